Source: an optimization exercise on an open RTL-to-GDS flow (aim: small area). Production flows keep margins and buffers that such runs may drop.
Where RTL was checked, it was by simulation tests only, not by an equivalence proof against the original.
The runs stand in the order in which they began. Some may have run side by side, so a run need not build on the results above it, and the first need not be the original design.
The series may have gaps, and a smaller design here may also do less where the tests do not look.
No functional check of the RTL was part of runs 1 to 3.
In runs 5 to 11 the design's own scripts or RTL, not TritonCTS, make the clock network.
The flow treats the clock pin as an ideal source. Dropping or thinning the clock tree relies on that and would not hold on a real chip.
Power and IR drop assume default switching activity.

==> design/flow/run.sh <==
#!/bin/bash
# synth_recipe.tcl (not shown) runs the flow's synth.tcl, then flattens the netlist and writes it again
# the make line also repeats each setting of config.mk as NAME=value (left out here)
make -C /OpenROAD-flow-scripts/flow DESIGN_CONFIG=/design/flow/config.mk WORK_HOME=/design/flow/orfs CLKGATE_MAP_FILE= SYNTH_SCRIPT=/design/flow/synth_recipe.tcl finish
==> design/flow/config.mk <==
export PLATFORM = sky130hd
export DESIGN_NAME = Clock_one
export DESIGN_NICKNAME = Clock_one
export VERILOG_FILES = /design/flow/design.v
export SDC_FILE = /design/flow/constraint.sdc
export NUM_CORES = 4
export LEC_CHECK = 0
export CAP_MARGIN = 20
export CORE_MARGIN = 2
export CORE_UTILIZATION = 40
export SLEW_MARGIN = 20
==> design/flow/constraint.sdc <==
create_clock -name core_clock -period 10.0 [get_ports {clk}]
set_input_delay 2.0000 -clock core_clock [delete_from_list [all_inputs] [get_ports {clk}]]
set_output_delay 2.0000 -clock core_clock [all_outputs]
set_load 0.01 [all_outputs]
==> design/flow/design.v <==
`timescale 1ns / 1ps
module UnBounceBB(
input  iclk,
input  rst ,
input  en  ,
input  iin ,
output iout
);
parameter STAGE = 10;
wire  [STAGE-1:0] chain_nxt;
wire  deb_nxt; 
reg   [STAGE-1:0] chain;
reg   deb;
assign iout = deb;
assign chain_nxt = {chain[STAGE-2:0], iin};
assign deb_nxt   = &chain[STAGE-1:1] ? 1'b1 : ~(|chain[STAGE-1:1]) ? 1'b0 : deb;
always @(posedge iclk)
	begin
        if (rst) begin
            chain <= {STAGE{1'b0}};
            deb   <= 1'b0;
        end
        else if (en) begin
            chain <= chain_nxt;
            deb   <= deb_nxt;
        end
	end
endmodule
`timescale 1ns / 1ps
module onbeep #(parameter [31:0] BEEP_LAST = 32'd24)
(
	input	 clk,
	input  rst,
	input  en,
	output beep	
);
wire[31:0]addcnt; 
reg[31:0]cnt_khz;
reg clk_1k;
assign addcnt[31:0] = cnt_khz[31:0] + 1'b1; 
assign beep = clk_1k;
	always@(posedge clk)
		if(rst) begin
				cnt_khz[31:0] <= {32{1'b0}};
				clk_1k <= 1'b0;
			end
		else if(cnt_khz[31:0] == BEEP_LAST)
			begin 				
				cnt_khz[31:0] <= {32{1'b0}};
				if(en == 1'b1) begin
					clk_1k <= !clk_1k;
				end
			end
		else begin 
			cnt_khz[31:0] <= addcnt[31:0];
			end
endmodule
`timescale 1ns / 1ps
module SixteenToSixteen(
								selD, 
								numPart0, numPart1, numPart2, numPart3,
								numPart4, numPart5, numPart6, numPart7,
								numPart8, numPart9, numPart10, numPart11,
								numPart12, numPart13, numPart14, numPart15,
								outD
							  );
    input wire [1:0]selD;
	 input wire [3:0]numPart0;
    input wire [3:0]numPart1;
	 input wire [3:0]numPart2;
    input wire [3:0]numPart3;
	 input wire [3:0]numPart4;
    input wire [3:0]numPart5;
	 input wire [3:0]numPart6;
    input wire [3:0]numPart7;
	 input wire [3:0]numPart8;
    input wire [3:0]numPart9;
	 input wire [3:0]numPart10;
    input wire [3:0]numPart11;
 	 input wire [3:0]numPart12;
    input wire [3:0]numPart13;
	 input wire [3:0]numPart14;
    input wire [3:0]numPart15;
	 output reg [15:0] outD;
    always @(selD, numPart0, numPart1, numPart2, numPart3, 
				 numPart4, numPart5, numPart6, numPart7,
				 numPart8, numPart9, numPart10, numPart11, 
				 numPart12, numPart13, numPart14, numPart15)
    begin
        case (selD)
            2'b00: outD <= {numPart12, numPart13, numPart14, numPart15};
				2'b01: outD <= {numPart4, numPart5, numPart6, numPart7};
	         2'b10: outD <= {numPart8, numPart9, numPart10, numPart11};
   			2'b11: outD <= {numPart0, numPart1, numPart2, numPart3};
        endcase
    end
endmodule
`timescale 1ns / 1ps
module SixteenToFour(selData, numPart0, numPart1, numPart2, numPart3, outData);
    input wire [1:0] selData;
	 input wire [3:0]numPart0;
    input wire [3:0]numPart1;
	 input wire [3:0]numPart2;
	 input wire [3:0]numPart3;
	 output reg [3:0] outData;
    always @(selData, numPart0, numPart1, numPart2, numPart3)
    begin
        case (selData)
            2'b00: outData <= numPart0;
				2'b01: outData <= numPart1;
            2'b10: outData <= numPart2;
            2'b11: outData <= numPart3;            
        endcase
    end
endmodule
`timescale 1ns / 1ps
module Bublik_two(
		inrg,
		DNM
	);  
	input [1:0]inrg;
	output reg [3:0]DNM;
	always @ (inrg)
	begin
		case(inrg)			
			2'b00: DNM <= 4'b0111;
			2'b01: DNM <= 4'b1011;
			2'b10: DNM <= 4'b1101;
			2'b11: DNM <= 4'b1110;
		endcase
	end   
endmodule
`timescale 1ns / 1ps
module Bublik_segment(
		inrg,
		DNMSEG
	);  
	input [3:0]inrg;
	output reg [6:0]DNMSEG;
	always @ (inrg)
	begin
		case(inrg)			
			4'b0000: DNMSEG <= 7'b1111110;  
			4'b0001: DNMSEG <= 7'b0110000;  
			4'b0010: DNMSEG <= 7'b1101101;  
			4'b0011: DNMSEG <= 7'b1111001;  
			4'b0100: DNMSEG <= 7'b0110011;  
			4'b0101: DNMSEG <= 7'b1011011;  
			4'b0110: DNMSEG <= 7'b1011111;  
			4'b0111: DNMSEG <= 7'b1110000;  
			4'b1000: DNMSEG <= 7'b1111111;  
			4'b1001: DNMSEG <= 7'b1111011;  
			4'b1010: DNMSEG <= 7'b1110111;  
			4'b1011: DNMSEG <= 7'b0011111;  
			4'b1100: DNMSEG <= 7'b1001110;  
			4'b1101: DNMSEG <= 7'b0111101;  
			4'b1110: DNMSEG <= 7'b1001111;  
			4'b1111: DNMSEG <= 7'b1000111;  
		endcase
	end   
endmodule
`timescale 1ns / 1ps
module Clock_one #(parameter MAINCLOCK = 15)
	(
	 input    clk, 
	 input    rst,
	 input    [1:0]swch,
	 input 	 BUT1,
	 input 	 BUT2,
	 output   [15:0]OUTCR
	 );
localparam [MAINCLOCK:0]   SEC_LAST  = 50000;
localparam integer         KHZ_BITS  = 6;
localparam [KHZ_BITS-1:0]  KHZ_MATCH = 6'h27;
localparam [MAINCLOCK-2:0] SET_MATCH = 12500;
reg  [1:0]Reg_dynamics;
reg  [MAINCLOCK:0]RG;
reg  sec1KHZ;
reg  tikTak;
reg  SETtikTak;
reg  [1:0]Atamaton;
reg  prev_BUT1;
reg  prev_BUT2;
reg  ALARM;
reg  [3:0]Reg_milisecth;
reg  [3:0]Reg_milisecsec;
reg  [3:0]Reg_milisecfrst;
reg  [3:0]Reg_secundes;
reg  [2:0]Reg_secten;
reg  [3:0]Reg_minutes;
reg  [3:0]Reg_minTT;
reg  [2:0]Reg_minten;
reg  [2:0]Reg_mTT;
reg  [3:0]Reg_HourJun;
reg  [3:0]Reg_HourTT;
reg  [1:0]Reg_HourSen;
reg  [1:0]Reg_TT;
wire in_BUT1;
wire in_BUT2;
wire in_BUT3;
wire in_BUT4;
wire [MAINCLOCK:0]add;
wire [1:0]add_dynamics;
wire [3:0]Connect_MUX;
wire [15:0]Connect_MUXTWO;
wire GND;
wire [3:0]add_milisecth;
wire [3:0]add_milisecsec;
wire [3:0]add_milisecfrst;
wire [3:0]add_secundes;
wire [2:0]add_secten;
wire [3:0]add_minutes;
wire [3:0]add_minTT;
wire [2:0]add_minten;
wire [2:0]add_mTT;
wire [3:0]add_HourJun;
wire [3:0]add_HourTT;
wire [1:0]add_HourSen;
wire [1:0]add_TT;
assign add_milisecth[3:0] = Reg_milisecth[3:0] + 1'b1; 
assign add_milisecsec[3:0] = Reg_milisecsec[3:0] + 1'b1;
assign add_milisecfrst[3:0] = Reg_milisecfrst[3:0] + 1'b1;
assign add[MAINCLOCK:0] = RG[MAINCLOCK:0] + 1'b1;
assign add_dynamics[1:0] = Reg_dynamics[1:0] + 1'b1;
assign add_secundes[3:0] = Reg_secundes[3:0] + 1'b1;
assign add_secten[2:0] = Reg_secten[2:0] + 1'b1;
assign add_minutes[3:0] = Reg_minutes[3:0] + 1'b1;
assign add_minten[2:0] = Reg_minten[2:0] + 1'b1;
assign add_HourJun[3:0] = Reg_HourJun[3:0] + 1'b1;
assign add_HourSen[1:0] = Reg_HourSen[1:0] + 1'b1;
assign add_HourTT[3:0] = Reg_HourTT[3:0] + 1'b1;
assign add_TT[1:0] = Reg_TT[1:0] + 1'b1;
assign add_minTT[3:0] = Reg_minTT[3:0] + 1'b1;
assign add_mTT[2:0] = Reg_mTT[2:0] + 1'b1;
assign OUTCR[11] = Reg_secundes[0];
assign OUTCR[12] = RG[MAINCLOCK];
assign OUTCR[14] = 1'b1;
assign OUTCR[15] = 1'b1;
assign GND = 0;
UnBounceBB ubnc_c(.iclk(clk), .rst(rst), .en(sec1KHZ), .iin(swch[0]), .iout(in_BUT3));
UnBounceBB ubnc_d(.iclk(clk), .rst(rst), .en(sec1KHZ), .iin(swch[1]), .iout(in_BUT4));
always@(in_BUT3, in_BUT4) begin
		Atamaton[0] <= in_BUT4;
		Atamaton[1] <= in_BUT3;
end
UnBounceBB ubnc_a(.iclk(clk), .rst(rst), .en(sec1KHZ), .iin(BUT1), .iout(in_BUT1));
UnBounceBB ubnc_b(.iclk(clk), .rst(rst), .en(sec1KHZ), .iin(BUT2), .iout(in_BUT2));
always@(posedge clk) begin
		if(rst) begin
		  ALARM <= 1'b1;
		  SETtikTak <= 1'b0;
		  RG <= {(MAINCLOCK+1){1'b0}};
		  tikTak <= 1'b0;
		  sec1KHZ <= 1'b0;
		  Reg_dynamics <= 2'b0;
		  Reg_HourJun <= 4'b0;
		  Reg_HourSen <= 2'b0;
		  Reg_minutes <= 4'b0;
		  Reg_minten <= 3'b0;
		  Reg_secundes <= 4'b0;
		  Reg_secten <= 3'b0;
		end
		else begin
		  if({Reg_HourSen[1:0],Reg_HourJun[3:0],Reg_minten[2:0],Reg_minutes[3:0]}
		   == {Reg_TT[1:0],Reg_HourTT[3:0],Reg_mTT[2:0],Reg_minTT[3:0]}) 
			begin
			 ALARM <= RG[MAINCLOCK];
			end
		  else begin
			 ALARM <= 1'b0;
		  end
		  SETtikTak <= (RG[MAINCLOCK-2:0] == SET_MATCH) ? 1'b1 : 1'b0;
		  if(RG[MAINCLOCK:0] < SEC_LAST) begin
			RG[MAINCLOCK:0] <= add[MAINCLOCK:0];
			tikTak <= 1'b0;
		  end
		  else begin
		   RG[MAINCLOCK:0] <= {(MAINCLOCK+1){1'b0}};
		   tikTak <= 1'b1;			
		  end		  
		  sec1KHZ <= (RG[KHZ_BITS-1:0] == KHZ_MATCH) ? 1'b1 : 1'b0; 
		  if(sec1KHZ)
		  begin
		  	  Reg_dynamics[1:0] <= add_dynamics[1:0];
		  end		  
			if ((Atamaton[1:0] == {1'b1, 1'b1}) && (SETtikTak && !in_BUT1)) begin	
						if({Reg_HourSen[1:0],Reg_HourJun[3:0]} == {2'b10,4'b0011}) begin							 
							Reg_HourJun[3:0] <= 4'b0;
							Reg_HourSen[1:0] <= 2'b0;
						end 
						else begin
							if(Reg_HourJun[3:0] < 4'b1001) begin						
								Reg_HourJun[3:0] <= add_HourJun[3:0];						
							end
							else begin						  
								Reg_HourJun[3:0] <= 4'b0;							 
								if(Reg_HourSen[1:0] < 2'b10) begin
									Reg_HourSen[1:0] <= add_HourSen[1:0];
								end
								else begin
									Reg_HourSen[1:0] <= 2'b0;				 
								end							 
						   end						  
						end
			end
			if ((Atamaton[1:0] == {1'b1, 1'b1}) && (SETtikTak && !in_BUT2)) begin	
							if(Reg_minutes[3:0] < 4'b1001) begin
								Reg_minutes[3:0] <= add_minutes[3:0];
							end
							else begin
							Reg_minutes[3:0] <= 4'b0;
									if(Reg_minten[2:0] < 3'b101) begin
									Reg_minten[2:0] <= add_minten[2:0];
									end
									else begin
									Reg_minten[2:0] <= 3'b0;
									end
							end
			end
			if(tikTak) begin
				if(Reg_secundes[3:0] < 4'b1001) begin				 
					Reg_secundes[3:0] <= add_secundes[3:0];
				end
				else begin
					Reg_secundes[3:0] <= 4'b0;
						if(Reg_secten[2:0] < 3'b101) begin
							Reg_secten[2:0] <= add_secten[2:0];					
						end
						else begin
							Reg_secten[2:0] <= 3'b0;
							if(Reg_minutes[3:0] < 4'b1001) begin
								Reg_minutes[3:0] <= add_minutes[3:0];
							end
							else begin
							Reg_minutes[3:0] <= 4'b0;
									if(Reg_minten[2:0] < 3'b101) begin
									Reg_minten[2:0] <= add_minten[2:0];
									end
									else begin
									Reg_minten[2:0] <= 3'b0;
										if({Reg_HourSen[1:0],Reg_HourJun[3:0]} == {2'b10,4'b0011}) begin							 
											Reg_HourJun[3:0] <= 4'b0;
											Reg_HourSen[1:0] <= 2'b0;
										end 
										else begin
										if(Reg_HourJun[3:0] < 4'b1001) begin						
												Reg_HourJun[3:0] <= add_HourJun[3:0];						
										end
										else begin						  
												Reg_HourJun[3:0] <= 4'b0;							 
												if(Reg_HourSen[1:0] < 2'b10) begin
														Reg_HourSen[1:0] <= add_HourSen[1:0];
											   end
											   else begin
														Reg_HourSen[1:0] <= 2'b0;				 
												 	  end							 
											 end
										end									
									end							
							end							
						end						
			end				
			end
		end
end
always@(posedge clk) begin
		if(rst) begin
			Reg_milisecth <= 4'b0;
			Reg_milisecsec <= 4'b0;
			Reg_milisecfrst <= 4'b0;
		end
   	else if(sec1KHZ) begin
			if(Reg_milisecth[3:0] < 4'b1001) begin
				 Reg_milisecth[3:0] <= add_milisecth[3:0];
				end
			else begin
				 Reg_milisecth[3:0] <= 4'b0;
						if(Reg_milisecsec[3:0] < 4'b1001) begin
							Reg_milisecsec[3:0] <= add_milisecsec[3:0];
						end
						else begin
							Reg_milisecsec[3:0] <= 4'b0;
								if(Reg_milisecfrst[3:0] < 4'b1001) begin
									Reg_milisecfrst[3:0] <= add_milisecfrst[3:0];
								end
								else begin
									Reg_milisecfrst[3:0] <= 4'b0;
								end
						end
				end
		end
end
always@(posedge clk) begin
	if(rst) begin
		prev_BUT1 <= 1'b0;
		prev_BUT2 <= 1'b0;
	end
	else begin
		prev_BUT1 <= in_BUT1;
		prev_BUT2 <= in_BUT2;
	end
end
always@(posedge clk) begin	
	if(rst) begin
		Reg_HourTT <= 4'b0;
		Reg_TT <= 2'b0;
	end
	else if(prev_BUT1 && !in_BUT1 && Atamaton[1:0] == {1'b0, 1'b0}) begin
		if({Reg_TT[1:0],Reg_HourTT[3:0]} == {2'b10,4'b0011}) begin							 
			Reg_HourTT[3:0] <= 4'b0;
  		   Reg_TT[1:0] <= 2'b0;
		end 
		else begin
			if(Reg_HourTT[3:0] < 4'b1001) begin						
				Reg_HourTT[3:0] <= add_HourTT[3:0];						
			end
			else begin						  
				Reg_HourTT[3:0] <= 4'b0;							 
				if(Reg_TT[1:0] < 2'b10) begin
					Reg_TT[1:0] <= add_TT[1:0];
				end
				else begin
					Reg_TT[1:0] <= 2'b0;				 
				end							 
			end
		end												
	end	
end
always@(posedge clk) begin	
			if(rst) begin
				Reg_minTT <= 4'b0101;
				Reg_mTT <= 3'b0;
			end
			else if (prev_BUT2 && !in_BUT2 && Atamaton[1:0] == {1'b0, 1'b0}) begin	
							if(Reg_minTT[3:0] < 4'b1001) begin
								Reg_minTT[3:0] <= add_minTT[3:0];
							end
							else begin
							Reg_minTT[3:0] <= 4'b0;
									if(Reg_mTT[2:0] < 3'b101) begin
									Reg_mTT[2:0] <= add_mTT[2:0];
									end
									else begin
									Reg_mTT[2:0] <= 3'b0;
									end
							end							
			end
end
onbeep beepalarm ( .clk(clk), .rst(rst), .en(ALARM), .beep(OUTCR[13]) );
SixteenToSixteen switchData(
									.selD({in_BUT4,in_BUT3}), 																		
									.numPart15(Reg_minTT[3:0]), 
									.numPart14({GND,Reg_mTT[2:0]}), 
									.numPart13(Reg_HourTT[3:0]), 
									.numPart12({{2{GND}},Reg_TT[1:0]}), 
									.numPart11(Reg_milisecth[3:0]), 
									.numPart10(Reg_milisecsec[3:0]), 
									.numPart9(Reg_milisecfrst[3:0]), 
									.numPart8(Reg_secundes[3:0]), 									
									.numPart7(Reg_secundes[3:0]), 
									.numPart6({GND,Reg_secten[2:0]}), 
									.numPart5(Reg_minutes[3:0]), 
									.numPart4({GND,Reg_minten[2:0]}),
									.numPart3(Reg_minutes[3:0]), 
									.numPart2({GND,Reg_minten[2:0]}), 
									.numPart1(Reg_HourJun[3:0]), 
									.numPart0({{2{GND}},Reg_HourSen[1:0]}), 
   								.outD(Connect_MUXTWO[15:0])
									 );
SixteenToFour stofmult(
							 .selData(Reg_dynamics[1:0]), 
							 .numPart0(Connect_MUXTWO[3:0]), 
							 .numPart1(Connect_MUXTWO[7:4]), 
							 .numPart2(Connect_MUXTWO[11:8]), 
							 .numPart3(Connect_MUXTWO[15:12]), 
							 .outData(Connect_MUX[3:0])
						    );
Bublik_two Dynamic_d(.inrg(Reg_dynamics[1:0]), .DNM(OUTCR[3:0]));
Bublik_segment serout(.inrg(Connect_MUX[3:0]), .DNMSEG(OUTCR[10:4]));
endmodule
==> notes.md, run 1 <==
WL final 14920 um; worst r2r src Reg_secundes[0]; Arrival @ worst endpoint between 3 and 4 ns; largest net degree at the start of global routing 88; core area about 18000 um2; commonest non-fill, non-tap cell in the layout dfxtp_1; fin crit period roughly 5.8 ns; Yosys reg bits about 150; critical path class reg -> out; setup TNS 0 ns; ratio of final minimum period to clock period 0.5781; GRT Total Usage 0.1600; Pleak between 2 and 3 nW; Synth async-reset ratio 0; Setup Buffers After CTS 0; post-cts resize count 0; vias in the first global route 5214; clock skew about 0.0069 ns; VDD IR max between 0.09 and 0.1 mV; Pre-antenna DRT Iters 4; clock latency (worst-skew pair) approximately 0.43 ns; Final Hold Viols 0; Overflow after GRT 0; DR iter-0 viols 332; PD cells 148.6 nW/um2; sequential share of the synthesized area 0.3973; CP most frequent cell inv_1; FF-to-FF End Reg_minten[0]; Worst Hold Class reg -> reg; status no timing/DRC/antenna violations; slowest stage cell, crit path dfxtp_1; IO Count 22; Initial Utilization 0.4081; Register-to-Register Path Depth 8; Mapped Area roughly 7400 um2; CTS Buffer Depth 2; ANT nets after route 0; CTS tree built; DR WL/cell about 14 um; Site Rows 49; most frequent cells in the layout dfxtp_1, nor2_1, mux2i_1, nand2_1, inv_1; Die Y 139.6 um; GR peak layer met2; Syn. warnings 7; critical path endpoint category output port; initial antenna violation count 0; ANT cells 0; fmax 0.1730 GHz; layout cell share with drive strength beyond 1 0.05965; unrepaired setup endpoints after global routing no; RD Place Congestion 0.8346; crit-path max FO 23; HPWL Detailed roughly 10000 um; instance count on the critical path 8; CP Cell Sequence inv_1 > o311ai_0 > o41a_1 > inv_1 > ha_1 > mux2_2 > o22ai_1 > clkdlybuf4s50_1; Layout area overhead 11.43%; Tot Pwr 1.218 mW; Worst Tran Pin Value a little under 0.9 ns; grt met3 use 0.04301; DIE WIDTH between 100 and 150 um; CTS Buf Count 17; relative slew slack 0.4147; first-pass GRT wire length 25610 um; Vias 5665; max incr delay on CP 0.86 ns; clock sinks approximately 150; Post-synth EDFFs 0; reg-to-reg slack, setup around 7.4 ns; drt via density between 5 and 6; CP bufs+invs 3; Die ar. between 15000 and 20000 um2; GR Util met1 0.2174; Slew Limit Fails 0; clock slew at reported path FFs approximately 0.060 ns; hold buffer count at CTS 0; DRC Markers 0; Final #Nets about 900; Critical Path Sink OUTCR[7]; main flop type after synthesis dfxtp_1; worst path required time 8.00 ns; crit-path leading delay family buffers and inverters; Crit. Startpoint ubnc_d.deb; endpoints failing setup 0; htree depth 4; CP startpoint kind register; Max-Cap Viols 0; met2 usage 0.2433; distinct cell type count after synthesis 66; syn_area_per_cell 8.726 um2; CTS root buf clkbuf_16; Buffers on Ports 19; synthesized netlist cell count between 800 and 900
==> synth_stat cells (4+ instances only) <==
master	n	share of area
o21ai_0	24	0.016
dfxtp_1	146	0.40
or3_1	9	0.0077
a21oi_1	38	0.026
xor2_1	37	0.044
buf_1	4	0.0020
buf_4	6	0.0061
nand3_1	28	0.019
o21a_1	4	0.0041
buf_6	4	0.0061
nor2b_1	6	0.0051
buf_2	10	0.0068
xnor2_1	29	0.035
ha_1	35	0.060
clkbuf_1	17	0.0087
nand2b_1	13	0.011
inv_1	43	0.022
a31oi_1	4	0.0034
nor2_1	136	0.069
nor3_1	24	0.016
nand4_1	20	0.017
mux4_2	4	0.012
nor4_1	14	0.012
nand2_1	50	0.026
and3_1	11	0.0094
mux2i_1	50	0.068
a41oi_1	8	0.0095
a22oi_1	5	0.0051
and4_1	7	0.0083
==> state kept, by name, indices dropped and copies added, names as in the netlist, 4 cells and up <==
register / flops
Reg_minTT: 4
RG: 16
beepalarm.cnt_khz: 32
ubnc_c.chain: 10
Reg_HourTT: 4
ubnc_d.chain: 10
Reg_milisecfrst: 4
Reg_milisecth: 4
Reg_HourJun: 4
Reg_secundes: 4
Reg_minutes: 4
ubnc_b.chain: 10
Reg_milisecsec: 4
ubnc_a.chain: 10
==> layer usage <==
layer | wire length [um] | share of wire
met1 | 7534 | 0.51
met2 | 6571 | 0.44
met3 | 497 | 0.033
met4 | 312 | 0.021
met5 | 0 | 0
==> how the worst min path moves through the flow <==
stage	startpoint	to	slack, ns	cells after the start
3_3_place_gp	beepalarm.cnt_khz[0]	beepalarm.cnt_khz[0]	0.45	1
6_report	beepalarm.cnt_khz[0]	beepalarm.cnt_khz[0]	0.46	1
5_1_grt	ubnc_b.chain[9]	ubnc_b.deb	0.51	1
2_1_floorplan	beepalarm.cnt_khz[0]	beepalarm.cnt_khz[0]	0.43	1
3_5_place_dp	beepalarm.cnt_khz[0]	beepalarm.cnt_khz[0]	0.45	1
4_1_cts	beepalarm.cnt_khz[0]	beepalarm.cnt_khz[0]	0.47	1
==> final cells by class <==
cell class              instances  area (um2)
clock inverters                14       132.6
repair buffers                 21       200.2
fillers                      1797        9828
clock buffers                  18       439.2
inverters                      43       161.4
well taps                     229       286.5
multi-input cells             613        4051
flip-flops and latches        146        2925
==> worst reg2reg max path, delay by kind of cell, from the launching register on <==
family	cells	cell delay [ns]
adder cells (fa/ha/maj)	1	0.20
flip-flops	1	0.50
multiplexers	1	0.25
AO/OA/AOI/OAI	2	0.75
AND/OR/NAND/NOR	2	0.60
buffers and inverters	2	0.14
==> logic make-up after synthesis <==
group           after synthesis  synth area share
flops                       146            0.3973
simple gates                337            0.2215
fa+ha+maj                    35           0.05953
xor+xnor                     66           0.07858
buf+inv                      85           0.05239
other cells                   1         0.0005098
mux                          55           0.08182
compound gates              118            0.1084
==> through the flow <==
| step | area, um2 | hold WS [ns] | utilization | worst slack, ns | std cells |
|---|---|---|---|---|---|
| 5_1_grt | 8197 | 0.5137 | 0.4547 | 3.907 | 1084 |
| 2_1_floorplan | 7360 | 0.4296 | - | 5.514 | 844 |
| 3_3_place_gp | 7624 | 0.4460 | 0.4229 | 4.545 | 1052 |
| 6_report | 8197 | 0.4625 | 0.4547 | 4.219 | 1084 |
| 3_5_place_dp | 7624 | 0.4513 | 0.4229 | 4.501 | 1052 |
| 4_1_cts | 8195 | 0.4654 | 0.4547 | 4.031 | 1084 |
==> where the power goes <==
group	internal (mW)	leakage [nW]	switching [mW]
registers	0.584	1.18	0.00276
logic	0.00627	1.45	0.0132
clock network	0.351	0.267	0.261
==> run 2: changes to the inputs <==
==> design/flow/design.v (replaced) <==
module UnBounceBB(
input  iclk,
input  rst ,
input  en  ,
input  iin ,
output iout
);
reg       d;
reg       v;
reg [3:0] c;
reg       deb;
assign iout = deb;
always @(posedge iclk)
	begin
        if (rst) begin
            d   <= 1'b0;
            v   <= 1'b0;
            c   <= 4'd8;
            deb <= 1'b0;
        end
        else if (en) begin
            d <= iin;
            v <= d;
            if (c[3]) deb <= v;
            if (d != v) c <= 4'd0;
            else if (!c[3]) c <= c + 1'b1;
        end
	end
endmodule
module onbeep
(
	input  clk,
	input  rst,
	input  en,
	output beep
);
reg [4:0] cnt;
reg clk_1k;
wire top = cnt[4] & cnt[3];    
assign beep = clk_1k;
always @(posedge clk)
	if (rst | top) cnt <= 5'd0;
	else cnt <= cnt + 1'b1;
always @(posedge clk)
	if (rst) clk_1k <= 1'b0;
	else if (top & en) clk_1k <= !clk_1k;
endmodule
module bcd_digit(
		input  clk,
		input  rst,
		input  en,
		output reg [3:0] q
	);
	always @(posedge clk)
		if (rst) q <= 4'd0;
		else if (en) begin
			q[0] <= !q[0];
			q[1] <= q[1] ^ (q[0] & !q[3]);
			q[2] <= q[2] ^ (q[0] & q[1]);
			q[3] <= q[3] ? !q[0] : (q[0] & q[1] & q[2]);
		end
endmodule
module digit_mux(
		input  [1:0] sel,
		input  [1:0] dyn,
		input  [3:0] minTT, input [2:0] mTT, input [3:0] HourTT, input [1:0] TT,
		input  [3:0] msth, input [3:0] mssec, input [3:0] msfrst,
		input  [3:0] sec, input [2:0] secten,
		input  [3:0] min, input [2:0] minten,
		input  [3:0] hj, input [1:0] hs,
		output reg [3:0] out
	);
	always @* begin
		case ({sel, dyn})
			4'b0000: out = minTT;
			4'b0001: out = {1'b0, mTT};
			4'b0010: out = HourTT;
			4'b0011: out = {2'b0, TT};
			4'b0100: out = sec;
			4'b0101: out = {1'b0, secten};
			4'b0110: out = min;
			4'b0111: out = {1'b0, minten};
			4'b1000: out = msth;
			4'b1001: out = mssec;
			4'b1010: out = msfrst;
			4'b1011: out = sec;
			4'b1100: out = min;
			4'b1101: out = {1'b0, minten};
			4'b1110: out = hj;
			default: out = {2'b0, hs};
		endcase
	end
endmodule
module Bublik_two(
		input  [1:0] inrg,
		output [3:0] DNM
	);
	assign DNM = ~(4'b1000 >> inrg);
endmodule
module Bublik_segment(
		input  [3:0] inrg,
		output [6:0] DNMSEG
	);
	wire A = inrg[3], B = inrg[2], C = inrg[1], D = inrg[0];
	assign DNMSEG[6] = A | C | (B & D) | (!B & !D);
	assign DNMSEG[5] = !B | (C & D) | (!C & !D);
	assign DNMSEG[4] = B | !C | D;
	assign DNMSEG[3] = A | (!B & !D) | (!B & C) | (C & !D) | (B & !C & D);
	assign DNMSEG[2] = (!B & !D) | (C & !D);
	assign DNMSEG[1] = A | (!C & !D) | (B & !C) | (B & !D);
	assign DNMSEG[0] = A | (!B & C) | (B & !C) | (C & !D);
endmodule
module Clock_one #(parameter MAINCLOCK = 15)
	(
	 input    clk,
	 input    rst,
	 input    [1:0]swch,
	 input 	 BUT1,
	 input 	 BUT2,
	 output   [15:0]OUTCR
	 );
reg  [15:0] RG;
reg         tikTak;
wire        rg_last = RG[15] & RG[14] & RG[9] & RG[8] & RG[6] & RG[4];
always @(posedge clk) begin
	if (rst | rg_last) RG <= 16'd0;
	else RG <= RG + 1'b1;
	tikTak <= !rst & rg_last;
end
wire sec1KHZ   = (RG[5:0] == 6'h28);
wire SETtikTak = (RG[13:0] == 14'd12501);
wire in_BUT1, in_BUT2, in_BUT3, in_BUT4;
UnBounceBB ubnc_c(.iclk(clk), .rst(rst), .en(sec1KHZ), .iin(swch[0]), .iout(in_BUT3));
UnBounceBB ubnc_d(.iclk(clk), .rst(rst), .en(sec1KHZ), .iin(swch[1]), .iout(in_BUT4));
UnBounceBB ubnc_a(.iclk(clk), .rst(rst), .en(sec1KHZ), .iin(BUT1), .iout(in_BUT1));
UnBounceBB ubnc_b(.iclk(clk), .rst(rst), .en(sec1KHZ), .iin(BUT2), .iout(in_BUT2));
wire mode_set   = in_BUT3 & in_BUT4;
wire mode_alarm = !in_BUT3 & !in_BUT4;
reg [1:0] Reg_dynamics;
always @(posedge clk)
	if (rst) Reg_dynamics <= 2'b0;
	else if (sec1KHZ) Reg_dynamics <= Reg_dynamics + 1'b1;
wire [3:0] Reg_milisecth, Reg_milisecsec, Reg_milisecfrst;
wire ms_c0 = sec1KHZ & Reg_milisecth[3] & Reg_milisecth[0];
wire ms_c1 = ms_c0 & Reg_milisecsec[3] & Reg_milisecsec[0];
bcd_digit ms_th  (.clk(clk), .rst(rst), .en(sec1KHZ), .q(Reg_milisecth));
bcd_digit ms_sec (.clk(clk), .rst(rst), .en(ms_c0),   .q(Reg_milisecsec));
bcd_digit ms_frst(.clk(clk), .rst(rst), .en(ms_c1),   .q(Reg_milisecfrst));
reg  [2:0] Reg_secten;
reg  [2:0] Reg_minten;
reg  [3:0] Reg_HourJun;
reg  [1:0] Reg_HourSen;
wire [3:0] Reg_secundes, Reg_minutes;
wire sec9   = Reg_secundes[3] & Reg_secundes[0];
wire sec59  = sec9 & Reg_secten[2] & Reg_secten[0];
wire min9   = Reg_minutes[3] & Reg_minutes[0];
wire min59  = min9 & Reg_minten[2] & Reg_minten[0];
wire min_inc  = (mode_set & SETtikTak & !in_BUT2) | (tikTak & sec59);
wire hour_inc = (mode_set & SETtikTak & !in_BUT1) | (tikTak & sec59 & min59);
bcd_digit d_sec(.clk(clk), .rst(rst), .en(tikTak),  .q(Reg_secundes));
bcd_digit d_min(.clk(clk), .rst(rst), .en(min_inc), .q(Reg_minutes));
always @(posedge clk) begin
	if (rst) begin
		Reg_secten <= 3'b0;
		Reg_minten <= 3'b0;
	end
	else begin
		if (tikTak & sec9) Reg_secten <= inc6(Reg_secten);
		if (min_inc & min9) Reg_minten <= inc6(Reg_minten);
	end
end
always @(posedge clk)
	if (rst) {Reg_HourSen, Reg_HourJun} <= 6'b0;
	else if (hour_inc) {Reg_HourSen, Reg_HourJun} <= inc24({Reg_HourSen, Reg_HourJun});
reg prev_BUT1, prev_BUT2;
always @(posedge clk) begin
	prev_BUT1 <= !rst & in_BUT1;
	prev_BUT2 <= !rst & in_BUT2;
end
reg [3:0] Reg_HourTT;
reg [1:0] Reg_TT;
reg [3:0] Reg_minTT;
reg [2:0] Reg_mTT;
wire amin_inc  = prev_BUT2 & !in_BUT2 & mode_alarm;
wire ahour_inc = prev_BUT1 & !in_BUT1 & mode_alarm;
always @(posedge clk)
	if (rst) {Reg_TT, Reg_HourTT} <= 6'b0;
	else if (ahour_inc) {Reg_TT, Reg_HourTT} <= inc24({Reg_TT, Reg_HourTT});
always @(posedge clk)
	if (rst) begin
		Reg_minTT <= 4'd5;
		Reg_mTT   <= 3'd0;
	end
	else if (amin_inc) begin
		Reg_minTT <= inc10(Reg_minTT);
		if (Reg_minTT[3] & Reg_minTT[0]) Reg_mTT <= inc6(Reg_mTT);
	end
reg ALARM;
always @(posedge clk)
	if (rst) ALARM <= 1'b1;
	else ALARM <= RG[15] & ({Reg_HourSen, Reg_HourJun, Reg_minten, Reg_minutes}
	                        == {Reg_TT, Reg_HourTT, Reg_mTT, Reg_minTT});
onbeep beepalarm(.clk(clk), .rst(rst), .en(ALARM), .beep(OUTCR[13]));
wire [3:0] digit;
digit_mux dmux(
	.sel({in_BUT4, in_BUT3}), .dyn(Reg_dynamics),
	.minTT(Reg_minTT), .mTT(Reg_mTT), .HourTT(Reg_HourTT), .TT(Reg_TT),
	.msth(Reg_milisecth), .mssec(Reg_milisecsec), .msfrst(Reg_milisecfrst),
	.sec(Reg_secundes), .secten(Reg_secten),
	.min(Reg_minutes), .minten(Reg_minten),
	.hj(Reg_HourJun), .hs(Reg_HourSen),
	.out(digit));
Bublik_two Dynamic_d(.inrg(Reg_dynamics), .DNM(OUTCR[3:0]));
Bublik_segment serout(.inrg(digit), .DNMSEG(OUTCR[10:4]));
assign OUTCR[11] = Reg_secundes[0];
assign OUTCR[12] = RG[15];
assign OUTCR[15:14] = 2'b11;
function [3:0] inc10(input [3:0] q);
	inc10 = {q[3] ? !q[0] : (q[0] & q[1] & q[2]),
	         q[2] ^ (q[0] & q[1]),
	         q[1] ^ (q[0] & !q[3]),
	         !q[0]};
endfunction
function [2:0] inc6(input [2:0] q);
	inc6 = {q[2] ? !q[0] : (q[0] & q[1]),
	        q[1] ^ (q[0] & !q[2]),
	        !q[0]};
endfunction
function [5:0] inc24(input [5:0] h);
	if (h[5] & h[1] & h[0]) inc24 = 6'd0;
	else inc24 = {h[5] | (h[4] & h[3] & h[0]), h[4] ^ (h[3] & h[0]), inc10(h[3:0])};
endfunction
endmodule
--- a/design/flow/config.mk
+++ b/design/flow/config.mk
@@ -8,4 +8,7 @@
 export CAP_MARGIN = 20
 export CORE_MARGIN = 2
 export CORE_UTILIZATION = 40
+export CTS_BUF_LIST = sky130_fd_sc_hd__clkbuf_8
+export CTS_CLUSTER_DIAMETER = 500
+export CTS_CLUSTER_SIZE = 100
 export SLEW_MARGIN = 20
==> run 2 against run 1 <==
Effect of this change:
- synthesized area decreased by 28%
- first-iteration DRC count is 16% lower
- worst hold slack worse by 0.0048 ns
- still clean
- via count shrank 26%
==> notes.md, run 2 <==
commonest non-fill, non-tap cell in the layout dfxtp_1; DR iter-0 viols 279 (-16%); RD Place Congestion 0.8703 (+4.3%); CTS Buffer Depth 2 (unchanged); dpl cells 793 (-25%); max incr delay on CP 0.95 ns (+0.09 ns); endpoints failing setup 0 (unchanged); CP most frequent cell a2111oi_2; synthesized netlist cell count 636 (-25%); Arrival @ worst endpoint 3.57 ns (-0.21 ns); hold buffer count at CTS 0 (unchanged); Setup Buffers After CTS 0 (unchanged); critical path endpoint category output port; vias in the first global route 3917 (-25%); distinct cell type count after synthesis 65 (-1.5%); clock latency (worst-skew pair) 0.39 ns (-0.04 ns); Synth Area in Adders 0.04744 (-0.01210); Slew Limit Fails 0 (unchanged); slowest stage cell, crit path dfxtp_1; Overflow after GRT 0 (unchanged); status no timing/DRC/antenna violations; CP startpoint kind register; PD cells 117.4 nW/um2 (-21%); drt via density 5.219 (-0.13%); fin crit period 5.568 ns (-0.2131 ns); GRT Total Usage 0.1663 (+0.006313); clock sinks 101 (-31%); Final Hold Viols 0 (unchanged); Post-synth EDFFs 0 (unchanged); relative slew slack 0.3634 (-0.05133); Yosys top cell by area dfxtp_1; Initial Utilization 0.4146 (+0.006540); most frequent cell after synthesis dfxtp_1; Syn. warnings 5 (-2); largest registers RG: 16 flops, beepalarm.cnt: 5 flops; CP Cell Sequence nand2_1 > a2111oi_2 > a2111oi_2 > a21oi_2 > nor4_1 > a211oi_1 > clkdlybuf4s50_1; DRC Markers 0 (unchanged); Final #Nets 658 (-25%); Compound-Gate Fraction of Synth Area 0.1444 (+0.03610); ANT nets after route 0 (unchanged); clock slew at reported path FFs 0.09 ns (+0.03 ns); Yosys reg bits 101 (-31%); Pre-antenna DRT Iters 4 (unchanged); dpl ws 4.867 ns (+0.3652 ns); clock skew 0.01379 ns (+0.006851 ns); Synth async-reset ratio 0 (unchanged); worst path required time 8.00 ns (about the same); main flop type after synthesis dfxtp_1; ratio of final minimum period to clock period 0.5568 (-0.02131); Largest Register RG; Max-Cap Viols 0 (unchanged); Layout area overhead 7.804%; unrepaired setup endpoints after global routing no; IO Count 22 (unchanged); most frequent cells in the layout dfxtp_1, nor2_1, nand2_1; crit-path max FO 27 (+17%); DR WL/cell 14.05 um (+2.1%); initial antenna violation count 0 (unchanged); post-cts resize count 0 (unchanged); setup TNS 0 ns (unchanged); layout cell share with drive strength beyond 1 0.05346 (-0.006190); Synth Area in Simple Gates 0.2645 (+0.04300); ranking of synthesized cells by area dfxtp_1, nor2_1, nand2_1; Worst Hold Class reg -> reg; Die ar. 14120 um2 (-28%); Finished Layout Cells 808 (-25%); fmax 0.1796 GHz (+3.8%); fill cell count 1312 (-27%); post-synthesis mux area share 0.02609 (-0.05573); setup ws final 4.432 ns (+0.2131 ns); CTS root buf clkbuf_8; Post-synth top cells dfxtp_1, nor2_1, nand2_1, a21oi_1, xnor2_1; HPWL Detailed 8010 um (-20%); largest net degree at the start of global routing 82 (-6.8%); WL final 11350 um (-24%); share of the synthesized area in the top cell type 0.3833 (-0.01404); Pleak 2.068 nW (-29%); ANT cells 0 (unchanged); FF/Latch Area 2022 um2 (-31%); first-pass GRT wire length 18820 um (-27%); combinational family with the most area after synthesis simple AND/OR/NAND/NOR gates; critical path class reg -> out; htree depth 3 (-1); CTS tree built; max reg flops 16 (-50%); sequential share of the synthesized area 0.3833 (-0.01404); core area 12720 um2 (-29%); Multi-input gate area 3020 um2 (-25%); Synth Area in XOR/XNOR 0.08800 (+0.009413); Worst Tran Pin Value 0.9536 ns (+0.07569 ns); Vias 4217 (-26%); Mapped Area 5275 um2 (-28%); Site Rows 41 (-16%); DIE WIDTH 118.8 um (-15%); Buffers on Ports 19 (unchanged); VDD IR max 0.08301 mV (-15%); CTS Buf Count 9 (-8); syn_area_per_cell 8.294 um2 (-4.9%); Die Y 118.8 um (-15%)
==> run 2: cell count changes after synthesis, sizes merged, moves of 8 or more <==
cell	delta
o21ai	-8
nand2	+31
mux2i	-40
dfxtp	-45
nand2b	-9
nor4	-12
inv	-29
nor2	-44
o21bai	+9
ha	-15
and2	+14
xor2	-17
nand4	-14
nor3	-14
==> run 2: final timing paths <==
kind | endpoint | start | slack (ns) | depth (start not counted)
max | OUTCR[7] | ubnc_c.deb | 4.43 | 7
max reg2reg | Reg_minten[1] | ubnc_c.deb | 7.45 | 6
min reg2reg | beepalarm.cnt[0] | beepalarm.cnt[0] | 0.46 | 1
min | beepalarm.cnt[0] | beepalarm.cnt[0] | 0.46 | 1
==> run 2: critical path, delay by kind of cell (launching register included) <==
family                 cells  cell delay (ns)
AO/OA/AOI/OAI              4             1.32
AND/OR/NAND/NOR            2             0.33
buffers and inverters      1             0.58
flip-flops                 1             0.95
==> run 2: layout make-up <==
class / instances / share of cell area
flip-flops and latches: 101 / 0.3556
multi-input cells: 485 / 0.5311
clock buffers: 11 / 0.02662
clock inverters: 4 / 0.004400
well taps: 172 / 0.03784
repair buffers: 21 / 0.03520
inverters: 14 / 0.009241
==> run 2: cell families after synthesis <==
family,count (synthesis)
other,1
buffers and inverters,51
and+or+nand+nor,287
adders and majority gates,20
muxes,13
DFF,101
xor gates and xnor gates,53
AOI/OAI and AO/OA,110
==> run 2: power breakdown <==
part | leakage [nW] | switching, mW | internal (mW)
Sequential | 0.815 | 0.00223 | 0.404
Combinational | 1.16 | 0.00978 | 0.00527
Clock | 0.0926 | 0.144 | 0.102
==> run 2: layer usage <==
metal,vias to the layer above,wire [um],GRT usage
met5,-,0,0
met4,0,263,0.06771
met3,21,428,0.04646
met2,63,5261,0.2730
met1,1969,5398,0.2056
li1,2164,-,-
==> run 2: metrics by stage <==
step,instance area (um2),utilization,power (mW),hold WS (ns)
after floorplan,5279,-,0.4265,0.4178
after global placement,5507,0.4328,0.4303,0.4273
after global routing,5687,0.4470,0.6955,0.4699
final,5687,0.4470,0.6676,0.4577
after CTS,5683,0.4467,0.6770,0.4601
after detailed placement,5507,0.4328,0.4310,0.4397
==> run 3: changes to the inputs <==
--- a/design/flow/config.mk
+++ b/design/flow/config.mk
@@ -5,6 +5,7 @@
 export SDC_FILE = /design/flow/constraint.sdc
 export NUM_CORES = 4
 export LEC_CHECK = 0
+export ABC_AREA = 1
 export CAP_MARGIN = 20
 export CORE_MARGIN = 2
 export CORE_UTILIZATION = 40
==> run 3 against run 2 <==
Effect of this change:
- worst hold slack better by 0.0052 ns
- critical path type unchanged
- flip-flop and latch count unchanged
- setup slack better by 0.71 ns
- register-to-register slack better by 0.35 ns
- non-clock buffer count unchanged
- sequential share of layout area down 1.6 points
- via count up 18%
- combinational power up 13%
- die area up 3.1%
- critical path depth up 7
==> notes.md, run 3 <==
status no timing/DRC/antenna violations; combinational family with the most area after synthesis simple AND/OR/NAND/NOR gates; Post-synth top cells nand2_1, dfxtp_1, inv_1, a21oi_1; Slew Limit Fails 0 (unchanged); Worst Hold Class reg -> reg; DR iter-0 viols 318 (+14%); Layout area overhead 9.398%; clock skew 0.01421 ns (+0.0004199 ns); commonest non-fill, non-tap cell in the layout nand2_1; fill cell count 1384 (+5.5%); unrepaired setup endpoints after global routing no; Post-synth EDFFs 0 (unchanged); Die ar. 14560 um2 (+3.1%); hold buffer count at CTS 0 (unchanged); Sequential Power Share 0.555 (-0.054); sequential share of the synthesized area 0.3713 (-0.01198); vias in the first global route 4570 (+17%); ANT nets after route 0 (unchanged); Final Hold Viols 0 (unchanged); GRT Total Usage 0.1836 (+0.01722); Initial Utilization 0.4112 (-0.003447); FF/Latch Area 2022 um2 (unchanged); CP startpoint kind register; VDD IR max 0.07680 mV (-7.5%); PD cells 122.9 nW/um2 (+4.7%); Yosys reg bits 101 (unchanged); htree depth 3 (unchanged); CTS Buffer Depth 2 (unchanged); Overflow after GRT 0 (unchanged); Buffers on Ports 19 (unchanged); clock latency (worst-skew pair) 0.39 ns (about the same); clock slew at reported path FFs 0.10 ns (about the same); CTS root buf clkbuf_8; Synth Area in Simple Gates 0.3178 (+0.05332); Pleak 2.455 nW (+19%); ANT cells 0 (unchanged); layout cell share with drive strength beyond 1 0.07252 (+0.01906); core area 13240 um2 (+4.1%); DRC Markers 0 (unchanged); Die Y 120.7 um (+1.5%); CTS Buf Count 9 (unchanged); reg-to-reg slack, setup 7.80 ns (+0.35 ns); post-cts resize count 0 (unchanged); ratio of final minimum period to clock period 0.4863 (-0.07053); first-pass GRT wire length 21450 um (+14%); IO Count 22 (unchanged); Synth Area in Adders 0.04596 (-0.001482); Vias 4963 (+18%); endpoints failing setup 0 (unchanged); Finished Layout Cells 962 (+19%); largest registers RG: 16 flops, beepalarm.cnt: 5 flops; Multi-input gate area 2873 um2 (-4.9%); Arrival @ worst endpoint 2.86 ns (-0.71 ns); Psw 0.1566 mW (+0.22%); clock sinks 101 (unchanged); drt via density 5.159 (-1.1%); Largest Register RG; crit-path max FO 12 (-56%); worst path required time 8.00 ns (about the same); setup TNS 0 ns (unchanged); Site Rows 42 (+2.4%); Yosys top cell by area dfxtp_1; distinct cell type count after synthesis 42 (-35%); RD Place Congestion 0.9190 (+5.6%); share of the synthesized area in the top cell type 0.3713 (-0.01198); critical path class reg -> out; clock share of power 0.421 (+0.052); Synth Area in XOR/XNOR 0.02574 (-0.06226); Setup Buffers After CTS 0 (unchanged); Max-Cap Viols 0 (unchanged); Final #Nets 808 (+23%); Sw Ratio 0.2139 (-0.02007); most frequent cells in the layout nand2_1, inv_1, dfxtp_1; Synth async-reset ratio 0 (unchanged); fin crit period 4.863 ns (-0.7053 ns); largest net degree at the start of global routing 44 (-46%); DIE WIDTH 120.7 um (+1.5%); Compound-Gate Fraction of Synth Area 0.1367 (-0.007731); Mapped Area 5445 um2 (+3.2%); initial antenna violation count 0 (unchanged); fmax 0.2057 GHz (+15%); WL final 12810 um (+13%); Pre-antenna DRT Iters 5 (+1); main flop type after synthesis dfxtp_1; most frequent cell after synthesis nand2_1; dpl cells 947 (+19%); relative slew slack 0.5855 (+0.2221); combinational share of power 0.023 (about the same); synthesized netlist cell count 775 (+22%); Worst Tran Pin Value 0.6209 ns (-0.3327 ns); Syn. warnings 5 (unchanged); post-synthesis mux area share 0 (-0.02609); HPWL Detailed 9531 um (+19%); syn_area_per_cell 7.026 um2 (-15%); Internal 0.5753 mW (+12%); ranking of synthesized cells by area dfxtp_1, nand2_1, inv_1; DR WL/cell 13.31 um (-5.2%); max reg flops 16 (unchanged); critical path endpoint category output port; CTS tree built
-- run 3: cell types whose count changed after synthesis, sizes merged, moves of 14 or more --
| cell | previous run | this run |
|---|---|---|
| a21oi | 45 | 68 |
| and2 | 16 | 0 |
| inv | 14 | 105 |
| nand2 | 81 | 164 |
| nand3 | 25 | 72 |
| nor3 | 11 | 25 |
| o21ai | 16 | 49 |
| xnor2 | 33 | 9 |
-- run 3: through the flow --
| step | hold slack, ns | setup WS [ns] | utilization | area (um2) | power (mW) |
|---|---|---|---|---|---|
| after floorplan | 0.4179 | 6.407 | - | 5449 | 0.4277 |
| after global placement | 0.4291 | 5.643 | 0.4321 | 5722 | 0.4327 |
| after detailed placement | 0.4514 | 5.587 | 0.4321 | 5722 | 0.4332 |
| after CTS | 0.4650 | 5.142 | 0.4498 | 5957 | 0.7429 |
| after global routing | 0.4902 | 4.907 | 0.4498 | 5957 | 0.7636 |
| final | 0.4629 | 5.137 | 0.4498 | 5957 | 0.7319 |
-- run 3: cell families (layout without fill, tap and decap cells) --
logic type,after synthesis,in the layout
AOI/OAI and AO/OA,138,138
DFF,101,101
other,1,2
buffers and inverters,133,143
and+or+nand+nor,366,366
xor gates and xnor gates,16,16
adders and majority gates,20,20
-- run 3: power by group through the flow --
stage,clock network [mW],logic (mW),registers (mW)
floorplan,0,0.0124,0.415
global placement,0,0.0169,0.416
detailed placement,0,0.0173,0.416
CTS,0.319,0.0173,0.407
global route,0.337,0.0196,0.407
finish,0.308,0.0171,0.406
-- run 3: critical path, cell delays in order (launching register included) --
cell             delay [ns]
dfxtp_1                0.38
inv_1                  0.10
ha_1                   0.36
nand3_1                0.18
inv_1                  0.07
nand2_1                0.06
nand2_1                0.06
nor2_1                 0.17
nand2_1                0.08
nor2_2                 0.19
nand3_2                0.14
nand2_1                0.07
inv_1                  0.04
nand2_1                0.05
clkdlybuf4s50_1        0.52
-- run 3: final timing paths --
kind,start,to,cells after the start
setup / recovery,Reg_dynamics[0],OUTCR[7],14
setup reg to reg,RG[0],ubnc_c.c[2],7
hold reg to reg,beepalarm.cnt[0],beepalarm.cnt[0],1
hold / removal,beepalarm.cnt[0],beepalarm.cnt[0],1
-- run 3: final cells by class --
type / count / share of cell area
clock buffer: 9 / 0.02079
clock inverter: 6 / 0.01869
inverter: 107 / 0.06742
multi-input combinational: 542 / 0.4823
sequential: 101 / 0.3394
tap: 176 / 0.03697
timing repair buffer: 21 / 0.03445
-- run 3: routing by layer --
metal	routed length (um)	part of all wire	track usage	up-vias
met1	5943	0.46	0.2338	2292
li1	-	-	-	2550
met3	576	0.045	0.04953	21
met4	320	0.025	0.06904	0
met2	5969	0.47	0.2966	100
met5	0	0	0	-
==> run 4: changes to the inputs <==
==> design/flow/design.v (replaced) <==
module Clock_one #(parameter MAINCLOCK = 15)
	(
	 input    clk,
	 input    rst,
	 input    [1:0]swch,
	 input 	 BUT1,
	 input 	 BUT2,
	 output   [15:0]OUTCR
	 );
function [3:0] inc10(input [3:0] q);
	inc10 = {q[3] ? !q[0] : (q[0] & q[1] & q[2]),
	         q[2] ^ (q[0] & q[1]),
	         q[1] ^ (q[0] & !q[3]),
	         !q[0]};
endfunction
function [2:0] inc6(input [2:0] q);
	inc6 = {q[2] ? !q[0] : (q[0] & q[1]),
	        q[1] ^ (q[0] & !q[2]),
	        !q[0]};
endfunction
function [5:0] inc24(input [5:0] h);
	if (h[5] & h[1] & h[0]) inc24 = 6'd0;
	else inc24 = {h[5] | (h[4] & h[3] & h[0]), h[4] ^ (h[3] & h[0]), inc10(h[3:0])};
endfunction
reg  [15:0] RG;
reg         tikTak;
wire        rg_last = RG[15] & RG[14] & RG[9] & RG[8] & RG[6] & RG[4];
always @(posedge clk) begin
	if (rst | rg_last) RG <= 16'd0;
	else RG <= RG + 1'b1;
	tikTak <= !rst & rg_last;
end
wire sec1KHZ   = (RG[5:0] == 6'h28);
wire SETtikTak = (RG[13:0] == 14'd12501);
wire [3:0]  db_in = {BUT2, BUT1, swch[1], swch[0]};
reg  [3:0]  db_d, db_v, db_full, db_deb;
reg  [11:0] db_cnt;
integer i;
always @(posedge clk)
	if (rst) begin
		db_d    <= 4'b0;
		db_v    <= 4'b0;
		db_full <= 4'hf;
		db_deb  <= 4'b0;
	end
	else if (sec1KHZ) begin
		db_d <= db_in;
		db_v <= db_d;
		for (i = 0; i < 4; i = i + 1) begin
			if (db_full[i]) db_deb[i] <= db_v[i];
			if (db_d[i] != db_v[i]) db_full[i] <= 1'b0;
			else if (&db_cnt[3*i +: 3]) db_full[i] <= 1'b1;
		end
	end
always @(posedge clk)
	if (sec1KHZ)
		for (i = 0; i < 4; i = i + 1)
			db_cnt[3*i +: 3] <= (db_d[i] != db_v[i]) ? 3'd0 : db_cnt[3*i +: 3] + 1'b1;
wire in_BUT3 = db_deb[0];    
wire in_BUT4 = db_deb[1];    
wire in_BUT1 = db_deb[2];
wire in_BUT2 = db_deb[3];
wire mode_set   = in_BUT3 & in_BUT4;
wire mode_alarm = !in_BUT3 & !in_BUT4;
reg  [1:0] dyn_g;
always @(posedge clk)
	if (rst) dyn_g <= 2'b0;
	else if (sec1KHZ) dyn_g <= {dyn_g[0], !dyn_g[1]};
reg  [3:0] Reg_milisecth, Reg_milisecsec, Reg_milisecfrst;
wire ms_c0 = Reg_milisecth[3] & Reg_milisecth[0];
wire ms_c1 = ms_c0 & Reg_milisecsec[3] & Reg_milisecsec[0];
always @(posedge clk)
	if (rst) begin
		Reg_milisecth   <= 4'd0;
		Reg_milisecsec  <= 4'd0;
		Reg_milisecfrst <= 4'd0;
	end
	else if (sec1KHZ) begin
		Reg_milisecth <= inc10(Reg_milisecth);
		if (ms_c0) Reg_milisecsec <= inc10(Reg_milisecsec);
		if (ms_c1) Reg_milisecfrst <= inc10(Reg_milisecfrst);
	end
reg  [3:0] Reg_secundes;
reg  [2:0] Reg_secten;
reg  [3:0] Reg_minutes;
reg  [2:0] Reg_minten;
reg  [3:0] Reg_HourJun;
reg  [1:0] Reg_HourSen;
wire sec9     = Reg_secundes[3] & Reg_secundes[0];
wire sec59    = sec9 & Reg_secten[2] & Reg_secten[0];
wire min9     = Reg_minutes[3] & Reg_minutes[0];
wire min59    = min9 & Reg_minten[2] & Reg_minten[0];
wire min_inc  = (mode_set & SETtikTak & !in_BUT2) | (tikTak & sec59);
wire hour_inc = (mode_set & SETtikTak & !in_BUT1) | (tikTak & sec59 & min59);
always @(posedge clk)
	if (rst) begin
		Reg_secundes <= 4'd0;
		Reg_secten   <= 3'd0;
		Reg_minutes  <= 4'd0;
		Reg_minten   <= 3'd0;
		{Reg_HourSen, Reg_HourJun} <= 6'd0;
	end
	else begin
		if (tikTak) Reg_secundes <= inc10(Reg_secundes);
		if (tikTak & sec9) Reg_secten <= inc6(Reg_secten);
		if (min_inc) Reg_minutes <= inc10(Reg_minutes);
		if (min_inc & min9) Reg_minten <= inc6(Reg_minten);
		if (hour_inc) {Reg_HourSen, Reg_HourJun} <= inc24({Reg_HourSen, Reg_HourJun});
	end
reg prev_BUT1, prev_BUT2;
always @(posedge clk) begin
	prev_BUT1 <= !rst & in_BUT1;
	prev_BUT2 <= !rst & in_BUT2;
end
reg [3:0] Reg_HourTT;
reg [1:0] Reg_TT;
reg [3:0] Reg_minTT;
reg [2:0] Reg_mTT;
wire amin_inc  = prev_BUT2 & !in_BUT2 & mode_alarm;
wire ahour_inc = prev_BUT1 & !in_BUT1 & mode_alarm;
always @(posedge clk)
	if (rst) begin
		{Reg_TT, Reg_HourTT} <= 6'd0;
		Reg_minTT <= 4'd5;
		Reg_mTT   <= 3'd0;
	end
	else begin
		if (ahour_inc) {Reg_TT, Reg_HourTT} <= inc24({Reg_TT, Reg_HourTT});
		if (amin_inc) Reg_minTT <= inc10(Reg_minTT);
		if (amin_inc & Reg_minTT[3] & Reg_minTT[0]) Reg_mTT <= inc6(Reg_mTT);
	end
reg ALARM;
always @(posedge clk)
	ALARM <= RG[15] & ({Reg_HourSen, Reg_HourJun, Reg_minten, Reg_minutes}
	                   == {Reg_TT, Reg_HourTT, Reg_mTT, Reg_minTT});
reg [4:0] beep_cnt;
reg       clk_1k;
wire      beep_top = beep_cnt[4] & beep_cnt[3];    
always @(posedge clk) begin
	if (rst | beep_top) beep_cnt <= 5'd0;
	else beep_cnt <= beep_cnt + 1'b1;
	if (rst) clk_1k <= 1'b0;
	else if (beep_top & ALARM) clk_1k <= !clk_1k;
end
reg [3:0] digit;
always @* begin
	case ({in_BUT4, in_BUT3, dyn_g})
		4'b0000: digit = Reg_minTT;
		4'b0001: digit = {1'b0, Reg_mTT};
		4'b0011: digit = Reg_HourTT;
		4'b0010: digit = {2'b0, Reg_TT};
		4'b0100: digit = Reg_secundes;
		4'b0101: digit = {1'b0, Reg_secten};
		4'b0111: digit = Reg_minutes;
		4'b0110: digit = {1'b0, Reg_minten};
		4'b1000: digit = Reg_milisecth;
		4'b1001: digit = Reg_milisecsec;
		4'b1011: digit = Reg_milisecfrst;
		4'b1010: digit = Reg_secundes;
		4'b1100: digit = Reg_minutes;
		4'b1101: digit = {1'b0, Reg_minten};
		4'b1111: digit = Reg_HourJun;
		default: digit = {2'b0, Reg_HourSen};
	endcase
end
wire A = digit[3], B = digit[2], C = digit[1], D = digit[0];
assign OUTCR[10] = A | C | (B & D) | (!B & !D);
assign OUTCR[9]  = !B | (C & D) | (!C & !D);
assign OUTCR[8]  = B | !C | D;
assign OUTCR[7]  = A | (!B & !D) | (!B & C) | (C & !D) | (B & !C & D);
assign OUTCR[6]  = (!B & !D) | (C & !D);
assign OUTCR[5]  = A | (!C & !D) | (B & !C) | (B & !D);
assign OUTCR[4]  = A | (!B & C) | (B & !C) | (C & !D);
assign OUTCR[3] = dyn_g[1] | dyn_g[0];
assign OUTCR[2] = dyn_g[1] | !dyn_g[0];
assign OUTCR[1] = !(dyn_g[1] & dyn_g[0]);
assign OUTCR[0] = !dyn_g[1] | dyn_g[0];
assign OUTCR[11] = Reg_secundes[0];
assign OUTCR[12] = RG[15];
assign OUTCR[13] = clk_1k;
assign OUTCR[15:14] = 2'b11;
endmodule
==> design/flow/flow/run.sh (new file) <==
#!/bin/bash
# Own layout flow: the standard flow (standard.sh) with
#  - a one-level clock tree without dummy loads;
#  - the smallest buffer on every port.
# Every tool's output goes to a log file in this folder.
set -euo pipefail
W=$PWD
P=$FLOW_PLATFORM

# synth_recipe.tcl with the abc override after its first line.
{ head -1 synth_recipe.tcl; cat flow/abc_proc.tcl; tail -n +2 synth_recipe.tcl; } > synth_area.tcl

# standard.sh's make command with another WORK_HOME and synthesis script.
variant() { # variant WORK_HOME SYNTH_SCRIPT_AND_EXTRA > script
  sed -e "s#WORK_HOME=[^ ]*#WORK_HOME=$1#" -e "s#SYNTH_SCRIPT=[^ ]*#SYNTH_SCRIPT=$2#" standard.sh
}
regs() { grep -E '^\s*sky130_fd_sc_hd__[a-z0-9_]+ ' "$1" | awk '$1 ~ /__(df|edf|sdf|dl)/ {print $1, $2}' | sort; }
area() { grep 'Chip area' "$1" | awk '{print $NF}'; }

# Standard synthesis, for reference.
variant "$W/std" "$W/synth_recipe.tcl" > std.sh
bash std.sh synth > std_synth.log 2>&1
regs std/results/$P/Clock_one/base/1_2_yosys.v > std_regs.txt
echo "standard synthesis: $(area std/reports/$P/Clock_one/base/synth_stat.txt) um2, $(wc -l < std_regs.txt) registers"

best=""; best_area=""
for s in flow/abc_*.script; do
  n=$(basename $s .script)
  variant "$W/try_$n" "$W/synth_area.tcl ADDER_MAP_FILE=" > try_$n.sh
  MY_ABC_SCRIPT=$W/$s bash try_$n.sh synth > synth_$n.log 2>&1 || { echo "$n: synthesis failed"; continue; }
  regs try_$n/results/$P/Clock_one/base/1_2_yosys.v > regs_$n.txt
  if ! cmp -s regs_$n.txt std_regs.txt; then echo "$n: registers differ from the standard synthesis"; continue; fi
  a=$(area try_$n/reports/$P/Clock_one/base/synth_stat.txt)
  echo "$n: $a um2"
  if [[ -z "$best" ]] || awk "BEGIN{exit !($a < $best_area)}"; then best=$n; best_area=$a; fi
done
[[ -n "$best" ]] || { echo "no area synthesis kept the standard registers"; exit 1; }
echo "using $best"

variant "$W/orfs" "$W/synth_area.tcl ADDER_MAP_FILE=" > area.sh
MY_ABC_SCRIPT=$W/flow/$best.script bash area.sh synth > synth.log 2>&1
regs orfs/results/$P/Clock_one/base/1_2_yosys.v > regs_final.txt
cmp regs_final.txt std_regs.txt

export CTS_ARGS="-sink_clustering_enable -sink_clustering_size 100 -sink_clustering_max_diameter 500 -buf_list sky130_fd_sc_hd__clkbuf_16 -dont_use_dummy_load -repair_clock_nets"
export BUFFER_PORTS_ARGS="-buffer_cell sky130_fd_sc_hd__buf_1"
bash standard.sh > layout.log 2>&1
tail -3 layout.log
==> design/flow/flow/abc_a1.script (new file) <==
strash
dch -f
map -a
topo
==> design/flow/flow/abc_a2.script (new file) <==
&get -n
&st
&dch -f
&nf -a
&put
==> design/flow/flow/abc_a3.script (new file) <==
strash
ifraig
scorr
dc2
strash
&get -n
&dch -f
&nf
&put
==> design/flow/flow/abc_proc.tcl (new file) <==
# Added to synth_recipe.tcl: Yosys's abc call runs the ABC script named by
# MY_ABC_SCRIPT instead of ORFS's speed script. Everything before it (and so
# every register) is as in the standard synthesis.
proc abc {args} {
  set i [lsearch -exact $args -script]
  if { $i >= 0 && [info exists ::env(MY_ABC_SCRIPT)] } {
    set args [lreplace $args [expr {$i + 1}] [expr {$i + 1}] $::env(MY_ABC_SCRIPT)]
  }
  yosys abc {*}$args
}
==> design/flow/standard.sh (new file) <==
#!/bin/bash
# synth_recipe.tcl (not shown) runs the flow's synth.tcl, then flattens the netlist and writes it again
# the make line also repeats each setting of config.mk as NAME=value (left out here)
make -C /OpenROAD-flow-scripts/flow DESIGN_CONFIG=/design/flow/config.mk WORK_HOME=/design/flow/orfs CLKGATE_MAP_FILE= SYNTH_SCRIPT=/design/flow/synth_recipe.tcl "${@:-finish}"
==> design/flow/config.mk (replaced) <==
export PLATFORM = sky130hd
export DESIGN_NAME = Clock_one
export DESIGN_NICKNAME = Clock_one
export VERILOG_FILES = /design/flow/design.v
export SDC_FILE = /design/flow/constraint.sdc
export NUM_CORES = 4
export LEC_CHECK = 0
export CAP_MARGIN = 20
export CORE_MARGIN = 2
export CORE_UTILIZATION = 40
export SLEW_MARGIN = 20
removed: design/flow/run.sh
==> run 4 against run 3 <==
Effect of this change:
- synthesized area is 18% lower
- setup slack lost 0.10 ns
- clock power fell by 6%
- non-clock buffer count increased by 1
- final cell count is 29% lower
- power down 2.3%
- combinational power shrank 32%
- first-iteration DRC count fell by 51%
- register-to-register slack lost 0.66 ns
- maximum frequency fell by 2.1%
- largest power group unchanged
==> notes.md, run 4 <==
status no timing/DRC/antenna violations; endpoints failing setup 0 (unchanged); Mapped Area 4459 um2 (-18%); first-pass GRT wire length 16860 um (-21%); VDD IR max 0.1504 mV (+96%); Final #Nets 549 (-32%); fin crit period 4.967 ns (+0.1048 ns); ANT nets after route 0 (unchanged); ratio of final minimum period to clock period 0.4967 (+0.01048); Max-Cap Viols 0 (unchanged); PD cells 144.8 nW/um2 (+18%); GRT Total Usage 0.1844 (+0.0008187); Final Hold Viols 0 (unchanged); critical path class reg -> out; Synth async-reset ratio 0 (unchanged); Tot Pwr 0.7153 mW (-2.3%); dpl cell area 4716 um2 (-18%); clock skew 0.02669 ns (+0.01248 ns); WHS 0.4714 ns (+0.008531 ns); clock sinks 101 (unchanged); Yosys reg bits 101 (unchanged); fmax 0.2013 GHz (-2.1%); CP Cell Sequence nor4bb_1 > a32oi_1 > nand4_1 > nor3_1 > o22ai_1 > o211ai_1 > buf_1; htree depth 3 (unchanged); Layout area overhead 10.80%; Post-synth top cells dfxtp_1, a21oi_1, nor2_1, nand2_1, nor3_1; CP startpoint kind register; post-cts resize count 0 (unchanged); IO Count 22 (unchanged); Post-synth EDFFs 12 (+12); reg-to-reg slack, setup 7.14 ns (-0.66 ns); initial antenna violation count 0 (unchanged); Pre-antenna DRT Iters 4 (-1); clock slew at reported path FFs 0.07 ns (-0.03 ns); largest net degree at the start of global routing 63 (+43%); relative slew slack 0.5361 (-0.04939); worst hold start db_d[3]; main flop type after synthesis dfxtp_1; CTS root buf clkbuf_16; distinct cell type count after synthesis 43 (+2.4%); largest registers RG: 16 flops, db_cnt: 12 flops, beep_cnt: 5 flops; max incr delay on CP 0.77 ns (+0.25 ns); most frequent cells in the layout dfxtp_1, a21oi_1, nor2_1; WL final 10220 um (-20%); Worst Hold Class reg -> reg; HPWL Detailed 7224 um (-24%); Multi-input gate area 2212 um2 (-23%); crit-path max FO 21 (+9); Largest Register RG; Buffers on Ports 19 (unchanged); ranking of synthesized cells by area dfxtp_1, edfxtp_1, a21oi_1; Die ar. 12010 um2 (-18%); CTS Buf Count 9 (unchanged); Vias 3794 (-24%); worst r2r src db_deb[0]; most frequent cell after synthesis dfxtp_1; Die Y 109.6 um (-9.2%); ANT cells 0 (unchanged); syn_area_per_cell 8.676 um2 (+23%); Post-Route Utilization 0.4558 (+0.005964); max reg flops 16 (unchanged); Syn. warnings 1 (-4); synthesized netlist cell count 514 (-34%); worst path required time 8.00 ns (about the same); core area 10840 um2 (-18%); Crit. Startpoint db_deb[1]; DR iter-0 viols 155 (-51%); clock latency (worst-skew pair) 0.35 ns (-0.04 ns); crit-path leading delay family simple AND/OR/NAND/NOR gates; Slew Limit Fails 0 (unchanged); sequential share of the synthesized area 0.4804 (+0.1090); Yosys top cell by area dfxtp_1; FF/Latch Area 2142 um2 (+5.9%); Worst Tran Pin Value 0.6949 ns (+0.07398 ns); layout cell share with drive strength beyond 1 0.02403 (-0.04849); fill cell count 1067 (-23%); slowest stage cell, crit path dfxtp_1; DRC Markers 0 (unchanged); DR WL/cell 15.00 um (+13%); Overflow after GRT 0 (unchanged); unrepaired setup endpoints after global routing no; RD Place Congestion 0.8862 (-3.6%); setup TNS 0 ns (unchanged); CP bufs+invs 1 (-3); vias in the first global route 3418 (-25%); Setup Buffers After CTS 0 (unchanged); Site Rows 38 (-9.5%); critical path endpoint category output port; DIE WIDTH 109.6 um (-9.2%); Arrival @ worst endpoint 2.97 ns (+0.11 ns); Pleak 1.762 nW (-28%); CTS Buffer Depth 2 (unchanged); Initial Utilization 0.4114 (about the same); share of the synthesized area in the top cell type 0.3996 (+0.02823); commonest non-fill, non-tap cell in the layout dfxtp_1; drt via density 5.571 (+8.0%); Final Cell Area 4941 um2 (-17%); CTS tree built; hold buffer count at CTS 0 (unchanged)
==> run 4: cell count changes in the layout (fill, tap and decap cells not counted), moves of 12 or more <==
cell,before,now
clkdlybuf4s50_1,19,0
clkinv_1,2,19
nor2_1,66,51
o21ai_0,48,24
nor3_1,19,39
a22oi_1,0,13
and3_1,0,21
nand2_1,155,42
nand3_1,66,12
buf_1,0,18
dfxtp_1,101,89
ha_1,20,0
inv_1,102,0
edfxtp_1,0,12
==> run 4: final timing paths <==
check | to | depth (start not counted)
worst max-delay path | OUTCR[7] | 7
worst min-delay path | db_v[3] | 2
worst max register to register | Reg_HourJun[3] | 6
worst min register to register | db_v[3] | 2
==> run 4: through the flow <==
step / worst slack, ns / cells
global route: 4.712 / 681
finish: 5.033 / 681
detailed placement: 5.416 / 672
CTS: 5.043 / 681
global placement: 5.561 / 671
floorplan: 5.976 / 515
==> run 4: logic make-up after synthesis <==
| logic type | count (synthesis) | share of synthesized area |
|---|---|---|
| flip-flops | 101 | 0.4804 |
| buffers and inverters | 24 | 0.02441 |
| other | 1 | 0.0008409 |
| AO/OA/AOI/OAI | 139 | 0.1869 |
| AND/OR/NAND/NOR | 236 | 0.2820 |
| XOR/XNOR | 13 | 0.02553 |
==> run 4: power breakdown <==
group	leakage [nW]	switching [mW]	internal, mW	total (mW)
Combinational	0.825	0.00775	0.00395	0.0117
Sequential	0.826	0.00197	0.411	0.413
Clock	0.111	0.132	0.158	0.291
==> run 4: final cells by class <==
cell class                      instances  share of cell area
Clock buffer                            9             0.04558
Inverter                               19             0.01443
Timing Repair Buffer                   22             0.02330
Tap cell                              140             0.03545
Multi-Input combinational cell        390              0.4477
Sequential cell                       101              0.4335
==> run 4: metal layers <==
layer / vias up / global-route usage / share of wire
met5: - / 0 / 0
met2: 70 / 0.2906 / 0.45
li1: 1955 / - / -
met4: 0 / 0.06510 / 0.019
met3: 15 / 0.05987 / 0.045
met1: 1754 / 0.2370 / 0.48
==> run 4: worst register-to-register path: stages, from the launching register on <==
cell and delay, ns:
dfxtp_1 0.76, nand4_1 0.16, or4_1 0.61, o21ai_0 0.40, and2_0 0.43, a31o_1 0.30, a211oi_1 0.07
==> run 5: changes to the inputs <==
--- a/design/flow/flow/run.sh
+++ b/design/flow/flow/run.sh
@@ -1,6 +1,7 @@
 #!/bin/bash
 # Own layout flow: the standard flow (standard.sh) with
-#  - a one-level clock tree without dummy loads;
+#  - in place of ORFS's clock tree, MY_CTS_K buffers fed by the clock port,
+#    each driving a compact group of registers (cts_clusters.tcl);
 #  - the smallest buffer on every port.
 # Every tool's output goes to a log file in this folder.
 set -euo pipefail
@@ -42,7 +43,8 @@
 regs orfs/results/$P/Clock_one/base/1_2_yosys.v > regs_final.txt
 cmp regs_final.txt std_regs.txt
 
-export CTS_ARGS="-sink_clustering_enable -sink_clustering_size 100 -sink_clustering_max_diameter 500 -buf_list sky130_fd_sc_hd__clkbuf_16 -dont_use_dummy_load -repair_clock_nets"
+export PRE_CTS_TCL=$W/flow/cts_clusters.tcl
+export MY_CTS_K=4 MY_CTS_LEAF=sky130_fd_sc_hd__buf_12 MY_CTS_ROOT=
 export BUFFER_PORTS_ARGS="-buffer_cell sky130_fd_sc_hd__buf_1"
 bash standard.sh > layout.log 2>&1
 tail -3 layout.log
==> design/flow/flow/abc_b3.script (new file) <==
strash
ifraig
scorr
dc2
strash
&get -n
&dch -f
&nf -R 1000
&put
==> design/flow/flow/abc_b5.script (new file) <==
strash
dc2
balance
rewrite
refactor
balance
rewrite
rewrite -z
balance
refactor -z
rewrite -z
balance
dc2
dch -f
&get -n
&nf -R 1000
&put
==> design/flow/flow/abc_c1.script (new file) <==
strash
ifraig
scorr
dc2
strash
dch -f
amap
topo
==> design/flow/flow/abc_c4.script (new file) <==
strash
ifraig
scorr
dc2
strash
&get -n
&dch -f
&nf -R 1000
&put
strash
&get -n
&dch -f
&nf -R 1000
&put
==> design/flow/flow/abc_c5.script (new file) <==
strash
ifraig
scorr
dc2
strash
&get -n
&dch -f
&nf -R 10000 -E 1000
&put
==> design/flow/flow/cts_clusters.tcl (new file) <==
# Sourced before ORFS's CTS step: its clock_tree_synthesis call instead
# builds a two-level clock tree. The clock pins are split by recursive
# bisection into MY_CTS_K groups of nearly equal size, each driven by one
# MY_CTS_LEAF buffer at its centre; a MY_CTS_ROOT buffer at the centre of the
# leaf buffers drives them from the clock port.
proc cts_bisect {items k} {
  if {$k <= 1 || [llength $items] <= 1} { return [list $items] }
  set xs {}; set ys {}
  foreach it $items { lappend xs [lindex $it 0]; lappend ys [lindex $it 1] }
  set xs [lsort -real $xs]; set ys [lsort -real $ys]
  set dx [expr {[lindex $xs end] - [lindex $xs 0]}]
  set dy [expr {[lindex $ys end] - [lindex $ys 0]}]
  set idx [expr {$dx >= $dy ? 0 : 1}]
  set items [lsort -real -index $idx $items]
  set k1 [expr {$k / 2}]
  set n1 [expr {int(round([llength $items] * double($k1) / $k))}]
  return [concat [cts_bisect [lrange $items 0 [expr {$n1 - 1}]] $k1] \
                 [cts_bisect [lrange $items $n1 end] [expr {$k - $k1}]]]
}

proc clock_tree_synthesis {args} {
  set dbu [[ord::get_db_block] getDbUnitsPerMicron]
  set items {}
  foreach p [get_pins -of_objects [get_nets clk]] {
    if {[get_property $p direction] ne "input"} { continue }
    set b [[sta::sta_to_db_inst [get_cells -of_objects $p]] getBBox]
    lappend items [list [expr {([$b xMin] + [$b xMax]) / 2.0 / $dbu}] \
                        [expr {([$b yMin] + [$b yMax]) / 2.0 / $dbu}] $p]
  }
  set groups [cts_bisect $items $::env(MY_CTS_K)]
  set i 0; set lx 0.0; set ly 0.0
  foreach g $groups {
    set sx 0.0; set sy 0.0; set pins {}
    foreach it $g {
      set sx [expr {$sx + [lindex $it 0]}]; set sy [expr {$sy + [lindex $it 1]}]
      lappend pins [lindex $it 2]
    }
    set x [expr {$sx / [llength $g]}]; set y [expr {$sy / [llength $g]}]
    set lx [expr {$lx + $x}]; set ly [expr {$ly + $y}]
    puts "clock leaf $i: $::env(MY_CTS_LEAF) for [llength $g] pins at ($x, $y)"
    insert_buffer -buffer_cell $::env(MY_CTS_LEAF) -net clk -load_pins $pins \
      -location [list $x $y] -buffer_name clkbuf_leaf_$i -net_name clknet_leaf_$i
    incr i
  }
  if {[info exists ::env(MY_CTS_ROOT)] && $::env(MY_CTS_ROOT) ne ""} {
    set x [expr {$lx / $i}]; set y [expr {$ly / $i}]
    puts "clock root: $::env(MY_CTS_ROOT) for $i leaves at ($x, $y)"
    insert_buffer -buffer_cell $::env(MY_CTS_ROOT) -net clk -location [list $x $y] \
      -buffer_name clkbuf_root -net_name clknet_root
  }
  set_propagated_clock [all_clocks]
}
--- a/design/flow/config.mk
+++ b/design/flow/config.mk
@@ -7,5 +7,5 @@
 export LEC_CHECK = 0
 export CAP_MARGIN = 20
 export CORE_MARGIN = 2
-export CORE_UTILIZATION = 40
+export CORE_UTILIZATION = 80
 export SLEW_MARGIN = 20
removed: design/flow/flow/abc_a1.script
removed: design/flow/flow/abc_a2.script
==> run 5 against run 4 <==
Effect of this change:
- utilization up 42 points
- worst hold slack better by 0.0090 ns
- critical path depth up 2
- critical path type unchanged
- critical endpoint unchanged
==> notes.md, run 5 <==
worst hold path depth 1 (-1); Setup Buffers After CTS 0 (unchanged); worst path required time 8.00 ns (about the same); sequential share of the synthesized area 0.5001 (+0.01979); clock share of power 0.278 (-0.128); ranking of synthesized cells by area dfxtp_1, edfxtp_1, a21oi_1; fin crit period 4.757 ns (-0.2107 ns); Pre-antenna DRT Iters 6 (+2); Post-synth top cells dfxtp_1, nor2_1, a21oi_1, nor3_1, nand2_1; most frequent cell after synthesis dfxtp_1; reg-to-reg slack, setup 7.48 ns (+0.34 ns); VDD IR max 0.1474 mV (-2.0%); Post-synth EDFFs 12 (unchanged); Die ar. 5955 um2 (-50%); Max-Cap Viols 0 (unchanged); Final Hold Viols 0 (unchanged); RD Place Congestion 0.9937 (+12%); critical path endpoint category output port; Largest Register RG; GRT Total Usage 0.3384 (+0.1540); crit-path max FO 9 (-57%); core area 5140 um2 (-53%); post-cts resize count 0 (unchanged); endpoints failing setup 0 (unchanged); Buffers on Ports 19 (unchanged); Yosys top cell by area dfxtp_1; DR WL/cell 17.26 um (+15%); main flop type after synthesis dfxtp_1; Worst Hold Class reg -> reg; Arrival @ worst endpoint 2.76 ns (-0.21 ns); Sequential Power Share 0.703 (+0.126); CP startpoint kind register; drt via density 6.701 (+20%); worst r2r src RG[0]; DRC Markers 0 (unchanged); Vias 3940 (+3.8%); clock latency (worst-skew pair) 0.14 ns (-0.21 ns); Slew Limit Fails 0 (unchanged); ratio of final minimum period to clock period 0.4757 (-0.02107); Mapped Area 4283 um2 (-4.0%); status no timing/DRC/antenna violations; Worst Tran Pin Value 0.8610 ns (+0.1661 ns); synthesized netlist cell count 497 (-3.3%); syn_area_per_cell 8.617 um2 (-0.67%); Register-to-Register Path Depth 9 (+3); IO Count 22 (unchanged); critical path class reg -> out; relative slew slack 0.4216 (-0.1145); Overflow after GRT 0 (unchanged); DIE WIDTH 77.17 um (-30%); FF-to-FF End RG[14]; Final #Nets 526 (-4.2%); unrepaired setup endpoints after global routing no; DR iter-0 viols 482 (+210%); Final Cell Area 4504 um2 (-8.8%); layout cell share with drive strength beyond 1 0.01351 (-0.01052); Pleak 1.612 nW (-8.5%); distinct cell type count after synthesis 38 (-12%); dpl cell area 4424 um2 (-6.2%); largest net degree at the start of global routing 62 (-1.6%); Sw Ratio 0.1828 (-0.01573); fill cell count 278 (-74%); fmax 0.2102 GHz (+4.4%); vias in the first global route 3684 (+7.8%); ANT nets after route 0 (unchanged); ANT cells 0 (unchanged); Yosys reg bits 101 (unchanged); worst hold start beep_cnt[0]; Site Rows 26 (-32%); share of the synthesized area in the top cell type 0.4160 (+0.01646); hold-critical path endpoint beep_cnt[0]; Syn. warnings 1 (unchanged); hold buffer count at CTS 0 (unchanged); clock slew at reported path FFs 0.10 ns (+0.03 ns); combinational share of power 0.019 (+0.003); Internal 0.4791 mW (-16%); PD cells 130.1 nW/um2 (-10%); clock skew 0.009323 ns (-0.01737 ns); first-pass GRT wire length 16850 um (about the same); WL final 10150 um (-0.63%); Tot Pwr 0.5862 mW (-18%); Initial Utilization 0.8333 (+0.4219); setup TNS 0 ns (unchanged); most frequent cells in the layout dfxtp_1, nor2_1, a21oi_1; largest registers RG: 16 flops, db_cnt: 12 flops, beep_cnt: 5 flops; Synth async-reset ratio 0 (unchanged); initial antenna violation count 0 (unchanged); Layout area overhead 5.171%; commonest non-fill, non-tap cell in the layout dfxtp_1; Psw 0.1072 mW (-25%); HPWL Detailed 7415 um (+2.6%); Die Y 77.17 um (-30%); max reg flops 16 (unchanged)
==> run 5: worst max-delay path by stage <==
stage	startpoint	endpoint	slack, ns	cells after the start
after floorplan	dyn_g[1]	OUTCR[7]	5.89	8
after global placement	db_deb[1]	OUTCR[7]	5.77	9
after detailed placement	db_deb[1]	OUTCR[7]	5.50	9
after CTS	db_deb[1]	OUTCR[7]	5.33	9
after global routing	db_deb[1]	OUTCR[7]	5.16	9
final	db_deb[1]	OUTCR[7]	5.24	9
==> run 5: cells by family (layout without fill, tap and decap cells) <==
family,count (synthesis),after routing,synth area share
xor+xnor,14,14,0.02863
other cells,1,2,0.0008756
buf+inv,25,45,0.02629
compound gates,117,117,0.1753
flops,101,101,0.5001
simple gates,239,239,0.2688
==> run 5: power by group through the flow <==
stage / logic (mW) / clock network, mW / registers (mW)
2_1_floorplan: 0.00606 / 0 / 0.421
3_3_place_gp: 0.0104 / 0 / 0.421
3_5_place_dp: 0.0109 / 0 / 0.422
4_1_cts: 0.0108 / 0.162 / 0.412
5_1_grt: 0.0126 / 0.173 / 0.412
6_report: 0.0111 / 0.163 / 0.412
==> run 5: through the flow <==
stage	cells	utilization	hold WS, ns	worst slack (ns)
after floorplan	498	-	0.4306	5.893
after global placement	584	0.8608	0.4440	5.771
after detailed placement	584	0.8608	0.4638	5.498
after CTS	588	0.8763	0.4860	5.326
after global routing	588	0.8763	0.5083	5.160
final	588	0.8763	0.4805	5.243
==> run 5: worst max-delay path: stages, from the launching register on <==
cell and delay [ns]:
dfxtp_1 0.48, nand2b_1 0.22, o22ai_1 0.16, a222oi_1 0.40, nand4_1 0.16, a211oi_1 0.47, o21ai_0 0.26, nand2b_1 0.23
nand3b_1 0.09, buf_1 0.15
==> run 5: final cells by class, without the clock buffers <==
type,instances,area [um2],share of cell area
multi-input combinational,372,2032,0.4511
tap,70,87.58,0.01944
inverter,20,75.07,0.01667
timing repair buffer,21,87.58,0.01944
sequential,101,2142,0.4756
==> run 5: layer usage <==
| layer | up-vias | track usage | share of wire |
|---|---|---|---|
| li1 | 1850 | - | - |
| met1 | 1785 | 0.4142 | 0.38 |
| met2 | 252 | 0.6252 | 0.50 |
| met3 | 53 | 0.03176 | 0.079 |
| met4 | 0 | 0.1054 | 0.037 |
| met5 | - | 0 | 0 |
==> run 6: changes to the inputs <==
--- a/design/flow/design.v
+++ b/design/flow/design.v
@@ -62,13 +62,10 @@
 wire in_BUT2 = db_deb[3];
 wire mode_set   = in_BUT3 & in_BUT4;
 wire mode_alarm = !in_BUT3 & !in_BUT4;
-reg  [1:0] dyn_g;
-always @(posedge clk)
-	if (rst) dyn_g <= 2'b0;
-	else if (sec1KHZ) dyn_g <= {dyn_g[0], !dyn_g[1]};
 reg  [3:0] Reg_milisecth, Reg_milisecsec, Reg_milisecfrst;
 wire ms_c0 = Reg_milisecth[3] & Reg_milisecth[0];
 wire ms_c1 = ms_c0 & Reg_milisecsec[3] & Reg_milisecsec[0];
+wire [1:0] dyn = {Reg_milisecth[1] ^ Reg_milisecsec[0], Reg_milisecth[0]};
 always @(posedge clk)
 	if (rst) begin
 		Reg_milisecth   <= 4'd0;
@@ -144,22 +141,22 @@
 end
 reg [3:0] digit;
 always @* begin
-	case ({in_BUT4, in_BUT3, dyn_g})
+	case ({in_BUT4, in_BUT3, dyn})
 		4'b0000: digit = Reg_minTT;
 		4'b0001: digit = {1'b0, Reg_mTT};
-		4'b0011: digit = Reg_HourTT;
-		4'b0010: digit = {2'b0, Reg_TT};
+		4'b0010: digit = Reg_HourTT;
+		4'b0011: digit = {2'b0, Reg_TT};
 		4'b0100: digit = Reg_secundes;
 		4'b0101: digit = {1'b0, Reg_secten};
-		4'b0111: digit = Reg_minutes;
-		4'b0110: digit = {1'b0, Reg_minten};
+		4'b0110: digit = Reg_minutes;
+		4'b0111: digit = {1'b0, Reg_minten};
 		4'b1000: digit = Reg_milisecth;
 		4'b1001: digit = Reg_milisecsec;
-		4'b1011: digit = Reg_milisecfrst;
-		4'b1010: digit = Reg_secundes;
+		4'b1010: digit = Reg_milisecfrst;
+		4'b1011: digit = Reg_secundes;
 		4'b1100: digit = Reg_minutes;
 		4'b1101: digit = {1'b0, Reg_minten};
-		4'b1111: digit = Reg_HourJun;
+		4'b1110: digit = Reg_HourJun;
 		default: digit = {2'b0, Reg_HourSen};
 	endcase
 end
@@ -171,10 +168,10 @@
 assign OUTCR[6]  = (!B & !D) | (C & !D);
 assign OUTCR[5]  = A | (!C & !D) | (B & !C) | (B & !D);
 assign OUTCR[4]  = A | (!B & C) | (B & !C) | (C & !D);
-assign OUTCR[3] = dyn_g[1] | dyn_g[0];
-assign OUTCR[2] = dyn_g[1] | !dyn_g[0];
-assign OUTCR[1] = !(dyn_g[1] & dyn_g[0]);
-assign OUTCR[0] = !dyn_g[1] | dyn_g[0];
+assign OUTCR[3] = dyn != 2'd0;
+assign OUTCR[2] = dyn != 2'd1;
+assign OUTCR[1] = dyn != 2'd2;
+assign OUTCR[0] = dyn != 2'd3;
 assign OUTCR[11] = Reg_secundes[0];
 assign OUTCR[12] = RG[15];
 assign OUTCR[13] = clk_1k;
==> run 6 against run 5 <==
Effect of this change:
- power fell by 1.7%
- worst hold slack gained 0.014 ns
- synthesized area is 1.1% lower
- critical endpoint is now OUTCR[10]
- synthesized cell count decreased by 2.4%
- utilization fell by 0.23 points
- maximum frequency increased by 2.4%
- combinational power increased by 9%
- largest cell class unchanged
- setup slack better by 0.11 ns
- via count is 0.58% lower
- sequential power decreased by 2%
- sequential share of layout area decreased by 0.47 points
==> notes.md, run 6 <==
status no timing/DRC/antenna violations; worst r2r src db_deb[1]; critical path endpoint category output port; Pleak 1.576 nW (-2.2%); WL final 9971 um (-1.8%); DRC Markers 0 (unchanged); VDD IR max 0.1820 mV (+24%); hold buffer count at CTS 0 (unchanged); Register-to-Register Path Depth 9 (unchanged); Initial Utilization 0.8297 (-0.003512); IO Count 22 (unchanged); HPWL Detailed 6925 um (-6.6%); Yosys reg bits 99 (-2.0%); worst hold start RG[14]; Post-synth EDFFs 12 (unchanged); CP Cell Sequence xor2_1 > nand2b_1 > nor3_1 > a22oi_1 > and3_1 > nand3_1 > nor2_1 > or2_0 > a211o_1 > buf_1; Slew Limit Fails 0 (unchanged); Vias 3917 (-0.58%); fill cell count 256 (-7.9%); crit-path leading delay family simple AND/OR/NAND/NOR gates; vias in the first global route 3792 (+2.9%); Post-Route Utilization 0.8741 (-0.002258); Final Hold Viols 0 (unchanged); worst path required time 8.00 ns (about the same); most frequent cells in the layout dfxtp_1, nor2_1, a21oi_1; share of the synthesized area in the top cell type 0.4110 (-0.005026); dpl ws 5.593 ns (+0.09512 ns); main flop type after synthesis dfxtp_1; Arrival @ worst endpoint 2.64 ns (-0.12 ns); Synth async-reset ratio 0 (unchanged); dpl cell area 4384 um2 (-0.91%); CP bufs+invs 1 (unchanged); endpoints failing setup 0 (unchanged); Layout area overhead 5.344%; ratio of final minimum period to clock period 0.4643 (-0.01134); setup TNS 0 ns (unchanged); most frequent cell after synthesis dfxtp_1; max incr delay on CP 0.43 ns (-0.05 ns); distinct cell type count after synthesis 38 (unchanged); ANT cells 0 (unchanged); Pre-antenna DRT Iters 6 (unchanged); dpl cells 572 (-2.1%); DIE WIDTH 76.78 um (-0.51%); clock skew 0.01036 ns (+0.001037 ns); drt via density 6.800 (+1.5%); slowest stage cell, crit path dfxtp_1; Worst Hold Class reg -> reg; relative slew slack 0.5932 (+0.1716); initial antenna violation count 0 (unchanged); Worst Tran Pin Value 0.6102 ns (-0.2508 ns); clock slew at reported path FFs 0.10 ns (about the same); critical path class reg -> out; largest net degree at the start of global routing 61 (-1.6%); Site Rows 26 (unchanged); max reg flops 16 (unchanged); Finished Layout Cells 576 (-2.0%); Buffers on Ports 19 (unchanged); commonest non-fill, non-tap cell in the layout dfxtp_1; ranking of synthesized cells by area dfxtp_1, edfxtp_1, a21oi_1; core area 5107 um2 (-0.63%); fin crit period 4.643 ns (-0.1134 ns); FF-to-FF End Reg_minten[1]; RD Place Congestion 1.083 (+9.0%); crit-path max FO 6 (-3); reg-to-reg slack, setup 7.15 ns (-0.33 ns); setup ws final 5.357 ns (+0.1134 ns); worst hold path depth 1 (unchanged); layout cell share with drive strength beyond 1 0.01581 (+0.002297); PD cells 129.1 nW/um2 (-0.82%); Max-Cap Viols 0 (unchanged); Die Y 76.78 um (-0.51%); Largest Register RG; unrepaired setup endpoints after global routing no; GRT Total Usage 0.3535 (+0.01515); Final Cell Area 4464 um2 (-0.89%); clock latency (worst-skew pair) 0.13 ns (about the same); Multi-input gate area 2032 um2 (unchanged); post-cts resize count 0 (unchanged); Post-synth top cells dfxtp_1, nor2_1, a21oi_1, nor3_1, nand2_1; WHS 0.4944 ns (+0.01396 ns); Tot Pwr 0.5763 mW (-1.7%); synthesized netlist cell count 485 (-2.4%); largest registers RG: 16 flops, db_cnt: 12 flops, beep_cnt: 5 flops; Die ar. 5895 um2 (-1.0%); first-pass GRT wire length 17520 um (+4.0%); Final #Nets 514 (-2.3%); Setup Buffers After CTS 0 (unchanged); DR WL/cell 17.31 um (+0.27%); CP startpoint kind register; Yosys top cell by area dfxtp_1; Mapped Area 4238 um2 (-1.1%); syn_area_per_cell 8.738 um2 (+1.4%); Overflow after GRT 0 (unchanged); Syn. warnings 1 (unchanged); hold-critical path endpoint RG[14]; DR iter-0 viols 557 (+16%); sequential share of the synthesized area 0.4960 (-0.004132); fmax 0.2154 GHz (+2.4%); FF/Latch Area 2102 um2 (-1.9%); ANT nets after route 0 (unchanged)
[run 6: cell types whose count changed after synthesis, moves of 6 or more]
cell      previous run  this run
a211oi_1             8         2
and3_1              32        20
mux2i_1              0         8
nand2_1             42        28
nor3_1              52        45
o21ai_0              3        11
[run 6: cell families after synthesis]
logic type | synth area share
simple gates | 0.2394
compound gates | 0.1831
flops | 0.4960
buf+inv | 0.02657
xor+xnor | 0.03514
mux | 0.01890
other cells | 0.0008849
[run 6: area by class of cell, without the clock buffers]
cell class / instances / share of cell area
sequential: 99 / 0.4709
multi-input combinational: 362 / 0.4552
timing repair buffer: 21 / 0.01962
tap: 70 / 0.01962
inverter: 20 / 0.01682
[run 6: power by group]
part | total [mW] | switching [mW] | leakage (nW) | internal, mW
Sequential | 0.405 | 0.00240 | 0.810 | 0.403
Combinational | 0.0121 | 0.00831 | 0.729 | 0.00381
Clock | 0.159 | 0.0940 | 0.0376 | 0.0652
Total | 0.576 | 0.105 | 1.58 | 0.472
[run 6: how the worst max path moves through the flow]
stage                           from                  to  slack (ns)  cells after the start
global route        Reg_milisecth[1]            OUTCR[4]        5.13                     11
detailed placement  Reg_milisecth[1]           OUTCR[10]        5.59                     10
CTS                 Reg_milisecth[1]           OUTCR[10]        5.43                     10
finish              Reg_milisecth[1]           OUTCR[10]        5.36                     10
global placement    Reg_milisecth[1]           OUTCR[10]        5.72                     10
floorplan                      RG[0]  Reg_milisecfrst[3]        5.67                      9
[run 6: metal layers]
| layer | GRT usage | part of all wire | vias up | routed length, um |
|---|---|---|---|---|
| met3 | 0.03765 | 0.084 | 43 | 842 |
| met4 | 0.08364 | 0.026 | 0 | 264 |
| met5 | 0 | 0 | - | 0 |
| li1 | - | - | 1806 | - |
| met2 | 0.6412 | 0.50 | 259 | 5007 |
| met1 | 0.4535 | 0.39 | 1809 | 3856 |
==> run 7: changes to the inputs <==
--- a/design/flow/config.mk
+++ b/design/flow/config.mk
@@ -5,7 +5,7 @@
 export SDC_FILE = /design/flow/constraint.sdc
 export NUM_CORES = 4
 export LEC_CHECK = 0
-export CAP_MARGIN = 20
+export CAP_MARGIN = 0
 export CORE_MARGIN = 2
 export CORE_UTILIZATION = 80
-export SLEW_MARGIN = 20
+export SLEW_MARGIN = 0
==> run 7 against run 6 <==
Effect of this change:
- global-route usage is the same
- register-to-register slack is essentially flat
- sequential power barely moved
- final cell count is the same
- critical path depth is the same
- utilization unchanged
- synthesized cell count did not move
==> notes.md, run 7 <==
dpl ws 5.593 ns (unchanged); distinct cell type count after synthesis 38 (unchanged); max incr delay on CP 0.43 ns (about the same); Initial Utilization 0.8297 (unchanged); Arrival @ worst endpoint 2.64 ns (about the same); largest net degree at the start of global routing 61 (unchanged); ANT cells 0 (unchanged); Pleak 1.576 nW (unchanged); RD Place Congestion 1.083 (unchanged); Setup Buffers After CTS 0 (unchanged); vias in the first global route 3792 (unchanged); Worst Hold Class reg -> reg; fin crit period 4.643 ns (unchanged); worst path required time 8.00 ns (about the same); Final Hold Viols 0 (unchanged); Slew Limit Fails 0 (unchanged); slowest stage cell, crit path dfxtp_1; Max-Cap Viols 0 (unchanged); combinational family with the most area after synthesis simple AND/OR/NAND/NOR gates; ranking of synthesized cells by area dfxtp_1, edfxtp_1, a21oi_1; unrepaired setup endpoints after global routing no; Synth Area in Simple Gates 0.2394 (unchanged); HPWL Detailed 6925 um (unchanged); post-synthesis mux area share 0.01890 (unchanged); ratio of final minimum period to clock period 0.4643 (unchanged); worst r2r src db_deb[1]; relative slew slack 0.5932 (unchanged); GRT Total Usage 0.3535 (unchanged); Crit. Startpoint Reg_milisecth[1]; Vias 3917 (unchanged); sequential share of the synthesized area 0.4960 (unchanged); fill cell count 256 (unchanged); IO Count 22 (unchanged); PD cells 129.1 nW/um2 (unchanged); max reg flops 16 (unchanged); Worst Tran Pin Value 0.6102 ns (unchanged); largest registers RG: 16 flops, db_cnt: 12 flops, beep_cnt: 5 flops; Syn. warnings 1 (unchanged); CP Cell Sequence xor2_1 > nand2b_1 > nor3_1 > a22oi_1 > and3_1 > nand3_1 > nor2_1 > or2_0 > a211o_1 > buf_1; clock latency (worst-skew pair) 0.13 ns (about the same); fmax 0.2154 GHz (unchanged); most frequent cells in the layout dfxtp_1, nor2_1, a21oi_1; Post-synth top cells dfxtp_1, nor2_1, a21oi_1, nor3_1, nand2_1; Layout area overhead 5.344% (unchanged); Mapped Area 4238 um2 (unchanged); hold buffer count at CTS 0 (unchanged); WHS 0.4944 ns (unchanged); Overflow after GRT 0 (unchanged); Yosys reg bits 99 (unchanged); Compound-Gate Fraction of Synth Area 0.1831 (unchanged); DR WL/cell 17.31 um (unchanged); layout cell share with drive strength beyond 1 0.01581 (unchanged); clock skew 0.01036 ns (unchanged); VDD IR max 0.1820 mV (unchanged); CP bufs+invs 1 (unchanged); crit-path max FO 6 (unchanged); Post-synth EDFFs 12 (unchanged); endpoints failing setup 0 (unchanged); DR iter-0 viols 557 (unchanged); critical path class reg -> out; Synth Area in XOR/XNOR 0.03513 (unchanged); commonest non-fill, non-tap cell in the layout dfxtp_1; Final #Nets 514 (unchanged); initial antenna violation count 0 (unchanged); drt via density 6.800 (unchanged); syn_area_per_cell 8.738 um2 (unchanged); setup ws final 5.357 ns (unchanged); Post-Route Utilization 0.8741 (unchanged); Buffers on Ports 19 (unchanged); critical path endpoint category output port; Pre-antenna DRT Iters 6 (unchanged); WL final 9971 um (unchanged); setup TNS 0 ns (unchanged); Die Y 76.78 um (unchanged); Site Rows 26 (unchanged); most frequent cell after synthesis dfxtp_1; main flop type after synthesis dfxtp_1; post-cts resize count 0 (unchanged); Synth Area in Adders 0 (unchanged); Yosys top cell by area dfxtp_1; worst hold start RG[14]; CP startpoint kind register; Largest Register RG; crit-path leading delay family simple AND/OR/NAND/NOR gates; Synth async-reset ratio 0 (unchanged); core area 5107 um2 (unchanged); reg-to-reg slack, setup 7.15 ns (about the same); first-pass GRT wire length 17520 um (unchanged); ANT nets after route 0 (unchanged); synthesized netlist cell count 485 (unchanged); Die ar. 5895 um2 (unchanged); DRC Markers 0 (unchanged); share of the synthesized area in the top cell type 0.4110 (unchanged); clock slew at reported path FFs 0.10 ns (about the same); status no timing/DRC/antenna violations; DIE WIDTH 76.78 um (unchanged)
-- run 7: cell counts after synthesis --
Identical to the previous run, type by type.
-- run 7: cells by family after synthesis --
family / after synthesis
xor gates and xnor gates: 17
and+or+nand+nor: 211
AOI/OAI and AO/OA: 124
DFF: 99
buffers and inverters: 25
other: 1
muxes: 8
-- run 7: path summary, 6_finish.rpt --
path | to | depth (start not counted)
max | OUTCR[10] | 10
min | RG[14] | 1
max reg2reg | Reg_minten[1] | 9
min reg2reg | RG[14] | 1
-- run 7: stage by stage --
step,cell area [um2],instances,power [mW]
floorplan,4242,486,0.4197
global placement,4384,572,0.4244
detailed placement,4384,572,0.4252
CTS,4464,576,0.5752
global route,4464,576,0.5898
finish,4464,576,0.5763
-- run 7: layout make-up, without the clock buffers --
class / instances / area, um2 / share of cell area
inverter: 20 / 75.07 / 0.01682
sequential: 99 / 2102 / 0.4709
multi-input combinational: 362 / 2032 / 0.4552
tap: 70 / 87.58 / 0.01962
timing repair buffer: 21 / 87.58 / 0.01962
-- run 7: layer usage --
layer | global-route usage | up-vias | wire length [um]
li1 | - | 1806 | -
met1 | 0.4535 | 1809 | 3856
met5 | 0 | - | 0
met2 | 0.6412 | 259 | 5007
met3 | 0.03765 | 43 | 842
met4 | 0.08364 | 0 | 264
-- run 7: report_power, final --
part | switching (mW) | total (mW) | internal (mW)
clock | 0.0940 | 0.159 | 0.0652
sequential | 0.00240 | 0.405 | 0.403
combinational | 0.00831 | 0.0121 | 0.00381
total | 0.105 | 0.576 | 0.472
-- run 7: worst reg2reg max path: cells and delay by family (launching register included) --
family,cells,cell delay [ns]
AND/OR/NAND/NOR,6,1.69
flip-flops,1,0.53
AO/OA/AOI/OAI,3,0.53
==> run 8: changes to the inputs <==
==> design/flow/flow/abc_e2.script (new file) <==
strash
ifraig
scorr
dc2
strash
&get -n
&dch -f
&nf -R 1000 -p -F 8 -A 4
&put
==> design/flow/flow/abc_e4.script (new file) <==
strash
ifraig
scorr
dc2
strash
&get -n
&dch -f
&nf -R 1000 -p -C 32
&put
==> design/flow/flow/abc_e7.script (new file) <==
strash
ifraig
scorr
dc2
strash
&get -n
&dch -f
&nf -R 1000 -p -C 32 -F 8 -A 4
&put
==> design/flow/flow/abc_e9.script (new file) <==
strash
ifraig
scorr
dc2
strash
&get -n
&dch -f
&nf -R 1000 -p -C 32
&put
strash
&get -n
&dch -f
&nf -R 1000 -p -C 32
&put
--- a/design/flow/config.mk
+++ b/design/flow/config.mk
@@ -5,7 +5,7 @@
 export SDC_FILE = /design/flow/constraint.sdc
 export NUM_CORES = 4
 export LEC_CHECK = 0
-export CAP_MARGIN = 0
+export CAP_MARGIN = 20
 export CORE_MARGIN = 2
 export CORE_UTILIZATION = 80
-export SLEW_MARGIN = 0
+export SLEW_MARGIN = 20
removed: design/flow/flow/abc_a3.script
removed: design/flow/flow/abc_b5.script
removed: design/flow/flow/abc_c1.script
==> run 8 against run 7 <==
Effect of this change:
- final cell count fell by 1.7%
- sequential share of layout area rose by 0.37 points
- worst hold slack got worse by 0.019 ns
- cell area fell by 0.78%
- first-iteration DRC count fell by 7.2%
- synthesized area fell by 0.71%
- die area fell by 0.66%
- synthesized cell count fell by 1.9%
- setup slack got worse by 0.12 ns
- combinational power fell by 8%
- via count fell by 4.7%
- utilization fell by 0.69 points
- highest routed layer unchanged
==> notes.md, run 8 <==
Final Hold Viols 0 (unchanged); reg-to-reg slack, setup 7.22 ns (+0.07 ns); Synth async-reset ratio 0 (unchanged); Largest Register RG; IO Count 22 (unchanged); main flop type after synthesis dfxtp_1; max reg flops 16 (unchanged); PD cells 129.8 nW/um2 (+0.56%); setup ws final 5.233 ns (-0.1235 ns); Yosys top cell by area dfxtp_1; dpl ws 5.520 ns (-0.07245 ns); worst hold start beep_cnt[0]; Buffers on Ports 19 (unchanged); FF/Latch Area 2102 um2 (unchanged); layout cell share with drive strength beyond 1 0.01411 (-0.001697); WL final 9509 um (-4.6%); ratio of final minimum period to clock period 0.4767 (+0.01235); DR WL/cell 16.80 um (-2.9%); VDD IR max 0.1283 mV (-30%); hold-critical path endpoint beep_cnt[0]; Final #Nets 504 (-1.9%); commonest non-fill, non-tap cell in the layout dfxtp_1; status no timing/DRC/antenna violations; most frequent cells in the layout dfxtp_1, nor2_1, a21oi_1; DR iter-0 viols 517 (-7.2%); Layout area overhead 5.263% (about the same); DRC Markers 0 (unchanged); Register-to-Register Path Depth 9 (unchanged); Arrival @ worst endpoint 2.77 ns (+0.13 ns); Pleak 1.639 nW (+4.0%); endpoints failing setup 0 (unchanged); largest net degree at the start of global routing 61 (unchanged); Die Y 76.53 um (-0.33%); Max-Cap Viols 0 (unchanged); DIE WIDTH 76.53 um (-0.33%); first-pass GRT wire length 16150 um (-7.8%); critical path class reg -> out; fin crit period 4.767 ns (+0.1235 ns); fmax 0.2098 GHz (-2.6%); sequential share of the synthesized area 0.4996 (+0.003540); Pre-antenna DRT Iters 6 (unchanged); ANT nets after route 0 (unchanged); ranking of synthesized cells by area dfxtp_1, edfxtp_1, nor2_1; worst r2r src db_deb[0]; distinct cell type count after synthesis 40 (+5.3%); HPWL Detailed 6886 um (-0.56%); unrepaired setup endpoints after global routing no; Yosys reg bits 99 (unchanged); GRT Total Usage 0.3297 (-0.02386); drt via density 6.595 (-3.0%); worst hold path depth 1 (unchanged); relative slew slack 0.5794 (-0.01387); Crit. Startpoint Reg_milisecth[1]; Syn. warnings 1 (unchanged); ANT cells 0 (unchanged); Site Rows 26 (unchanged); fill cell count 292 (+14%); clock skew 0.008061 ns (-0.002300 ns); share of the synthesized area in the top cell type 0.4139 (+0.002933); FF-to-FF End Reg_HourJun[3]; hold buffer count at CTS 0 (unchanged); syn_area_per_cell 8.840 um2 (+1.2%); vias in the first global route 3598 (-5.1%); crit-path max FO 6 (unchanged); initial antenna violation count 0 (unchanged); Multi-input gate area 2043 um2 (+0.55%); post-cts resize count 0 (unchanged); Initial Utilization 0.8239 (-0.005879); core area 5107 um2 (unchanged); Slew Limit Fails 0 (unchanged); clock latency (worst-skew pair) 0.13 ns (about the same); Setup Buffers After CTS 0 (unchanged); Mapped Area 4208 um2 (-0.71%); Overflow after GRT 0 (unchanged); Die ar. 5856 um2 (-0.66%); most frequent cell after synthesis dfxtp_1; synthesized netlist cell count 476 (-1.9%); Post-Route Utilization 0.8672 (-0.006859); Worst Tran Pin Value 0.6310 ns (+0.02081 ns); critical path endpoint category output port; Post-synth top cells dfxtp_1, nor2_1, a21oi_1, nor3_1, nand2_1; Vias 3733 (-4.7%); CP startpoint kind register; worst path required time 8.00 ns (about the same); clock slew at reported path FFs 0.10 ns (about the same); Worst Hold Class reg -> reg; largest registers RG: 16 flops, db_cnt: 12 flops, beep_cnt: 5 flops; setup TNS 0 ns (unchanged); RD Place Congestion 0.9833 (-9.2%); Post-synth EDFFs 12 (unchanged)
[run 8: report_power, final]
part,total [mW],switching [mW],internal (mW)
clock network,0.159,0.0943,0.0652
registers,0.404,0.00180,0.403
logic,0.0111,0.00767,0.00338
total,0.575,0.104,0.471
[run 8: worst max-delay path: stages, from the launching register on]
cell and delay, ns:
dfxtp_1 0.45, xor2_1 0.30, or2_0 0.30, nor3_1 0.14, a222oi_1 0.33, nand2_1 0.11
or4_1 0.57, nor2_1 0.13, nor2_1 0.08, nand3_1 0.07, buf_1 0.15
[run 8: layout make-up, without the clock buffers]
cell class,instances,area share
flip-flops and latches,99,0.4746
multi-input cells,364,0.4613
inverters,9,0.007627
well taps,70,0.01977
repair buffers,20,0.01864
[run 8: kinds of logic after synthesis]
family | share of synthesized area
AO/OA/AOI/OAI | 0.1573
other | 0.0008912
flip-flops | 0.4996
XOR/XNOR | 0.03747
buffers and inverters | 0.01695
multiplexers | 0.01903
AND/OR/NAND/NOR | 0.2688
[run 8: stage by stage]
step / instance area (um2) / hold WS (ns) / cells / total power [mW]
2_1_floorplan: 4212 / 0.4260 / 477 / 0.4190
3_3_place_gp: 4347 / 0.4443 / 562 / 0.4234
3_5_place_dp: 4347 / 0.4563 / 562 / 0.4242
4_1_cts: 4427 / 0.4773 / 566 / 0.5746
5_1_grt: 4429 / 0.5021 / 566 / 0.5902
6_report: 4429 / 0.4755 / 566 / 0.5750
[run 8: metal layers]
metal,track usage,routed length [um],up-vias
li1,-,-,1779
met1,0.4303,3912,1717
met4,0.1055,287,0
met2,0.5858,4623,204
met3,0.02370,685,33
met5,0,0,-
[run 8: worst max-delay path by stage]
stage / endpoint / slack [ns] / cells past startpoint
3_3_place_gp: OUTCR[10] / 5.60 / 10
3_5_place_dp: OUTCR[7] / 5.52 / 10
5_1_grt: OUTCR[7] / 5.05 / 10
2_1_floorplan: OUTCR[10] / 5.75 / 9
4_1_cts: OUTCR[7] / 5.30 / 10
6_report: OUTCR[10] / 5.23 / 10
==> run 9: changes to the inputs <==
--- a/design/flow/design.v
+++ b/design/flow/design.v
@@ -33,29 +33,33 @@
 wire sec1KHZ   = (RG[5:0] == 6'h28);
 wire SETtikTak = (RG[13:0] == 14'd12501);
 wire [3:0]  db_in = {BUT2, BUT1, swch[1], swch[0]};
-reg  [3:0]  db_d, db_v, db_full, db_deb;
-reg  [11:0] db_cnt;
+reg  [3:0]  db_deb;
+reg  [15:0] db_c;
+reg  [15:0] db_nc;
+reg  [3:0]  db_flip;
+reg         c3, c2, c1, c0, m;
 integer i;
+always @* begin
+	for (i = 0; i < 4; i = i + 1) begin
+		{c3, c2, c1, c0} = db_c[4*i +: 4];
+		m = db_in[i] ^ db_deb[i];
+		db_flip[i] = c3 & c1;
+		db_nc[4*i +: 4] = {
+			(c3 & !c1 & c0) | (c3 & !c1 & m) | (c2 & c1 & c0 & m),
+			(c2 & !c0 & m) | (c2 & !c1 & m) | (!c3 & !c2 & c1 & c0 & m),
+			(!c1 & c0 & m) | (c3 & c0 & !m) | (!c3 & c1 & !c0 & m),
+			(!c3 & !c0 & m) | (!c1 & !c0 & m) | (c3 & !c1 & c0 & !m) | (c3 & c1 & !c0 & !m)};
+	end
+end
 always @(posedge clk)
 	if (rst) begin
-		db_d    <= 4'b0;
-		db_v    <= 4'b0;
-		db_full <= 4'hf;
-		db_deb  <= 4'b0;
+		db_deb <= 4'b0;
+		db_c   <= 16'b0;
 	end
 	else if (sec1KHZ) begin
-		db_d <= db_in;
-		db_v <= db_d;
-		for (i = 0; i < 4; i = i + 1) begin
-			if (db_full[i]) db_deb[i] <= db_v[i];
-			if (db_d[i] != db_v[i]) db_full[i] <= 1'b0;
-			else if (&db_cnt[3*i +: 3]) db_full[i] <= 1'b1;
-		end
+		db_deb <= db_deb ^ db_flip;
+		db_c   <= db_nc;
 	end
-always @(posedge clk)
-	if (sec1KHZ)
-		for (i = 0; i < 4; i = i + 1)
-			db_cnt[3*i +: 3] <= (db_d[i] != db_v[i]) ? 3'd0 : db_cnt[3*i +: 3] + 1'b1;
 wire in_BUT3 = db_deb[0];    
 wire in_BUT4 = db_deb[1];    
 wire in_BUT1 = db_deb[2];
==> run 9 against run 8 <==
Effect of this change:
- still clean
- final cell count increased by 3.9%
- routed wire length down 1.0%
- sequential share of layout area down 5.2 points
- maximum frequency increased by 0.56%
- via count rose by 4.6%
- power decreased by 7.4%
- synthesized area down 2.9%
- clock power decreased by 4%
- largest cell class is now multi-input gates
- largest power group unchanged
==> notes.md, run 9 <==
status no timing/DRC/antenna violations; combinational family with the most area after synthesis simple AND/OR/NAND/NOR gates; Yosys reg bits 91 (-8.1%); Internal 0.4336 mW (-8.0%); Arrival @ worst endpoint 2.74 ns (-0.03 ns); Pleak 1.582 nW (-3.5%); syn_area_per_cell 8.220 um2 (-7.0%); DRC Markers 0 (unchanged); RD Place Congestion 0.9432 (-4.1%); clock slew at reported path FFs 0.09 ns (about the same); setup TNS 0 ns (unchanged); layout cell share with drive strength beyond 1 0.01351 (-0.0005994); DIE WIDTH 75.46 um (-1.4%); Worst Tran Pin Value 0.8548 ns (+0.2238 ns); worst path required time 8.00 ns (about the same); ratio of final minimum period to clock period 0.4740 (-0.002635); combinational share of power 0.026 (+0.007); Slew Limit Fails 0 (unchanged); first-pass GRT wire length 14860 um (-8.0%); Overflow after GRT 0 (unchanged); endpoints failing setup 0 (unchanged); core area 5010 um2 (-1.9%); hold buffer count at CTS 0 (unchanged); Final #Nets 526 (+4.4%); fmax 0.2110 GHz (+0.56%); post-cts resize count 0 (unchanged); Yosys top cell by area dfxtp_1; Site Rows 26 (unchanged); Synth Area in Adders 0 (unchanged); Post-synth top cells dfxtp_1, nor2_1, a21oi_1, nor3_1, nand2_1; Setup Buffers After CTS 0 (unchanged); clock latency (worst-skew pair) 0.13 ns (about the same); fill cell count 301 (+3.1%); relative slew slack 0.4284 (-0.1509); Synth Area in XOR/XNOR 0.04074 (+0.003269); Vias 3906 (+4.6%); Mapped Area 4085 um2 (-2.9%); unrepaired setup endpoints after global routing no; Psw 0.09883 mW (-4.7%); Post-synth EDFFs 0 (-12); Buffers on Ports 19 (unchanged); Compound-Gate Fraction of Synth Area 0.2034 (+0.04607); fin crit period 4.740 ns (-0.02635 ns); ANT nets after route 0 (unchanged); Max-Cap Viols 0 (unchanged); Layout area overhead 5.421%; WL final 9414 um (-1.0%); Worst Hold Class reg -> reg; Die ar. 5694 um2 (-2.8%); clock skew 0.008764 ns (+0.0007038 ns); Initial Utilization 0.8154 (-0.008426); Pre-antenna DRT Iters 8 (+2); sequential share of the synthesized area 0.4459 (-0.05361); HPWL Detailed 6852 um (-0.49%); largest net degree at the start of global routing 65 (+6.6%); share of the synthesized area in the top cell type 0.4459 (+0.03203); synthesized netlist cell count 497 (+4.4%); distinct cell type count after synthesis 43 (+7.5%); drt via density 6.643 (+0.72%); clock share of power 0.286 (+0.009); commonest non-fill, non-tap cell in the layout dfxtp_1; initial antenna violation count 0 (unchanged); Sequential Power Share 0.687 (-0.016); Synth Area in Simple Gates 0.2879 (+0.01909); Final Hold Viols 0 (unchanged); most frequent cell after synthesis dfxtp_1; post-synthesis mux area share 0 (-0.01903); Synth async-reset ratio 0 (unchanged); vias in the first global route 3387 (-5.9%); CP startpoint kind register; Die Y 75.46 um (-1.4%); WHS 0.4776 ns (+0.002055 ns); VDD IR max 0.1409 mV (+9.8%); largest registers RG: 16 flops, db_c: 16 flops, beep_cnt: 5 flops; DR iter-0 viols 545 (+5.4%); reg-to-reg slack, setup 7.24 ns (+0.02 ns); critical path endpoint category output port; critical path class reg -> out; most frequent cells in the layout dfxtp_1, nor2_1, a21oi_1; PD cells 123.6 nW/um2 (-4.8%); main flop type after synthesis dfxtp_1; IO Count 22 (unchanged); GRT Total Usage 0.3246 (-0.005028); ANT cells 0 (unchanged); Syn. warnings 1 (unchanged); ranking of synthesized cells by area dfxtp_1, nor2_1, a21oi_1; DR WL/cell 16.01 um (-4.7%); crit-path max FO 6 (unchanged); Sw Ratio 0.1856 (+0.005170)
[run 9: layout make-up, without the clock buffers]
type | count | area, um2 | share of cell area
multi-input combinational | 389 | 2181 | 0.5064
sequential | 91 | 1822 | 0.4230
timing repair buffer | 21 | 87.58 | 0.02034
tap | 70 | 87.58 | 0.02034
inverter | 13 | 48.80 | 0.01133
[run 9: per-layer routing]
layer  up-vias  global-route usage  part of all wire
li1       1873                   -                 -
met5         -                   0                 0
met4         0              0.1131             0.039
met1      1796              0.4128              0.41
met3        45             0.04497             0.070
met2       192              0.5662              0.48
[run 9: power groups by stage]
stage                     sequential [mW]  combinational [mW]  clock (mW)
after floorplan                     0.374             0.00812           0
after global placement              0.374              0.0132           0
after detailed placement            0.374              0.0137           0
after CTS                           0.366              0.0137       0.151
after global routing                0.366              0.0155       0.161
final                               0.366              0.0139       0.153
[run 9: worst paths after layout]
| kind | start | endpoint | depth (start not counted) |
|---|---|---|---|
| worst max-delay path | Reg_milisecth[1] | OUTCR[8] | 10 |
| worst min-delay path | RG[0] | RG[0] | 1 |
| worst max register to register | db_deb[1] | Reg_minten[1] | 9 |
| worst min register to register | RG[0] | RG[0] | 1 |
[run 9: kinds of logic after synthesis]
kind of cell,Yosys count
AOI/OAI and AO/OA,127
xor gates and xnor gates,19
and+or+nand+nor,241
DFF,91
buffers and inverters,18
other,1
[run 9: metrics by stage]
step / std cells / power, mW / utilization / instance area, um2 / worst slack, ns
detailed placement: 584 / 0.3878 / 0.8437 / 4227 / 5.509
global placement: 584 / 0.3871 / 0.8437 / 4227 / 5.635
CTS: 588 / 0.5310 / 0.8596 / 4307 / 5.328
finish: 588 / 0.5324 / 0.8596 / 4307 / 5.260
global route: 588 / 0.5427 / 0.8596 / 4307 / 4.967
floorplan: 498 / 0.3818 / - / 4089 / 5.797
[run 9: critical path, cell delays in order, from the launching register on]
cell and delay, ns:
dfxtp_1 0.45, xor2_1 0.27, or2_0 0.29, o22ai_1 0.20, a222oi_1 0.39, nand4_1 0.13
a221o_1 0.30, clkinv_1 0.10, o21ai_0 0.16, nand2b_1 0.19, buf_1 0.13
==> run 10: changes to the inputs <==
--- a/design/flow/design.v
+++ b/design/flow/design.v
@@ -23,13 +23,12 @@
 	else inc24 = {h[5] | (h[4] & h[3] & h[0]), h[4] ^ (h[3] & h[0]), inc10(h[3:0])};
 endfunction
 reg  [15:0] RG;
-reg         tikTak;
-wire        rg_last = RG[15] & RG[14] & RG[9] & RG[8] & RG[6] & RG[4];
-always @(posedge clk) begin
-	if (rst | rg_last) RG <= 16'd0;
+wire        tikTak = RG[15] & RG[14] & RG[9] & RG[8] & RG[6] & RG[4] & RG[0];
+wire        rg15 = RG[15] & !tikTak;
+always @(posedge clk)
+	if (rst) RG <= 16'd0;
+	else if (tikTak) RG <= 16'd1;
 	else RG <= RG + 1'b1;
-	tikTak <= !rst & rg_last;
-end
 wire sec1KHZ   = (RG[5:0] == 6'h28);
 wire SETtikTak = (RG[13:0] == 14'd12501);
 wire [3:0]  db_in = {BUT2, BUT1, swch[1], swch[0]};
@@ -132,7 +131,7 @@
 	end
 reg ALARM;
 always @(posedge clk)
-	ALARM <= RG[15] & ({Reg_HourSen, Reg_HourJun, Reg_minten, Reg_minutes}
+	ALARM <= rg15 & ({Reg_HourSen, Reg_HourJun, Reg_minten, Reg_minutes}
 	                   == {Reg_TT, Reg_HourTT, Reg_mTT, Reg_minTT});
 reg [4:0] beep_cnt;
 reg       clk_1k;
@@ -177,7 +176,7 @@
 assign OUTCR[1] = dyn != 2'd2;
 assign OUTCR[0] = dyn != 2'd3;
 assign OUTCR[11] = Reg_secundes[0];
-assign OUTCR[12] = RG[15];
+assign OUTCR[12] = rg15;
 assign OUTCR[13] = clk_1k;
 assign OUTCR[15:14] = 2'b11;
 endmodule
==> run 10 against run 9 <==
Effect of this change:
- die area is 0.38% lower
- still clean on timing, DRC and antenna
- worst hold slack better by 0.017 ns
- sequential power hardly changed
- via count is 0.10% higher
- combinational power hardly changed
- cell area is 0.46% lower
- global-route usage is 3.1 points higher
- sequential share of layout area is 0.27 points lower
- first-iteration DRC count is 16% higher
- final cell count is 0.68% lower
- critical path type unchanged
- clock power hardly changed
- largest power group unchanged
- largest cell class unchanged
- clock skew is 0.0027 ns lower
==> notes.md, run 10 <==
VDD IR max 0.1253 mV (-11%); ratio of final minimum period to clock period 0.4763 (+0.002301); DR iter-0 viols 632 (+16%); Die Y 75.32 um (-0.19%); fmax 0.2099 GHz (-0.48%); largest registers RG: 16 flops, db_c: 16 flops, beep_cnt: 5 flops; dpl cell area 4207 um2 (-0.47%); Synth Area in XOR/XNOR 0.04736 (+0.006620); HPWL Detailed 6796 um (-0.82%); Multi-input gate area 2185 um2 (+0.17%); layout cell share with drive strength beyond 1 0.01354 (+0.00002614); vias in the first global route 3587 (+5.9%); initial antenna violation count 0 (unchanged); Pre-antenna DRT Iters 10 (+2); Setup Buffers After CTS 0 (unchanged); IO Count 22 (unchanged); clock slew at reported path FFs 0.09 ns (about the same); fill cell count 249 (-17%); critical path endpoint category output port; Final Cell Area 4287 um2 (-0.46%); most frequent cells in the layout dfxtp_1, nor2_1, a21oi_1; fin crit period 4.763 ns (+0.02301 ns); syn_area_per_cell 8.203 um2 (-0.20%); DRC Markers 0 (unchanged); Post-Route Utilization 0.8899 (+0.03023); reg-to-reg slack, setup 7.33 ns (+0.09 ns); Yosys top cell by area dfxtp_1; RD Place Congestion 1.013 (+7.4%); unrepaired setup endpoints after global routing no; ANT nets after route 0 (unchanged); ranking of synthesized cells by area dfxtp_1, nor2_1, a21oi_1; main flop type after synthesis dfxtp_1; DIE WIDTH 75.32 um (-0.19%); post-cts resize count 0 (unchanged); Die ar. 5672 um2 (-0.38%); hold buffer count at CTS 0 (unchanged); Layout area overhead 5.351% (about the same); FF/Latch Area 1802 um2 (-1.1%); Compound-Gate Fraction of Synth Area 0.2073 (+0.003888); Post-synth EDFFs 0 (unchanged); most frequent cell after synthesis dfxtp_1; distinct cell type count after synthesis 38 (-12%); Synth async-reset ratio 0 (unchanged); combinational family with the most area after synthesis simple AND/OR/NAND/NOR gates; Worst Tran Pin Value 0.7706 ns (-0.08417 ns); setup ws final 5.237 ns (-0.02301 ns); critical path class reg -> out; Buffers on Ports 19 (unchanged); commonest non-fill, non-tap cell in the layout dfxtp_1; setup TNS 0 ns (unchanged); PD cells 123.8 nW/um2 (+0.11%); Yosys reg bits 90 (-1.1%); Site Rows 25 (-3.8%); clock skew 0.006064 ns (-0.002701 ns); synthesized netlist cell count 496 (-0.20%); ANT cells 0 (unchanged); GRT Total Usage 0.3555 (+0.03081); Max-Cap Viols 0 (unchanged); Arrival @ worst endpoint 2.76 ns (+0.02 ns); WL final 9705 um (+3.1%); endpoints failing setup 0 (unchanged); Finished Layout Cells 584 (-0.68%); Final #Nets 525 (-0.19%); Slew Limit Fails 0 (unchanged); first-pass GRT wire length 16040 um (+7.9%); DR WL/cell 16.62 um (+3.8%); sequential share of the synthesized area 0.4428 (-0.003137); Final Hold Viols 0 (unchanged); Pleak 1.524 nW (-3.7%); crit-path max FO 6 (unchanged); Syn. warnings 1 (unchanged); dpl cells 580 (-0.68%); Vias 3910 (+0.10%); Mapped Area 4069 um2 (-0.40%); Overflow after GRT 0 (unchanged); Post-synth top cells dfxtp_1, nor2_1, a21oi_1, nor3_1, nand2_1; post-synthesis mux area share 0 (unchanged); Worst Hold Class reg -> reg; largest net degree at the start of global routing 65 (unchanged); Synth Area in Simple Gates 0.2804 (-0.007459); drt via density 6.695 (+0.79%); CP startpoint kind register; Initial Utilization 0.8447 (+0.02924); status no timing/DRC/antenna violations; relative slew slack 0.4847 (+0.05628); Synth Area in Adders 0 (unchanged); share of the synthesized area in the top cell type 0.4428 (-0.003137); core area 4817 um2 (-3.8%); worst path required time 8.00 ns (about the same); dpl ws 5.523 ns (+0.01357 ns); clock latency (worst-skew pair) 0.13 ns (about the same)
[run 10: changes by cell type after synthesis, sizes merged, moves of 3 or more]
cell    before  now
nor3        43   38
o21bai       3    6
a211oi       6    9
and2        13    9
nor2        81   75
and3        22   17
a21oi       44   50
nand3       15   20
[run 10: final timing paths]
path,cells after the start,start,end
worst max-delay path,10,Reg_milisecth[1],OUTCR[7]
worst min-delay path,1,RG[14],RG[14]
worst max register to register,9,RG[0],RG[14]
worst min register to register,1,RG[14],RG[14]
[run 10: report_power, final]
group / internal, mW / switching, mW
Clock: 0.0651 / 0.0893
Combinational: 0.00409 / 0.00948
Sequential: 0.360 / 0.00228
Total: 0.429 / 0.101
[run 10: kinds of logic after synthesis]
| group | after synthesis |
|---|---|
| xor+xnor | 22 |
| other cells | 1 |
| buf+inv | 18 |
| compound gates | 132 |
| simple gates | 233 |
| flops | 90 |
[run 10: layer usage]
metal,global-route usage,vias up,part of all wire
met5,0,-,0
met4,0.1170,0,0.042
met3,0.07804,59,0.068
met2,0.6116,200,0.49
met1,0.4451,1785,0.40
li1,-,1866,-
[run 10: cell type report, without the clock buffers]
cell class,count,area share
flip-flops and latches,90,0.4203
repair buffers,21,0.02043
inverters,13,0.01138
multi-input cells,389,0.5096
well taps,67,0.01956
[run 10: through the flow]
| step | power (mW) | hold WS (ns) |
|---|---|---|
| 5_1_grt | 0.5413 | 0.5288 |
| 2_1_floorplan | 0.3777 | 0.4330 |
| 4_1_cts | 0.5292 | 0.4924 |
| 6_report | 0.5305 | 0.4946 |
| 3_3_place_gp | 0.3830 | 0.4483 |
| 3_5_place_dp | 0.3836 | 0.4764 |
[run 10: worst max-delay path, stage by stage, from the launching register on]
cell,delay [ns]
dfxtp_1,0.44
xor2_1,0.30
nand2b_1,0.25
o22ai_1,0.17
a222oi_1,0.40
nand4_1,0.19
a221o_1,0.35
a21oi_1,0.21
nand2_1,0.10
nand3_1,0.08
buf_1,0.15
==> run 11: changes to the inputs <==
--- a/design/flow/flow/run.sh
+++ b/design/flow/flow/run.sh
@@ -1,7 +1,8 @@
 #!/bin/bash
 # Own layout flow: the standard flow (standard.sh) with
-#  - in place of ORFS's clock tree, MY_CTS_K buffers fed by the clock port,
-#    each driving a compact group of registers (cts_clusters.tcl);
+#  - in place of ORFS's clock tree, a two-level inverter tree: one inverter
+#    fed by the clock port drives MY_CTS_K inverters, each driving a compact
+#    group of registers (cts_inv.tcl);
 #  - the smallest buffer on every port.
 # Every tool's output goes to a log file in this folder.
 set -euo pipefail
@@ -43,8 +44,8 @@
 regs orfs/results/$P/Clock_one/base/1_2_yosys.v > regs_final.txt
 cmp regs_final.txt std_regs.txt
 
-export PRE_CTS_TCL=$W/flow/cts_clusters.tcl
-export MY_CTS_K=4 MY_CTS_LEAF=sky130_fd_sc_hd__buf_12 MY_CTS_ROOT=
+export PRE_CTS_TCL=$W/flow/cts_inv.tcl
+export MY_CTS_K=6 MY_CTS_LEAF=sky130_fd_sc_hd__inv_6 MY_CTS_ROOT=sky130_fd_sc_hd__inv_8
 export BUFFER_PORTS_ARGS="-buffer_cell sky130_fd_sc_hd__buf_1"
 bash standard.sh > layout.log 2>&1
 tail -3 layout.log
==> design/flow/flow/cts_inv.tcl (new file) <==
# Sourced before ORFS's CTS step: its clock_tree_synthesis call instead
# builds a two-level inverter clock tree. The clock pins are split by
# recursive bisection into MY_CTS_K groups of nearly equal size, each driven
# by one MY_CTS_LEAF inverter at its centre; one MY_CTS_ROOT inverter at the
# centre of the leaves, fed by the clock port, drives the leaf inverters, so
# every register sees the clock through two inversions.
proc cts_bisect {items k} {
  if {$k <= 1 || [llength $items] <= 1} { return [list $items] }
  set xs {}; set ys {}
  foreach it $items { lappend xs [lindex $it 0]; lappend ys [lindex $it 1] }
  set xs [lsort -real $xs]; set ys [lsort -real $ys]
  set dx [expr {[lindex $xs end] - [lindex $xs 0]}]
  set dy [expr {[lindex $ys end] - [lindex $ys 0]}]
  set idx [expr {$dx >= $dy ? 0 : 1}]
  set items [lsort -real -index $idx $items]
  set k1 [expr {$k / 2}]
  set n1 [expr {int(round([llength $items] * double($k1) / $k))}]
  return [concat [cts_bisect [lrange $items 0 [expr {$n1 - 1}]] $k1] \
                 [cts_bisect [lrange $items $n1 end] [expr {$k - $k1}]]]
}

proc cts_place {name x y} {
  set inst [[ord::get_db_block] findInst $name]
  set dbu [[ord::get_db_block] getDbUnitsPerMicron]
  $inst setLocation [expr {int($x * $dbu)}] [expr {int($y * $dbu)}]
  $inst setPlacementStatus PLACED
}

proc clock_tree_synthesis {args} {
  set dbu [[ord::get_db_block] getDbUnitsPerMicron]
  set clk_net [get_nets clk]
  set items {}
  foreach p [get_pins -of_objects $clk_net] {
    if {[get_property $p direction] ne "input"} { continue }
    set b [[sta::sta_to_db_inst [get_cells -of_objects $p]] getBBox]
    lappend items [list [expr {([$b xMin] + [$b xMax]) / 2.0 / $dbu}] \
                        [expr {([$b yMin] + [$b yMax]) / 2.0 / $dbu}] $p]
  }
  set root_net [make_net clknet_root]
  set groups [cts_bisect $items $::env(MY_CTS_K)]
  set i 0; set lx 0.0; set ly 0.0
  foreach g $groups {
    set sx 0.0; set sy 0.0
    set leaf_net [make_net clknet_leaf_$i]
    foreach it $g {
      set sx [expr {$sx + [lindex $it 0]}]; set sy [expr {$sy + [lindex $it 1]}]
      disconnect_pin $clk_net [lindex $it 2]
      connect_pin $leaf_net [lindex $it 2]
    }
    set x [expr {$sx / [llength $g]}]; set y [expr {$sy / [llength $g]}]
    set lx [expr {$lx + $x}]; set ly [expr {$ly + $y}]
    set inst [make_instance clkinv_leaf_$i $::env(MY_CTS_LEAF)]
    connect_pin $root_net [get_pins clkinv_leaf_$i/A]
    connect_pin $leaf_net [get_pins clkinv_leaf_$i/Y]
    cts_place clkinv_leaf_$i $x $y
    puts "clock leaf $i: $::env(MY_CTS_LEAF) for [llength $g] pins at ($x, $y)"
    incr i
  }
  set x [expr {$lx / $i}]; set y [expr {$ly / $i}]
  make_instance clkinv_root $::env(MY_CTS_ROOT)
  connect_pin $clk_net [get_pins clkinv_root/A]
  connect_pin $root_net [get_pins clkinv_root/Y]
  cts_place clkinv_root $x $y
  puts "clock root: $::env(MY_CTS_ROOT) for $i leaves at ($x, $y)"
  set_propagated_clock [all_clocks]
}
removed: design/flow/flow/cts_clusters.tcl
==> run 11 against run 10 <==
Effect of this change:
- clock skew up 0.0017 ns
- flip-flop and latch count unchanged
- critical path type unchanged
- critical path depth down 1
- combinational power about the same
==> notes.md, run 11 <==
endpoints failing setup 0 (unchanged); reg-to-reg slack, setup 7.35 ns (+0.02 ns); WHS 0.4964 ns (+0.001813 ns); syn_area_per_cell 8.203 um2 (unchanged); Multi-input gate area 2185 um2 (unchanged); HPWL Detailed 6796 um (unchanged); Final Hold Viols 0 (unchanged); CP bufs+invs 1 (unchanged); commonest non-fill, non-tap cell in the layout dfxtp_1; Yosys reg bits 90 (unchanged); DR WL/cell 16.31 um (-1.9%); Post-synth top cells dfxtp_1, nor2_1, a21oi_1, nor3_1, nand2_1; synthesized netlist cell count 496 (unchanged); setup TNS 0 ns (unchanged); worst hold path depth 1 (unchanged); RD Place Congestion 1.013 (unchanged); Worst Hold Class reg -> reg; Site Rows 25 (unchanged); dpl cell area 4207 um2 (unchanged); fmax 0.2069 GHz (-1.4%); sequential share of the synthesized area 0.4428 (unchanged); hold-critical path endpoint RG[14]; largest registers RG: 16 flops, db_c: 16 flops, beep_cnt: 5 flops; Layout area overhead 4.951%; distinct cell type count after synthesis 38 (unchanged); Final Cell Area 4270 um2 (-0.38%); Post-synth EDFFs 0 (unchanged); Register-to-Register Path Depth 10 (+1); PD cells 121.5 nW/um2 (-1.8%); dpl ws 5.523 ns (unchanged); main flop type after synthesis dfxtp_1; largest net degree at the start of global routing 65 (unchanged); Arrival @ worst endpoint 2.83 ns (+0.07 ns); VDD IR max 0.1043 mV (-17%); Pre-antenna DRT Iters 9 (-1); Pleak 1.520 nW (-0.29%); clock slew at reported path FFs 0.10 ns (about the same); worst r2r src RG[4]; Setup Buffers After CTS 0 (unchanged); Worst Tran Pin Value 0.7661 ns (-0.004502 ns); grt met3 use 0.06746 (-0.01058); critical path endpoint category output port; worst hold start RG[14]; initial antenna violation count 0 (unchanged); dpl cells 580 (unchanged); first-pass GRT wire length 15860 um (-1.2%); fin crit period 4.832 ns (+0.06903 ns); ratio of final minimum period to clock period 0.4832 (+0.006903); Finished Layout Cells 587 (+0.51%); Synth async-reset ratio 0 (unchanged); WL final 9574 um (-1.3%); most frequent cell after synthesis dfxtp_1; ANT cells 0 (unchanged); clock skew 0.007774 ns (+0.001711 ns); Overflow after GRT 0 (unchanged); post-cts resize count 0 (unchanged); vias in the first global route 3544 (-1.2%); crit-path max FO 6 (unchanged); ranking of synthesized cells by area dfxtp_1, nor2_1, a21oi_1; unrepaired setup endpoints after global routing no; critical path class reg -> out; crit-path leading delay family compound AO/OA/AOI/OAI gates; Yosys top cell by area dfxtp_1; clock latency (worst-skew pair) 0.16 ns (+0.03 ns); Initial Utilization 0.8447 (unchanged); layout cell share with drive strength beyond 1 0.01923 (+0.005691); DIE WIDTH 75.32 um (unchanged); DR iter-0 viols 661 (+4.6%); Buffers on Ports 19 (unchanged); Post-Route Utilization 0.8865 (-0.003376); ANT nets after route 0 (unchanged); Mapped Area 4069 um2 (unchanged); worst path required time 8.00 ns (about the same); met2 usage 0.5961 (-0.01546); Die ar. 5672 um2 (unchanged); GR peak layer met2; CP startpoint kind register; drt via density 6.698 (about the same); Vias 3932 (+0.56%); Die Y 75.32 um (unchanged); Max-Cap Viols 0 (unchanged); Tot Pwr 0.5190 mW (-2.2%); Slew Limit Fails 0 (unchanged); DRC Markers 0 (unchanged); hold buffer count at CTS 0 (unchanged); max incr delay on CP 0.44 ns (about the same); GR Util met1 0.4436 (-0.001510); slowest stage cell, crit path dfxtp_1; FF/Latch Area 1802 um2 (unchanged); share of the synthesized area in the top cell type 0.4428 (unchanged); status no timing/DRC/antenna violations; core area 4817 um2 (unchanged); FF-to-FF End Reg_HourJun[1]; most frequent cells in the layout dfxtp_1, nor2_1, a21oi_1; CP Cell Sequence xor2_1 > or2_0 > o22ai_1 > a222oi_1 > nand4_1 > a21oi_1 > nand2_1 > nand3_1 > buf_1; Final #Nets 528 (+0.57%); IO Count 22 (unchanged); relative slew slack 0.4877 (+0.003010); setup ws final 5.168 ns (-0.06903 ns); fill cell count 251 (+0.80%); GRT Total Usage 0.3509 (-0.004573); Syn. warnings 1 (unchanged)
[run 11: cell count changes in the layout (fill, tap and decap cells not counted), sizes merged]
cell and delta:
inv +7, buf -4
[run 11: kinds of logic after synthesis]
family / Yosys count / share of synthesized area
AO/OA/AOI/OAI: 132 / 0.2073
XOR/XNOR: 22 / 0.04736
buffers and inverters: 18 / 0.02122
flip-flops: 90 / 0.4428
other: 1 / 0.0009216
AND/OR/NAND/NOR: 233 / 0.2804
[run 11: worst max-delay path by stage]
stage | from | endpoint | slack [ns] | depth (start not counted)
2_1_floorplan | Reg_milisecth[1] | OUTCR[7] | 5.81 | 9
3_3_place_gp | Reg_milisecth[1] | OUTCR[7] | 5.73 | 10
3_5_place_dp | Reg_milisecth[1] | OUTCR[7] | 5.52 | 10
4_1_cts | Reg_milisecth[1] | OUTCR[7] | 5.32 | 10
5_1_grt | Reg_milisecth[1] | OUTCR[7] | 4.96 | 10
6_report | Reg_milisecth[1] | OUTCR[7] | 5.17 | 9
[run 11: area by class of cell]
| cell class | count | area share |
|---|---|---|
| multi-input combinational | 389 | 0.5116 |
| sequential | 90 | 0.4219 |
| tap | 67 | 0.01963 |
| inverter | 20 | 0.02637 |
| timing repair buffer | 21 | 0.02051 |
[run 11: report_power, final]
group	total [mW]	internal, mW	switching, mW
registers	0.362	0.360	0.00205
clock network	0.143	0.0201	0.123
logic	0.0136	0.00410	0.00948
[run 11: routing by layer]
metal  vias to the layer above  share of wire
met2                       200           0.49
li1                       1877              -
met4                         0          0.038
met3                        52          0.073
met1                      1803           0.40
met5                         -              0

==> port drivers added, routing unchanged <==
The flow's constraints put no driver on any port. The routed layouts listed below were extracted and timed again, unchanged, in two steps. Step 1 assumes that a clkbuf_16 drives the clock port and a buf_2 every other input. Step 2 adds t to the input delays and takes it off the output delays; t is the mean of the earliest and latest rising clock arrival at the registers after step 1. Input paths then give back, and output paths get back, about the clock's delay inside the block. a / b / c = no drivers / after step 1 / after step 2; a / b = the first two.
run | t, ns | setup WS [ns] | worst hold slack (ns) | worst setup path after step 2
run 1 | 0.465 | 4.219 / 4.179 / 4.644 | 0.462 / 0.462 / 0.462 | register to output
run 2 | 0.417 | 4.432 / 4.400 / 4.817 | 0.458 / 0.458 / 0.458 | register to output
run 3 | 0.414 | 5.137 / 5.102 / 5.516 | 0.463 / 0.463 / 0.463 | register to output
run 4 | 0.378 | 5.033 / 4.995 / 5.372 | 0.471 / 0.471 / 0.471 | register to output
run 5 | 0.214 | 5.243 / 5.159 / 5.373 | 0.480 / 0.481 / 0.481 | register to output
run 6 | 0.218 | 5.357 / 5.267 / 5.485 | 0.494 / 0.494 / 0.494 | register to output
run 7 | 0.218 | 5.357 / 5.267 / 5.485 | 0.494 / 0.494 / 0.494 | register to output
run 8 | 0.210 | 5.233 / 5.151 / 5.361 | 0.476 / 0.476 / 0.476 | register to output
run 9 | 0.207 | 5.260 / 5.175 / 5.382 | 0.478 / 0.478 / 0.478 | register to output
run 10 | 0.209 | 5.237 / 5.151 / 5.360 | 0.495 / 0.495 / 0.495 | register to output
run 11 | 0.208 | 5.168 / 5.121 / 5.329 | 0.496 / 0.496 / 0.496 | register to output
After both steps setup and hold are still met in every run listed.
